This is an optimization exercise on Yosys and OpenROAD, whose aim is small area, not a production implementation.
RTL that was checked went through simulation tests only; none was proved equivalent to the original.
Order is by start time. A run may have started before the one above it ended, and the first run may already hold edits.
Some runs may be left out. An edit can pass the tests and still lose a function that they never use.
No functional check of the RTL was part of run 1.

===== standard.sh =====
#!/bin/bash
# synth_recipe.tcl (not shown) runs the flow's synth.tcl, then flattens the netlist and writes it again
# the make line also repeats each setting of config.mk as NAME=value (left out here)
make -C /OpenROAD-flow-scripts/flow DESIGN_CONFIG=/design/flow/config.mk WORK_HOME=/design/flow/orfs CLKGATE_MAP_FILE= SYNTH_SCRIPT=/design/flow/synth_recipe.tcl "${@:-finish}"

===== design.v =====
module coef_rom(ix, fsel, k, d, r);
  input [9:0] ix;
  input [1:0] fsel;
  input [2:0] k;
  output reg [33:0] d;
  output [6:0] r;
  reg [6:0] msk;
  reg [2:0] shl;
  reg [5:0] sg0;
  reg [6:0] mk0;
  reg [2:0] sh0;
  always @(*) begin
    casez (ix)
      10'b000???????: begin sg0 = 6'd0; mk0 = 7'd127; sh0 = 3'd0; end
      10'b001???????: begin sg0 = 6'd1; mk0 = 7'd127; sh0 = 3'd0; end
      10'b0100??????: begin sg0 = 6'd2; mk0 = 7'd63; sh0 = 3'd1; end
      10'b0101??????: begin sg0 = 6'd3; mk0 = 7'd63; sh0 = 3'd1; end
      10'b0110??????: begin sg0 = 6'd4; mk0 = 7'd63; sh0 = 3'd1; end
      10'b0111??????: begin sg0 = 6'd5; mk0 = 7'd63; sh0 = 3'd1; end
      10'b1000??????: begin sg0 = 6'd6; mk0 = 7'd63; sh0 = 3'd1; end
      10'b1001??????: begin sg0 = 6'd7; mk0 = 7'd63; sh0 = 3'd1; end
      10'b1010??????: begin sg0 = 6'd8; mk0 = 7'd63; sh0 = 3'd1; end
      10'b1011??????: begin sg0 = 6'd9; mk0 = 7'd63; sh0 = 3'd1; end
      10'b11000?????: begin sg0 = 6'd10; mk0 = 7'd31; sh0 = 3'd2; end
      10'b11001?????: begin sg0 = 6'd11; mk0 = 7'd31; sh0 = 3'd2; end
      10'b11010?????: begin sg0 = 6'd12; mk0 = 7'd31; sh0 = 3'd2; end
      10'b11011?????: begin sg0 = 6'd13; mk0 = 7'd31; sh0 = 3'd2; end
      10'b11100?????: begin sg0 = 6'd14; mk0 = 7'd31; sh0 = 3'd2; end
      10'b111010????: begin sg0 = 6'd15; mk0 = 7'd15; sh0 = 3'd3; end
      10'b111011????: begin sg0 = 6'd16; mk0 = 7'd15; sh0 = 3'd3; end
      10'b111100????: begin sg0 = 6'd17; mk0 = 7'd15; sh0 = 3'd3; end
      10'b111101????: begin sg0 = 6'd18; mk0 = 7'd15; sh0 = 3'd3; end
      10'b1111100???: begin sg0 = 6'd19; mk0 = 7'd7; sh0 = 3'd4; end
      10'b1111101???: begin sg0 = 6'd20; mk0 = 7'd7; sh0 = 3'd4; end
      10'b1111110???: begin sg0 = 6'd21; mk0 = 7'd7; sh0 = 3'd4; end
      10'b11111110??: begin sg0 = 6'd22; mk0 = 7'd3; sh0 = 3'd5; end
      10'b11111111??: begin sg0 = 6'd23; mk0 = 7'd3; sh0 = 3'd5; end
      default: begin sg0 = 6'd0; mk0 = 7'd0; sh0 = 3'd0; end
    endcase
  end
  reg [33:0] c0_0;
  always @(*) begin
    case (sg0)
      6'd0: c0_0 = 34'h108400;
      6'd1: c0_0 = 34'h101b6600;
      6'd2: c0_0 = 34'h2068cb00;
      6'd3: c0_0 = 34'h28bfd800;
      6'd4: c0_0 = 34'h3145cb00;
      6'd5: c0_0 = 34'h3a082b00;
      6'd6: c0_0 = 34'h43182e00;
      6'd7: c0_0 = 34'h4c8bab00;
      6'd8: c0_0 = 34'h567fb000;
      6'd9: c0_0 = 34'h611e0000;
      6'd10: c0_0 = 34'h6ca5ff00;
      6'd11: c0_0 = 34'h72e01d00;
      6'd12: c0_0 = 34'h79821800;
      6'd13: c0_0 = 34'h80a90700;
      6'd14: c0_0 = 34'h88819e00;
      6'd15: c0_0 = 34'h91580900;
      6'd16: c0_0 = 34'h964b3000;
      6'd17: c0_0 = 34'h9bbfeb00;
      6'd18: c0_0 = 34'ha1ec3500;
      6'd19: c0_0 = 34'ha93bb900;
      6'd20: c0_0 = 34'had967d00;
      6'd21: c0_0 = 34'hb2c33c00;
      6'd22: c0_0 = 34'hb98fec00;
      6'd23: c0_0 = 34'hbe7a8000;
      default: c0_0 = 34'h0;
    endcase
  end
  reg [33:0] c0_1;
  always @(*) begin
    case (sg0)
      6'd0: c0_1 = 34'h1fffe100;
      6'd1: c0_1 = 34'h2040e000;
      6'd2: c0_1 = 34'h10875c00;
      6'd3: c0_1 = 34'h10d81800;
      6'd4: c0_1 = 34'h11418000;
      6'd5: c0_1 = 34'h11cc4000;
      6'd6: c0_1 = 34'h127c5f00;
      6'd7: c0_1 = 34'h135bdb00;
      6'd8: c0_1 = 34'h1482ac00;
      6'd9: c0_1 = 34'h160cd600;
      6'd10: c0_1 = 34'hc1aeb00;
      6'd11: c0_1 = 34'hcd44b00;
      6'd12: c0_1 = 34'hdbc4700;
      6'd13: c0_1 = 34'heed8500;
      6'd14: c0_1 = 34'h1091c600;
      6'd15: c0_1 = 34'h97cad00;
      6'd16: c0_1 = 34'ha598200;
      6'd17: c0_1 = 34'hb8b5000;
      6'd18: c0_1 = 34'hd510000;
      6'd19: c0_1 = 34'h820a200;
      6'd20: c0_1 = 34'h9617b00;
      6'd21: c0_1 = 34'hb9c6900;
      6'd22: c0_1 = 34'h850a100;
      6'd23: c0_1 = 34'hd100000;
      default: c0_1 = 34'h0;
    endcase
  end
  reg [33:0] c0_2;
  always @(*) begin
    case (sg0)
      6'd0: c0_2 = 34'hab00;
      6'd1: c0_2 = 34'h83ed00;
      6'd2: c0_2 = 34'h459700;
      6'd3: c0_2 = 34'h5f5900;
      6'd4: c0_2 = 34'h7fa700;
      6'd5: c0_2 = 34'h9b6900;
      6'd6: c0_2 = 34'hc02300;
      6'd7: c0_2 = 34'hff6300;
      6'd8: c0_2 = 34'h14b2700;
      6'd9: c0_2 = 34'h1c3f200;
      6'd10: c0_2 = 34'ha5f600;
      6'd11: c0_2 = 34'hc9f000;
      6'd12: c0_2 = 34'h109c800;
      6'd13: c0_2 = 34'h159ec00;
      6'd14: c0_2 = 34'h1d85c00;
      6'd15: c0_2 = 34'hbc7900;
      6'd16: c0_2 = 34'h1048100;
      6'd17: c0_2 = 34'h15b8700;
      6'd18: c0_2 = 34'h2014f00;
      6'd19: c0_2 = 34'hfc5800;
      6'd20: c0_2 = 34'h19cfd00;
      6'd21: c0_2 = 34'h258ab00;
      6'd22: c0_2 = 34'h1bb0000;
      6'd23: c0_2 = 34'h3fac00000;
      default: c0_2 = 34'h0;
    endcase
  end
  reg [33:0] c0_3;
  always @(*) begin
    case (sg0)
      6'd0: c0_3 = 34'h55cf;
      6'd1: c0_3 = 34'h6009;
      6'd2: c0_3 = 34'hf23;
      6'd3: c0_3 = 34'hfa1;
      6'd4: c0_3 = 34'he22;
      6'd5: c0_3 = 34'h17fa;
      6'd6: c0_3 = 34'h2a1e;
      6'd7: c0_3 = 34'h3203;
      6'd8: c0_3 = 34'h5109;
      6'd9: c0_3 = 34'h8416;
      6'd10: c0_3 = 34'h1863;
      6'd11: c0_3 = 34'h2ac3;
      6'd12: c0_3 = 34'h323b;
      6'd13: c0_3 = 34'h5b69;
      6'd14: c0_3 = 34'hbb1b;
      6'd15: c0_3 = 34'h2e1f;
      6'd16: c0_3 = 34'h36d6;
      6'd17: c0_3 = 34'h80ee;
      6'd18: c0_3 = 34'h12fef;
      6'd19: c0_3 = 34'h5b06;
      6'd20: c0_3 = 34'ha417;
      6'd21: c0_3 = 34'h33333;
      6'd22: c0_3 = 34'h29dab;
      6'd23: c0_3 = 34'h2e0000;
      default: c0_3 = 34'h0;
    endcase
  end
  reg [5:0] sg1;
  reg [6:0] mk1;
  reg [2:0] sh1;
  always @(*) begin
    casez (ix)
      10'b000???????: begin sg1 = 6'd0; mk1 = 7'd127; sh1 = 3'd0; end
      10'b001???????: begin sg1 = 6'd1; mk1 = 7'd127; sh1 = 3'd0; end
      10'b010???????: begin sg1 = 6'd2; mk1 = 7'd127; sh1 = 3'd0; end
      10'b011000????: begin sg1 = 6'd3; mk1 = 7'd15; sh1 = 3'd3; end
      10'b011001????: begin sg1 = 6'd4; mk1 = 7'd15; sh1 = 3'd3; end
      10'b01101?????: begin sg1 = 6'd5; mk1 = 7'd31; sh1 = 3'd2; end
      10'b0111??????: begin sg1 = 6'd6; mk1 = 7'd63; sh1 = 3'd1; end
      10'b1000??????: begin sg1 = 6'd7; mk1 = 7'd63; sh1 = 3'd1; end
      10'b1001??????: begin sg1 = 6'd8; mk1 = 7'd63; sh1 = 3'd1; end
      10'b10100?????: begin sg1 = 6'd9; mk1 = 7'd31; sh1 = 3'd2; end
      10'b10101?????: begin sg1 = 6'd10; mk1 = 7'd31; sh1 = 3'd2; end
      10'b1011??????: begin sg1 = 6'd11; mk1 = 7'd63; sh1 = 3'd1; end
      10'b110???????: begin sg1 = 6'd12; mk1 = 7'd127; sh1 = 3'd0; end
      default: begin sg1 = 6'd0; mk1 = 7'd0; sh1 = 3'd0; end
    endcase
  end
  reg [33:0] c1_0;
  always @(*) begin
    case (sg1)
      6'd0: c1_0 = 34'h10100;
      6'd1: c1_0 = 34'hf65900;
      6'd2: c1_0 = 34'h1af6100;
      6'd3: c1_0 = 34'h1fecb00;
      6'd4: c1_0 = 34'h1fffc00;
      6'd5: c1_0 = 34'h1ff3300;
      6'd6: c1_0 = 34'h1f7a100;
      6'd7: c1_0 = 34'h1d12700;
      6'd8: c1_0 = 34'h18dc100;
      6'd9: c1_0 = 34'h1319f00;
      6'd10: c1_0 = 34'hfc0600;
      6'd11: c1_0 = 34'hc27e00;
      6'd12: c1_0 = 34'h474600;
      default: c1_0 = 34'h0;
    endcase
  end
  reg [33:0] c1_1;
  always @(*) begin
    case (sg1)
      6'd0: c1_1 = 34'h1fff700;
      6'd1: c1_1 = 34'h1c0e700;
      6'd2: c1_1 = 34'h113d900;
      6'd3: c1_1 = 34'h46c00;
      6'd4: c1_1 = 34'h7a00;
      6'd5: c1_1 = 34'h3fff8d800;
      6'd6: c1_1 = 34'h3ffd1e300;
      6'd7: c1_1 = 34'h3ff94ef00;
      6'd8: c1_1 = 34'h3ff5ec700;
      6'd9: c1_1 = 34'h3ff996b00;
      6'd10: c1_1 = 34'h3ff90a100;
      6'd11: c1_1 = 34'h3ff133700;
      6'd12: c1_1 = 34'h3fe044a00;
      default: c1_1 = 34'h0;
    endcase
  end
  reg [33:0] c1_2;
  always @(*) begin
    case (sg1)
      6'd0: c1_2 = 34'h3200;
      6'd1: c1_2 = 34'h3ff849100;
      6'd2: c1_2 = 34'h3ff280200;
      6'd3: c1_2 = 34'h3fffbf700;
      6'd4: c1_2 = 34'h3fffc8f00;
      6'd5: c1_2 = 34'h3ffefe300;
      6'd6: c1_2 = 34'h3ffc0da00;
      6'd7: c1_2 = 34'h3ffc6b300;
      6'd8: c1_2 = 34'h3ffce5000;
      6'd9: c1_2 = 34'h3fff54d00;
      6'd10: c1_2 = 34'h3fff7d500;
      6'd11: c1_2 = 34'h3ffe77f00;
      6'd12: c1_2 = 34'h3ffebc400;
      default: c1_2 = 34'h0;
    endcase
  end
  reg [33:0] c1_3;
  always @(*) begin
    case (sg1)
      6'd0: c1_3 = 34'h3ffa76500;
      6'd1: c1_3 = 34'h3ffb51400;
      6'd2: c1_3 = 34'h3ffd24900;
      6'd4: c1_3 = 34'h3fffc7d00;
      6'd5: c1_3 = 34'h4e00;
      6'd6: c1_3 = 34'h2eb00;
      6'd7: c1_3 = 34'h18300;
      6'd8: c1_3 = 34'h72d00;
      6'd9: c1_3 = 34'h4e700;
      6'd10: c1_3 = 34'h19c00;
      6'd11: c1_3 = 34'ha6600;
      default: c1_3 = 34'h0;
    endcase
  end
  reg [33:0] c1_4;
  always @(*) begin
    case (sg1)
      6'd0: c1_4 = 34'h64e;
      6'd1: c1_4 = 34'hcdd;
      6'd2: c1_4 = 34'h1353;
      6'd4: c1_4 = 34'h4a0;
      6'd7: c1_4 = 34'h479;
      6'd9: c1_4 = 34'h3fffffc0a;
      default: c1_4 = 34'h0;
    endcase
  end
  reg [5:0] sg2;
  reg [6:0] mk2;
  reg [2:0] sh2;
  always @(*) begin
    casez (ix)
      10'b000???????: begin sg2 = 6'd0; mk2 = 7'd127; sh2 = 3'd0; end
      10'b0010??????: begin sg2 = 6'd1; mk2 = 7'd63; sh2 = 3'd1; end
      10'b0011??????: begin sg2 = 6'd2; mk2 = 7'd63; sh2 = 3'd1; end
      10'b01000?????: begin sg2 = 6'd3; mk2 = 7'd31; sh2 = 3'd2; end
      10'b01001?????: begin sg2 = 6'd4; mk2 = 7'd31; sh2 = 3'd2; end
      10'b0101??????: begin sg2 = 6'd5; mk2 = 7'd63; sh2 = 3'd1; end
      10'b011???????: begin sg2 = 6'd6; mk2 = 7'd127; sh2 = 3'd0; end
      10'b1000??????: begin sg2 = 6'd7; mk2 = 7'd63; sh2 = 3'd1; end
      10'b10010?????: begin sg2 = 6'd8; mk2 = 7'd31; sh2 = 3'd2; end
      10'b10011?????: begin sg2 = 6'd9; mk2 = 7'd31; sh2 = 3'd2; end
      10'b1010??????: begin sg2 = 6'd10; mk2 = 7'd63; sh2 = 3'd1; end
      10'b1011??????: begin sg2 = 6'd11; mk2 = 7'd63; sh2 = 3'd1; end
      10'b110???????: begin sg2 = 6'd12; mk2 = 7'd127; sh2 = 3'd0; end
      default: begin sg2 = 6'd0; mk2 = 7'd0; sh2 = 3'd0; end
    endcase
  end
  reg [33:0] c2_0;
  always @(*) begin
    case (sg2)
      6'd0: c2_0 = 34'h2000100;
      6'd1: c2_0 = 34'h1c0d900;
      6'd2: c2_0 = 34'h175f300;
      6'd3: c2_0 = 34'h113cd00;
      6'd4: c2_0 = 34'hdbdd00;
      6'd5: c2_0 = 34'ha08000;
      6'd6: c2_0 = 34'h233a00;
      6'd7: c2_0 = 34'h3ff2a0800;
      6'd8: c2_0 = 34'h3febd9900;
      6'd9: c2_0 = 34'h3fe8e8a00;
      6'd10: c2_0 = 34'h3fe653900;
      6'd11: c2_0 = 34'h3fe266200;
      6'd12: c2_0 = 34'h3fe04fd00;
      default: c2_0 = 34'h0;
    endcase
  end
  reg [33:0] c2_1;
  always @(*) begin
    case (sg2)
      6'd0: c2_1 = 34'h3ffff1100;
      6'd1: c2_1 = 34'h3ff84e500;
      6'd2: c2_1 = 34'h3ff512c00;
      6'd3: c2_1 = 34'h3ff942b00;
      6'd4: c2_1 = 34'h3ff8c7700;
      6'd5: c2_1 = 34'h3ff0cfd00;
      6'd6: c2_1 = 34'h3fe014400;
      6'd7: c2_1 = 34'h3ff176900;
      6'd8: c2_1 = 34'h3ff9ca800;
      6'd9: c2_1 = 34'h3ffa74300;
      6'd10: c2_1 = 34'h3ff673500;
      6'd11: c2_1 = 34'h3ff9ec200;
      6'd12: c2_1 = 34'h3ffb8c700;
      default: c2_1 = 34'h0;
    endcase
  end
  reg [33:0] c2_2;
  always @(*) begin
    case (sg2)
      6'd0: c2_2 = 34'h3feffa800;
      6'd1: c2_2 = 34'h3ffc76f00;
      6'd2: c2_2 = 34'h3ffd0f200;
      6'd3: c2_2 = 34'h3fff74f00;
      6'd4: c2_2 = 34'h3fff8d600;
      6'd5: c2_2 = 34'h3ffeb6100;
      6'd6: c2_2 = 34'h3ffedc700;
      6'd7: c2_2 = 34'h1af700;
      6'd8: c2_2 = 34'h9c300;
      6'd9: c2_2 = 34'hc2f00;
      6'd10: c2_2 = 34'h337000;
      6'd11: c2_2 = 34'h3b6400;
      6'd12: c2_2 = 34'hfe7300;
      default: c2_2 = 34'h0;
    endcase
  end
  reg [33:0] c2_3;
  always @(*) begin
    case (sg2)
      6'd0: c2_3 = 34'he100;
      6'd1: c2_3 = 34'h66300;
      6'd2: c2_3 = 34'h83f00;
      6'd3: c2_3 = 34'h14200;
      6'd4: c2_3 = 34'h19e00;
      6'd5: c2_3 = 34'hb9000;
      6'd6: c2_3 = 34'h580300;
      6'd7: c2_3 = 34'h90a00;
      6'd8: c2_3 = 34'h15c00;
      6'd10: c2_3 = 34'h5a200;
      6'd11: c2_3 = 34'h31c00;
      default: c2_3 = 34'h0;
    endcase
  end
  reg [33:0] c2_4;
  always @(*) begin
    case (sg2)
      6'd0: c2_4 = 34'h14ac;
      6'd5: c2_4 = 34'h3ffffff23;
      6'd6: c2_4 = 34'h3fffffbad;
      default: c2_4 = 34'h0;
    endcase
  end
  always @(*) begin
    case (fsel)
      2'd0: begin msk = mk0; shl = sh0; end
      2'd1: begin msk = mk1; shl = sh1; end
      default: begin msk = mk2; shl = sh2; end
    endcase
  end
  wire [6:0] rm = ix[6:0] & msk;
  assign r = rm << shl;
  always @(*) begin
    case ({fsel, k})
      {2'd0, 3'd0}: d = c0_0;
      {2'd0, 3'd1}: d = c0_1;
      {2'd0, 3'd2}: d = c0_2;
      {2'd0, 3'd3}: d = c0_3;
      {2'd1, 3'd0}: d = c1_0;
      {2'd1, 3'd1}: d = c1_1;
      {2'd1, 3'd2}: d = c1_2;
      {2'd1, 3'd3}: d = c1_3;
      {2'd1, 3'd4}: d = c1_4;
      {2'd2, 3'd0}: d = c2_0;
      {2'd2, 3'd1}: d = c2_1;
      {2'd2, 3'd2}: d = c2_2;
      {2'd2, 3'd3}: d = c2_3;
      {2'd2, 3'd4}: d = c2_4;
      default: d = 34'h0;
    endcase
  end
endmodule
module inv_kin(x, y, theta1, theta2, clock, rst);
  input  [31:0] x, y;
  output [31:0] theta1, theta2;
  input  clock;
  input  rst;
  localparam FA = 8;                        
  localparam [33:0] K265  = 34'd265 << 15;  
  localparam [33:0] K11   = 34'd11 << 15;
  localparam [33:0] MAGIC = 34'd4067204;    
  localparam [33:0] KAC1  = 34'd13177048;   
  localparam [33:0] KAC2  = 34'd13176792;   
  localparam [7:0] T_X2   = 8'd1;     
  localparam [7:0] T_SX   = 8'd17;
  localparam [7:0] T_Y2   = 8'd18;    
  localparam [7:0] T_SUM  = 8'd34;
  localparam [7:0] T_SUBK = 8'd35;
  localparam [7:0] T_ABSM = 8'd36;
  localparam [7:0] T_MG   = 8'd37;    
  localparam [7:0] T_E1   = 8'd48;    
  localparam [7:0] T_AC   = 8'd63;
  localparam [7:0] T_E2   = 8'd64;    
  localparam [7:0] T_S12  = 8'd84;    
  localparam [7:0] T_PX   = 8'd87;    
  localparam [7:0] T_E3   = 8'd103;   
  localparam [7:0] T_P1   = 8'd123;   
  localparam [7:0] T_PY   = 8'd126;   
  localparam [7:0] T_N    = 8'd142;   
  localparam [7:0] T_DIV  = 8'd144;   
  localparam [7:0] T_E4   = 8'd183;   
  localparam [7:0] T_END  = 8'd198;
  reg [31:0] xd, yd;
  reg [7:0]  t;
  reg [33:0] acc;
  reg [31:0] mq;
  reg        bc;
  reg [1:0]  bs;
  reg [30:0] s, py;
  reg [9:0]  ix;
  reg [16:0] th2;
  reg        sgn2, ssg, pxs, pys, nsg;
  wire chg = (x != xd) | (y != yd);
  assign theta2 = {15'd0, th2};
  assign theta1 = {nsg, 15'd0, acc[FA+15:FA]};
  wire [30:0] e16 = {acc[13:0], mq[31:15]};
  localparam A_ACC = 3'd0, A_ZERO = 3'd1, A_ACC31 = 3'd2, A_E16 = 3'd3,
             A_TDIV = 3'd4, A_KAC1 = 3'd5, A_KAC2 = 3'd6, A_K11 = 3'd7;
  localparam X_ZERO = 4'd0, X_X = 4'd1, X_Y = 4'd2, X_MAGIC = 4'd3, X_ROM = 4'd4,
             X_MQ = 4'd5, X_MQM = 4'd6, X_PY = 4'd7, X_S = 4'd8, X_ACC = 4'd9,
             X_ACCM = 4'd10, X_K265 = 4'd11;
  localparam C_HOLD = 3'd0, C_SUM = 3'd1, C_BOOTH = 3'd2, C_DIV = 3'd3, C_CLR = 3'd4;
  localparam M_HOLD = 3'd0, M_BOOTH = 3'd1, M_SUM = 3'd2, M_SUM10 = 3'd3, M_ACC = 3'd4, M_SHL = 3'd5;
  reg [2:0] a_sel;
  reg [3:0] x_sel;
  reg       two_c, inv_c;      
  reg       booth;             
  reg       use_r;             
  reg [2:0] acc_op, mq_op;
  reg [1:0] fsel;
  reg [2:0] kc;
  reg       ld_s_e16, ld_s_acc, ld_py, ld_ix_mg, ld_ix_ac, div_step, ld_th2;
  reg       bc_clr;
  function [4:0] evs;
    input [7:0] tt, t0;
    reg [7:0] d;
    begin
      d = tt - t0;
      evs = d[4:0];
    end
  endfunction
  wire in_e1 = (t >= T_E1) && (t < T_E1 + 8'd15);
  wire in_e2 = (t >= T_E2) && (t < T_E2 + 8'd20);
  wire in_e3 = (t >= T_E3) && (t < T_E3 + 8'd20);
  wire in_e4 = (t >= T_E4) && (t < T_E4 + 8'd15);
  wire [7:0] ev0 = in_e1 ? T_E1 : in_e2 ? T_E2 : in_e3 ? T_E3 : T_E4;
  wire [4:0] ev = evs(t, ev0);
  wire in_ev = in_e1 | in_e2 | in_e3 | in_e4;
  wire quart = in_e2 | in_e3;
  wire [1:0] est = (ev < 5'd5) ? 2'd0 : (ev < 5'd10) ? 2'd1 : (ev < 5'd15) ? 2'd2 : 2'd3;
  wire [4:0] est5 = {est, 2'b00} + {3'd0, est};
  wire [2:0] epos = ev - est5;
  wire sa = ~pxs;
  wire sb = pys;
  wire same = (sa == sb);
  always @(*) begin
    a_sel = A_ACC; x_sel = X_ZERO; two_c = 1'b0; inv_c = 1'b0;
    booth = 1'b0; use_r = 1'b0; acc_op = C_HOLD; mq_op = M_HOLD;
    fsel = in_e1 | in_e4 ? 2'd0 : in_e2 ? 2'd1 : 2'd2;
    kc = 2'd3;
    ld_s_e16 = 1'b0; ld_s_acc = 1'b0; ld_py = 1'b0; ld_ix_mg = 1'b0; ld_ix_ac = 1'b0;
    div_step = 1'b0; ld_th2 = 1'b0; bc_clr = 1'b0;
    if (t == 8'd0) begin
      a_sel = A_ZERO; x_sel = X_X; mq_op = M_SUM; acc_op = C_CLR; bc_clr = 1'b1;
    end else if (t >= T_X2 && t < T_X2 + 8'd16) begin
      booth = 1'b1; x_sel = X_X; acc_op = C_BOOTH; mq_op = M_BOOTH;
    end else if (t == T_SX) begin
      ld_s_e16 = 1'b1; a_sel = A_ZERO; x_sel = X_Y; mq_op = M_SUM; acc_op = C_CLR; bc_clr = 1'b1;
    end else if (t >= T_Y2 && t < T_Y2 + 8'd16) begin
      booth = 1'b1; x_sel = X_Y; acc_op = C_BOOTH; mq_op = M_BOOTH;
    end else if (t == T_SUM) begin
      a_sel = A_E16; x_sel = X_S; acc_op = C_SUM;
    end else if (t == T_SUBK) begin
      ld_s_acc = 1'b1; a_sel = A_ACC31; x_sel = X_K265; inv_c = 1'b1; acc_op = C_SUM;
    end else if (t == T_ABSM) begin
      if (acc[33]) begin a_sel = A_ZERO; x_sel = X_ACC; inv_c = 1'b1; end
      else begin a_sel = A_ACC; x_sel = X_ZERO; end
      mq_op = M_SUM10; acc_op = C_CLR; bc_clr = 1'b1;
    end else if (t >= T_MG && t < T_MG + 8'd11) begin
      booth = 1'b1; x_sel = X_MAGIC; acc_op = C_BOOTH; mq_op = M_BOOTH;
      if (t == T_MG + 8'd10) ld_ix_mg = 1'b1;
    end else if (in_ev) begin
      kc = (quart ? 3'd4 : 3'd3) - {1'b0, est} - ((epos == 3'd0) ? 3'd1 : 3'd0);
      if (epos == 3'd0) begin
        a_sel = A_ZERO; x_sel = X_ROM; acc_op = C_SUM;
        if (est != 2'd0) mq_op = M_ACC;
        if (in_e3 && est == 2'd0) ld_py = 1'b1;
      end else begin
        booth = 1'b1; use_r = 1'b1; acc_op = C_BOOTH;
        x_sel = (est == 2'd0) ? X_ROM : X_MQ;
      end
    end else if (t == T_AC) begin
      ld_th2 = 1'b1; ld_ix_ac = 1'b1;
      if (sgn2) begin a_sel = A_KAC2; x_sel = X_ACC; end
      else begin a_sel = A_KAC1; x_sel = X_ACC; inv_c = 1'b1; end
    end else if (t == T_S12) begin
      mq_op = M_ACC; a_sel = A_ZERO; x_sel = X_ACCM; inv_c = acc[33]; acc_op = C_SUM;
    end else if (t == T_S12 + 8'd1) begin
      a_sel = A_ACC; x_sel = X_MQM; two_c = 1'b1; inv_c = ssg; acc_op = C_SUM;
    end else if (t == T_S12 + 8'd2) begin
      a_sel = A_ACC; x_sel = X_ZERO; mq_op = M_SUM; acc_op = C_CLR; bc_clr = 1'b1;
    end else if (t >= T_PX && t < T_PX + 8'd16) begin
      booth = 1'b1; x_sel = X_X; acc_op = C_BOOTH; mq_op = M_BOOTH;
    end else if (t == T_P1) begin
      mq_op = M_ACC; a_sel = A_K11; x_sel = X_ACCM; acc_op = C_SUM;
    end else if (t == T_P1 + 8'd1) begin
      a_sel = A_ACC; x_sel = X_MQM; two_c = 1'b1; acc_op = C_SUM;
    end else if (t == T_P1 + 8'd2) begin
      if (acc[33]) begin a_sel = A_ZERO; x_sel = X_ACC; inv_c = 1'b1; end
      else begin a_sel = A_ACC; x_sel = X_ZERO; end
      mq_op = M_SUM; acc_op = C_CLR; bc_clr = 1'b1;
    end else if (t >= T_PY && t < T_PY + 8'd16) begin
      booth = 1'b1; x_sel = X_Y; acc_op = C_BOOTH; mq_op = M_BOOTH;
    end else if (t == T_N) begin
      a_sel = A_E16; x_sel = X_PY; inv_c = ~same; acc_op = C_SUM;
    end else if (t == T_N + 8'd1) begin
      if (same) begin a_sel = A_ACC31; x_sel = X_ZERO; end
      else if (acc[33]) begin a_sel = A_ZERO; x_sel = X_ACC; inv_c = 1'b1; end
      else begin a_sel = A_ACC; x_sel = X_ZERO; end
      mq_op = M_SUM; acc_op = C_CLR;
    end else if (t >= T_DIV && t < T_DIV + 8'd39) begin
      a_sel = A_TDIV; x_sel = X_S; inv_c = 1'b1; acc_op = C_DIV; mq_op = M_SHL; div_step = 1'b1;
    end
  end
  wire [33:0] rom_d;
  wire [6:0]  rom_r;
  coef_rom u_rom(.ix(ix), .fsel(fsel), .k(kc), .d(rom_d), .r(rom_r));
  wire [7:0] rr = {1'b0, rom_r};
  reg  [2:0] rw;
  always @(*) begin
    case (bs)
      2'd0: rw = {rr[1:0], 1'b0};
      2'd1: rw = rr[3:1];
      2'd2: rw = rr[5:3];
      default: rw = rr[7:5];
    endcase
  end
  wire [2:0] bw = use_r ? rw : {mq[1], mq[0], bc};
  wire b_zero = (bw == 3'b000) | (bw == 3'b111);
  wire b_two  = (bw == 3'b011) | (bw == 3'b100);
  wire b_neg  = bw[2];
  reg [33:0] xv;
  always @(*) begin
    case (x_sel)
      X_X:     xv = {3'd0, xd[30:0]};
      X_Y:     xv = {3'd0, yd[30:0]};
      X_MAGIC: xv = MAGIC;
      X_ROM:   xv = rom_d;
      X_MQ:    xv = {{2{mq[31]}}, mq};
      X_MQM:   xv = {{2{mq[31]}}, mq[31:2], 2'b00};
      X_PY:    xv = {3'd0, py};
      X_S:     xv = {3'd0, s};
      X_ACC:   xv = acc;
      X_ACCM:  xv = {acc[33:2], 2'b00};
      X_K265:  xv = K265;
      default: xv = 34'd0;
    endcase
  end
  reg [33:0] av;
  always @(*) begin
    case (a_sel)
      A_ACC:   av = acc;
      A_ZERO:  av = 34'd0;
      A_ACC31: av = {3'd0, acc[30:0]};
      A_E16:   av = {3'd0, e16};
      A_TDIV:  av = {acc[32:0], mq[30]};
      A_KAC1:  av = KAC1;
      A_KAC2:  av = KAC2;
      default: av = K11;
    endcase
  end
  wire zero = booth ? b_zero : 1'b0;
  wire two  = booth ? b_two  : two_c;
  wire inv  = booth ? (b_neg & ~b_zero) : inv_c;
  wire [33:0] bv0 = zero ? 34'd0 : (two ? {xv[32:0], 1'b0} : xv);
  wire [33:0] sum = av + (bv0 ^ {34{inv}}) + {33'd0, inv};
  always @(posedge clock) begin
    xd <= x;
    yd <= y;
    if (rst | chg) t <= 8'd0;
    else if (t != T_END) t <= t + 8'd1;
    case (acc_op)
      C_SUM:   acc <= sum;
      C_BOOTH: acc <= {{2{sum[33]}}, sum[33:2]};
      C_DIV:   acc <= sum[33] ? av : sum;
      C_CLR:   acc <= 34'd0;
      default: ;
    endcase
    case (mq_op)
      M_BOOTH: mq <= {sum[1:0], mq[31:2]};
      M_SUM:   mq <= sum[31:0];
      M_SUM10: mq <= {11'd0, sum[30:10]};
      M_ACC:   mq <= acc[31:0];
      M_SHL:   mq <= {mq[30:0], 1'b0};
      default: ;
    endcase
    if (booth & ~use_r) bc <= mq[1];
    else if (bc_clr) bc <= 1'b0;
    if (booth & use_r) bs <= bs + 2'd1;
    else bs <= 2'd0;
    if (ld_s_e16) s <= e16;
    else if (ld_s_acc) s <= acc[30:0];
    if (ld_py) py <= e16;
    if (t == T_ABSM) sgn2 <= acc[33];
    if (t == T_S12) ssg <= acc[33];
    if (t == T_S12 + 8'd2) pxs <= ssg ^ xd[31];
    if (t == T_P1 + 8'd2) pys <= acc[33] ^ yd[31];
    if (t == T_N + 8'd1) begin
      if (same) nsg <= sa;
      else if (acc[33]) nsg <= sa;
      else nsg <= sb & (acc[30:0] != 31'd0);
    end
    if (ld_ix_mg) ix <= sum[16:7];
    else if (ld_ix_ac) ix <= sum[FA+16:FA+7];
    else if (div_step) ix <= {ix[8:0], ~sum[33]};
    if (ld_th2) th2 <= sum[FA+16:FA];
  end
endmodule

===== constraint.sdc =====
create_clock -name core_clock -period 20.0 [get_ports {clock}]
set_input_delay 4.0000 -clock core_clock [delete_from_list [all_inputs] [get_ports {clock}]]
set_output_delay 4.0000 -clock core_clock [all_outputs]
set_load 0.01 [all_outputs]

===== config.mk =====
export PLATFORM = sky130hd
export DESIGN_NAME = inv_kin
export DESIGN_NICKNAME = inv_kin
export VERILOG_FILES = /design/flow/design.v
export SDC_FILE = /design/flow/constraint.sdc
export NUM_CORES = 8
export LEC_CHECK = 0
export ABC_AREA = 1
export CAP_MARGIN = 20
export CORE_MARGIN = 2
export CORE_UTILIZATION = 22
export SLEW_MARGIN = 20
export SYNTH_MEMORY_MAX_BITS = 131072

===== flow/abc_area.script =====
strash
dch
map -a
strash
dch
map -a
topo

===== flow/run.sh =====
#!/bin/bash
# Own layout flow: the standard flow, except that synthesis maps the logic with an
# area-only ABC script (flow/abc_area.script) and the port buffers are buf_1 cells.
set -euo pipefail
here=$(pwd)
rm -rf scripts_own
cp -r "$FLOW_HOME/scripts" scripts_own
cp flow/abc_area.script scripts_own/abc_area.script
bash standard.sh SCRIPTS_DIR="$here/scripts_own" synth > synth.log 2>&1
bash standard.sh "BUFFER_PORTS_ARGS=-buffer_cell sky130_fd_sc_hd__buf_1" finish > layout.log 2>&1

==> flow_metrics.tcl, run 1 <==
set metrics [dict create \
    relSlewSlack_pct 19.0 \
    hold_path_depth 0 \
    cp-end-kind "flip-flop" \
    avgSynthCellArea_sq_um 7.23 \
    drc 0 \
    post-route-min-period_ns 14.60 \
    ys_types 49 \
    cts.sinks 235 \
    pin_count 130 \
    async_flop_share_pct 0 \
    port_buffers 99 \
    r2r-end "mq[20]$_DFFE_PP_" \
    vias 24100 \
    grt.total_usage_pct 22.7 \
    antenna_left 0 \
    fill_cells 10200 \
    start_kind "flip-flop" \
    tightest_slew_ns 1.20 \
    ys_seq_area_share_pct 31.1 \
    clkTransAtPathRegs_ns 0.07 \
    cap_violations 0 \
    status "finished clean" \
    die-height_microns 308 \
    skew_ns 0.0224 \
    synth_edf_count 161 \
    drive_gt1_share_pct 4.77 \
    synthCells 2807 \
    fin_nets 3131 \
    postCtsHoldBufs 0 \
    synthFlopType "edfxtp_1" \
    syn_area_sq_um 20300 \
    dp_hpwl_microns 88000 \
    yosys_warnings 2 \
    vias_per_cell 5.75 \
    core_sq_um 91500 \
    synth_top_area_share_pct 23.8 \
    setup_viol 0 \
    cp_max_fo 13 \
    min_path_type "reg2reg" \
    yosys.area.top_type "edfxtp_1" \
    antenna_found_initial 6 \
    overflow 0 \
    hold_path.startpoint "mq[19]$_DFFE_PP_" \
    globalplace.congestion 1.05 \
    cts_tree "built" \
    slowest_delay_ns 0.59 \
    largest_reg_flops 34 \
    synthToLayoutAreaGrowth_pct 15.1 \
    dr.first_iter.drc_count 3908 \
    grt_pass1_vias 22100 \
    root_buffer "clkbuf_16" \
    firstDrtPassIters 6 \
    slew_violations 0 \
    postCtsSetupRepairBufs 0 \
    arrival_ns 14.95 \
    r2r_start "t[3]$_SDFFE_PP0N_" \
    routed_wl_microns 112000 \
    cts_buffers 29 \
    top_register "acc" \
    synth_common_cells "nor2_1 (452), clkinv_1 (448), nand2_1 (313)" \
    required_ns 20.34 \
    cts_buffer_depth 3 \
    fmax_ghz 0.0685 \
    critPathKind "reg2reg" \
    synthMostInstantiatedCell "nor2_1" \
    grt_pass1_wl_microns 159000 \
    die_w_microns 308 \
    grt_setup_unrepaired "false" \
    htreeDepth 1 \
    initial_core_util_pct 22.2 \
    num_rows 111 \
    die_area_sq_um 94700 \
    clk_latency_ns 0.61 \
    setup_tns_ns 0 \
    cts_resized 0 \
    rr_worst_depth 79 \
    hold_ws_ns 0.460 \
    synth.area.top_cells "edfxtp_1 (24%), nor2_1 (8.4%), clkinv_1 (8.3%)" \
    synth_seq_cells 235 \
    period_share_pct 73.0 \
    path_common_cell "clkinv_1" \
    cp_slowest_cell "o311ai_0" \
    holdPathEnd "py[4]$_DFFE_PP_" \
    finish.utilization_pct 25.5 \
    grt_max_degree 63 \
    hold_violations 0 \
    rrSetupSlack_ns 5.40 \
    wl_per_cell_microns 26.8 \
]
-- cell usage in the layout, fill, tap and decap left out, types with 32 or more instances in the layout --
cell type	count
nor3_1	90
nand4_1	41
xor2_1	64
edfxtp_1	161
clkinv_1	449
o22ai_1	44
xnor2_1	40
a31oi_1	32
o21ai_0	216
ha_1	85
a21oi_1	202
nor2_1	444
buf_4	57
a221oi_1	51
a22oi_1	117
dfxtp_1	74
o221ai_1	39
buf_1	99
nand2_1	312
nand3_1	69
-- per-layer routing --
metal / vias up / track usage [%] / wire (microns)
li1: 10400 / - / -
met1: 11400 / 30.3 / 44000
met2: 1842 / 34.0 / 47100
met3: 385 / 5.15 / 13500
met4: 6 / 12.1 / 7490
met5: - / 0 / 41
-- worst max-delay path by stage --
stage,startpoint,cells past startpoint,to
finish,t[3]$_SDFFE_PP0N_,79,mq[20]$_DFFE_PP_
detailed placement,t[3]$_SDFFE_PP0N_,79,mq[30]$_DFFE_PP_
CTS,t[3]$_SDFFE_PP0N_,79,mq[20]$_DFFE_PP_
global route,t[3]$_SDFFE_PP0N_,81,mq[20]$_DFFE_PP_
global placement,t[3]$_SDFFE_PP0N_,81,mq[30]$_DFFE_PP_
floorplan,t[3]$_SDFFE_PP0N_,65,mq[30]$_DFFE_PP_
-- critical path: cells and delay by family, from the launching register on --
kind            cells  cell delay [ns]
buf+inv            18             2.70
fa+ha+maj           7             2.53
xor+xnor            4             0.61
flops               1             0.54
compound gates     23             4.39
simple gates       27             3.57
-- logic make-up after synthesis --
| logic type | share of synthesized area (%) |
|---|---|
| simple gates | 20.7 |
| compound gates | 27.8 |
| other cells | 0.0185 |
| xor+xnor | 4.53 |
| buf+inv | 10.0 |
| fa+ha+maj | 5.73 |
| flops | 31.1 |
| mux | 0.0493 |
-- final cells by class --
cell class	count	area (sq um)	share of cell area (%)
clock buffer	36	792	3.39
timing repair buffer	156	800	3.42
tap	1186	1480	6.36
multi-input combinational	2105	12100	51.9
antenna	1	2.50	0.0107
clock inverter	18	150	0.643
sequential	235	6320	27.1
inverter	448	1680	7.20
-- per-stage QoR --
step | std cells | setup slack, ns | area (sq um)
after floorplan | 2836 | 7.26 | 20400
after global placement | 4130 | 5.90 | 22400
after detailed placement | 4130 | 5.68 | 22400
after CTS | 4184 | 5.62 | 23300
after global routing | 4185 | 4.12 | 23300
final | 4185 | 5.40 | 23300
Power of run 1 is not shown: the default activity estimate is doubtful for this run.
==> inputs of run 2 (changes only) <==
==> design.v (replaced) <==
module coef_rom(ix, fsel, k, d, r);
  input [9:0] ix;
  input [1:0] fsel;
  input [2:0] k;
  output reg [33:0] d;
  output [6:0] r;
  reg [5:0] seg;
  reg [6:0] msk;
  reg [2:0] shl;
  wire [6:0] rm = ix[6:0] & msk;
  assign r = rm << shl;
  always @(*) begin
    seg = 6'd0; msk = 7'd0; shl = 3'd0;
    case (fsel)
      2'd0: begin
        casez (ix)
          10'b000???????: begin seg = 6'd0; msk = 7'd127; shl = 3'd0; end
          10'b001???????: begin seg = 6'd1; msk = 7'd127; shl = 3'd0; end
          10'b0100??????: begin seg = 6'd2; msk = 7'd63; shl = 3'd1; end
          10'b0101??????: begin seg = 6'd3; msk = 7'd63; shl = 3'd1; end
          10'b0110??????: begin seg = 6'd4; msk = 7'd63; shl = 3'd1; end
          10'b0111??????: begin seg = 6'd5; msk = 7'd63; shl = 3'd1; end
          10'b1000??????: begin seg = 6'd6; msk = 7'd63; shl = 3'd1; end
          10'b1001??????: begin seg = 6'd7; msk = 7'd63; shl = 3'd1; end
          10'b1010??????: begin seg = 6'd8; msk = 7'd63; shl = 3'd1; end
          10'b1011??????: begin seg = 6'd9; msk = 7'd63; shl = 3'd1; end
          10'b11000?????: begin seg = 6'd10; msk = 7'd31; shl = 3'd2; end
          10'b11001?????: begin seg = 6'd11; msk = 7'd31; shl = 3'd2; end
          10'b11010?????: begin seg = 6'd12; msk = 7'd31; shl = 3'd2; end
          10'b11011?????: begin seg = 6'd13; msk = 7'd31; shl = 3'd2; end
          10'b11100?????: begin seg = 6'd14; msk = 7'd31; shl = 3'd2; end
          10'b111010????: begin seg = 6'd15; msk = 7'd15; shl = 3'd3; end
          10'b111011????: begin seg = 6'd16; msk = 7'd15; shl = 3'd3; end
          10'b111100????: begin seg = 6'd17; msk = 7'd15; shl = 3'd3; end
          10'b111101????: begin seg = 6'd18; msk = 7'd15; shl = 3'd3; end
          10'b1111100???: begin seg = 6'd19; msk = 7'd7; shl = 3'd4; end
          10'b1111101???: begin seg = 6'd20; msk = 7'd7; shl = 3'd4; end
          10'b1111110???: begin seg = 6'd21; msk = 7'd7; shl = 3'd4; end
          10'b11111110??: begin seg = 6'd22; msk = 7'd3; shl = 3'd5; end
          10'b11111111??: begin seg = 6'd23; msk = 7'd3; shl = 3'd5; end
          default: begin seg = 6'd0; msk = 7'd0; end
        endcase
      end
      2'd1: begin
        casez (ix)
          10'b000???????: begin seg = 6'd0; msk = 7'd127; shl = 3'd0; end
          10'b001???????: begin seg = 6'd1; msk = 7'd127; shl = 3'd0; end
          10'b010???????: begin seg = 6'd2; msk = 7'd127; shl = 3'd0; end
          10'b011000????: begin seg = 6'd3; msk = 7'd15; shl = 3'd3; end
          10'b011001????: begin seg = 6'd4; msk = 7'd15; shl = 3'd3; end
          10'b01101?????: begin seg = 6'd5; msk = 7'd31; shl = 3'd2; end
          10'b0111??????: begin seg = 6'd6; msk = 7'd63; shl = 3'd1; end
          10'b1000??????: begin seg = 6'd7; msk = 7'd63; shl = 3'd1; end
          10'b1001??????: begin seg = 6'd8; msk = 7'd63; shl = 3'd1; end
          10'b10100?????: begin seg = 6'd9; msk = 7'd31; shl = 3'd2; end
          10'b10101?????: begin seg = 6'd10; msk = 7'd31; shl = 3'd2; end
          10'b1011??????: begin seg = 6'd11; msk = 7'd63; shl = 3'd1; end
          10'b110???????: begin seg = 6'd12; msk = 7'd127; shl = 3'd0; end
          default: begin seg = 6'd0; msk = 7'd0; end
        endcase
      end
      2'd2: begin
        casez (ix)
          10'b000???????: begin seg = 6'd0; msk = 7'd127; shl = 3'd0; end
          10'b0010??????: begin seg = 6'd1; msk = 7'd63; shl = 3'd1; end
          10'b0011??????: begin seg = 6'd2; msk = 7'd63; shl = 3'd1; end
          10'b01000?????: begin seg = 6'd3; msk = 7'd31; shl = 3'd2; end
          10'b01001?????: begin seg = 6'd4; msk = 7'd31; shl = 3'd2; end
          10'b0101??????: begin seg = 6'd5; msk = 7'd63; shl = 3'd1; end
          10'b011???????: begin seg = 6'd6; msk = 7'd127; shl = 3'd0; end
          10'b1000??????: begin seg = 6'd7; msk = 7'd63; shl = 3'd1; end
          10'b10010?????: begin seg = 6'd8; msk = 7'd31; shl = 3'd2; end
          10'b10011?????: begin seg = 6'd9; msk = 7'd31; shl = 3'd2; end
          10'b1010??????: begin seg = 6'd10; msk = 7'd63; shl = 3'd1; end
          10'b1011??????: begin seg = 6'd11; msk = 7'd63; shl = 3'd1; end
          10'b110???????: begin seg = 6'd12; msk = 7'd127; shl = 3'd0; end
          default: begin seg = 6'd0; msk = 7'd0; end
        endcase
      end
      default: ;
    endcase
  end
  reg [33:0] ck0;
  always @(*) begin
    case ({fsel, seg})
      {2'd0, 6'd0}: ck0 = 34'h108300;
      {2'd0, 6'd1}: ck0 = 34'h101b6600;
      {2'd0, 6'd2}: ck0 = 34'h2068ca00;
      {2'd0, 6'd3}: ck0 = 34'h28bfd600;
      {2'd0, 6'd4}: ck0 = 34'h3145c700;
      {2'd0, 6'd5}: ck0 = 34'h3a082c00;
      {2'd0, 6'd6}: ck0 = 34'h43185300;
      {2'd0, 6'd7}: ck0 = 34'h4c8bb000;
      {2'd0, 6'd8}: ck0 = 34'h567fb000;
      {2'd0, 6'd9}: ck0 = 34'h611e0000;
      {2'd0, 6'd10}: ck0 = 34'h6ca5ff00;
      {2'd0, 6'd11}: ck0 = 34'h72e00000;
      {2'd0, 6'd12}: ck0 = 34'h79820400;
      {2'd0, 6'd13}: ck0 = 34'h80a90000;
      {2'd0, 6'd14}: ck0 = 34'h8881a000;
      {2'd0, 6'd15}: ck0 = 34'h91580000;
      {2'd0, 6'd16}: ck0 = 34'h964b2800;
      {2'd0, 6'd17}: ck0 = 34'h9bbfee00;
      {2'd0, 6'd18}: ck0 = 34'ha1ecd800;
      {2'd0, 6'd19}: ck0 = 34'ha93b5000;
      {2'd0, 6'd20}: ck0 = 34'had963000;
      {2'd0, 6'd21}: ck0 = 34'hb2c3d000;
      {2'd0, 6'd22}: ck0 = 34'hb98fe000;
      {2'd0, 6'd23}: ck0 = 34'hbe7a8000;
      {2'd1, 6'd0}: ck0 = 34'h10100;
      {2'd1, 6'd1}: ck0 = 34'hf65900;
      {2'd1, 6'd2}: ck0 = 34'h1af6100;
      {2'd1, 6'd3}: ck0 = 34'h1fecb00;
      {2'd1, 6'd4}: ck0 = 34'h1fffc00;
      {2'd1, 6'd5}: ck0 = 34'h1ff3300;
      {2'd1, 6'd6}: ck0 = 34'h1f7a100;
      {2'd1, 6'd7}: ck0 = 34'h1d12700;
      {2'd1, 6'd8}: ck0 = 34'h18dc100;
      {2'd1, 6'd9}: ck0 = 34'h1319f00;
      {2'd1, 6'd10}: ck0 = 34'hfc0600;
      {2'd1, 6'd11}: ck0 = 34'hc27e00;
      {2'd1, 6'd12}: ck0 = 34'h474800;
      {2'd2, 6'd0}: ck0 = 34'h2000100;
      {2'd2, 6'd1}: ck0 = 34'h1c0d900;
      {2'd2, 6'd2}: ck0 = 34'h175f300;
      {2'd2, 6'd3}: ck0 = 34'h113cd00;
      {2'd2, 6'd4}: ck0 = 34'hdbdc00;
      {2'd2, 6'd5}: ck0 = 34'ha08000;
      {2'd2, 6'd6}: ck0 = 34'h233a00;
      {2'd2, 6'd7}: ck0 = 34'h3ff2a0800;
      {2'd2, 6'd8}: ck0 = 34'h3febd9a00;
      {2'd2, 6'd9}: ck0 = 34'h3fe8e8a00;
      {2'd2, 6'd10}: ck0 = 34'h3fe653900;
      {2'd2, 6'd11}: ck0 = 34'h3fe266200;
      {2'd2, 6'd12}: ck0 = 34'h3fe04fe00;
      default: ck0 = 34'h0;
    endcase
  end
  reg [33:0] ck1;
  always @(*) begin
    case ({fsel, seg})
      {2'd0, 6'd0}: ck1 = 34'h1fffed00;
      {2'd0, 6'd1}: ck1 = 34'h2040da00;
      {2'd0, 6'd2}: ck1 = 34'h10877800;
      {2'd0, 6'd3}: ck1 = 34'h10d83000;
      {2'd0, 6'd4}: ck1 = 34'h1141e000;
      {2'd0, 6'd5}: ck1 = 34'h11ccc000;
      {2'd0, 6'd6}: ck1 = 34'h127a4f00;
      {2'd0, 6'd7}: ck1 = 34'h135b8000;
      {2'd0, 6'd8}: ck1 = 34'h14828000;
      {2'd0, 6'd9}: ck1 = 34'h160cd500;
      {2'd0, 6'd10}: ck1 = 34'hc1ae800;
      {2'd0, 6'd11}: ck1 = 34'hcd62000;
      {2'd0, 6'd12}: ck1 = 34'hdbe2000;
      {2'd0, 6'd13}: ck1 = 34'heee6000;
      {2'd0, 6'd14}: ck1 = 34'h10920000;
      {2'd0, 6'd15}: ck1 = 34'h97ee000;
      {2'd0, 6'd16}: ck1 = 34'ha5ac000;
      {2'd0, 6'd17}: ck1 = 34'hb8b4000;
      {2'd0, 6'd18}: ck1 = 34'hd46e000;
      {2'd0, 6'd19}: ck1 = 34'h8270000;
      {2'd0, 6'd20}: ck1 = 34'h96e0000;
      {2'd0, 6'd21}: ck1 = 34'hb938000;
      {2'd0, 6'd22}: ck1 = 34'h84b8000;
      {2'd0, 6'd23}: ck1 = 34'hd100000;
      {2'd1, 6'd0}: ck1 = 34'h1fffc00;
      {2'd1, 6'd1}: ck1 = 34'h1c0e700;
      {2'd1, 6'd2}: ck1 = 34'h113e000;
      {2'd1, 6'd3}: ck1 = 34'h46c00;
      {2'd1, 6'd4}: ck1 = 34'h7900;
      {2'd1, 6'd5}: ck1 = 34'h3fff8da00;
      {2'd1, 6'd6}: ck1 = 34'h3ffd1e300;
      {2'd1, 6'd7}: ck1 = 34'h3ff94f100;
      {2'd1, 6'd8}: ck1 = 34'h3ff5ec800;
      {2'd1, 6'd9}: ck1 = 34'h3ff996b00;
      {2'd1, 6'd10}: ck1 = 34'h3ff90a100;
      {2'd1, 6'd11}: ck1 = 34'h3ff133700;
      {2'd1, 6'd12}: ck1 = 34'h3fe03e000;
      {2'd2, 6'd0}: ck1 = 34'h3ffff0f00;
      {2'd2, 6'd1}: ck1 = 34'h3ff84e500;
      {2'd2, 6'd2}: ck1 = 34'h3ff512b00;
      {2'd2, 6'd3}: ck1 = 34'h3ff942f00;
      {2'd2, 6'd4}: ck1 = 34'h3ff8c8600;
      {2'd2, 6'd5}: ck1 = 34'h3ff0cfb00;
      {2'd2, 6'd6}: ck1 = 34'h3fe014100;
      {2'd2, 6'd7}: ck1 = 34'h3ff176900;
      {2'd2, 6'd8}: ck1 = 34'h3ff9ca400;
      {2'd2, 6'd9}: ck1 = 34'h3ffa74300;
      {2'd2, 6'd10}: ck1 = 34'h3ff673300;
      {2'd2, 6'd11}: ck1 = 34'h3ff9ec000;
      {2'd2, 6'd12}: ck1 = 34'h3ffb8a000;
      default: ck1 = 34'h0;
    endcase
  end
  reg [33:0] ck2;
  always @(*) begin
    case ({fsel, seg})
      {2'd0, 6'd0}: ck2 = 34'h8000;
      {2'd0, 6'd1}: ck2 = 34'h840000;
      {2'd0, 6'd2}: ck2 = 34'h450000;
      {2'd0, 6'd3}: ck2 = 34'h5f0000;
      {2'd0, 6'd4}: ck2 = 34'h7e0000;
      {2'd0, 6'd5}: ck2 = 34'h970000;
      {2'd0, 6'd6}: ck2 = 34'hc87800;
      {2'd0, 6'd7}: ck2 = 34'h1010000;
      {2'd0, 6'd8}: ck2 = 34'h14c0000;
      {2'd0, 6'd9}: ck2 = 34'h1c3fc00;
      {2'd0, 6'd10}: ck2 = 34'ha64000;
      {2'd0, 6'd11}: ck2 = 34'hc40000;
      {2'd0, 6'd12}: ck2 = 34'h1000000;
      {2'd0, 6'd13}: ck2 = 34'h1560000;
      {2'd0, 6'd14}: ck2 = 34'h1d60000;
      {2'd0, 6'd15}: ck2 = 34'hb00000;
      {2'd0, 6'd16}: ck2 = 34'hfe0000;
      {2'd0, 6'd17}: ck2 = 34'h15c0000;
      {2'd0, 6'd18}: ck2 = 34'h22a0000;
      {2'd0, 6'd19}: ck2 = 34'he00000;
      {2'd0, 6'd20}: ck2 = 34'h15a0000;
      {2'd0, 6'd21}: ck2 = 34'h2800000;
      {2'd0, 6'd22}: ck2 = 34'h2000000;
      {2'd0, 6'd23}: ck2 = 34'h3fac00000;
      {2'd1, 6'd0}: ck2 = 34'hc00;
      {2'd1, 6'd1}: ck2 = 34'h3ff849600;
      {2'd1, 6'd2}: ck2 = 34'h3ff27ac00;
      {2'd1, 6'd3}: ck2 = 34'h3fffbf800;
      {2'd1, 6'd4}: ck2 = 34'h3fffc9600;
      {2'd1, 6'd5}: ck2 = 34'h3ffefd000;
      {2'd1, 6'd6}: ck2 = 34'h3ffc0da00;
      {2'd1, 6'd7}: ck2 = 34'h3ffc69f00;
      {2'd1, 6'd8}: ck2 = 34'h3ffce4600;
      {2'd1, 6'd9}: ck2 = 34'h3fff55c00;
      {2'd1, 6'd10}: ck2 = 34'h3fff7d500;
      {2'd1, 6'd11}: ck2 = 34'h3ffe77c00;
      {2'd1, 6'd12}: ck2 = 34'h3fff00000;
      {2'd2, 6'd0}: ck2 = 34'h3feffb200;
      {2'd2, 6'd1}: ck2 = 34'h3ffc77000;
      {2'd2, 6'd2}: ck2 = 34'h3ffd10200;
      {2'd2, 6'd3}: ck2 = 34'h3fff72d00;
      {2'd2, 6'd4}: ck2 = 34'h3fff89000;
      {2'd2, 6'd5}: ck2 = 34'h3ffeb6b00;
      {2'd2, 6'd6}: ck2 = 34'h3ffede500;
      {2'd2, 6'd7}: ck2 = 34'h1af700;
      {2'd2, 6'd8}: ck2 = 34'h9c600;
      {2'd2, 6'd9}: ck2 = 34'hc3000;
      {2'd2, 6'd10}: ck2 = 34'h338200;
      {2'd2, 6'd11}: ck2 = 34'h3b7200;
      {2'd2, 6'd12}: ck2 = 34'h1000000;
      default: ck2 = 34'h0;
    endcase
  end
  reg [33:0] ck3;
  always @(*) begin
    case ({fsel, seg})
      {2'd0, 6'd0}: ck3 = 34'h5600;
      {2'd0, 6'd1}: ck3 = 34'h6000;
      {2'd0, 6'd2}: ck3 = 34'h1000;
      {2'd0, 6'd3}: ck3 = 34'h1000;
      {2'd0, 6'd4}: ck3 = 34'h1000;
      {2'd0, 6'd5}: ck3 = 34'h2000;
      {2'd0, 6'd6}: ck3 = 34'h2000;
      {2'd0, 6'd7}: ck3 = 34'h3000;
      {2'd0, 6'd8}: ck3 = 34'h5000;
      {2'd0, 6'd9}: ck3 = 34'h8400;
      {2'd0, 6'd10}: ck3 = 34'h1800;
      {2'd0, 6'd11}: ck3 = 34'h3000;
      {2'd0, 6'd12}: ck3 = 34'h4000;
      {2'd0, 6'd13}: ck3 = 34'h6000;
      {2'd0, 6'd14}: ck3 = 34'hc000;
      {2'd0, 6'd15}: ck3 = 34'h4000;
      {2'd0, 6'd16}: ck3 = 34'h4000;
      {2'd0, 6'd17}: ck3 = 34'h8000;
      {2'd0, 6'd18}: ck3 = 34'h10000;
      {2'd0, 6'd19}: ck3 = 34'h8000;
      {2'd0, 6'd20}: ck3 = 34'h10000;
      {2'd0, 6'd21}: ck3 = 34'h30000;
      {2'd0, 6'd22}: ck3 = 34'h20000;
      {2'd0, 6'd23}: ck3 = 34'h2e0000;
      {2'd1, 6'd0}: ck3 = 34'h3ffa7c400;
      {2'd1, 6'd1}: ck3 = 34'h3ffb4f900;
      {2'd1, 6'd2}: ck3 = 34'h3ffd37e00;
      {2'd1, 6'd4}: ck3 = 34'h3fffc8000;
      {2'd1, 6'd5}: ck3 = 34'h8000;
      {2'd1, 6'd6}: ck3 = 34'h2eb00;
      {2'd1, 6'd7}: ck3 = 34'h1c000;
      {2'd1, 6'd8}: ck3 = 34'h74000;
      {2'd1, 6'd9}: ck3 = 34'h4c000;
      {2'd1, 6'd10}: ck3 = 34'h19c00;
      {2'd1, 6'd11}: ck3 = 34'ha7000;
      {2'd2, 6'd0}: ck3 = 34'he700;
      {2'd2, 6'd1}: ck3 = 34'h66000;
      {2'd2, 6'd2}: ck3 = 34'h82000;
      {2'd2, 6'd3}: ck3 = 34'h18000;
      {2'd2, 6'd4}: ck3 = 34'h20000;
      {2'd2, 6'd5}: ck3 = 34'hb9000;
      {2'd2, 6'd6}: ck3 = 34'h57a900;
      {2'd2, 6'd7}: ck3 = 34'h90a00;
      {2'd2, 6'd8}: ck3 = 34'h15c00;
      {2'd2, 6'd10}: ck3 = 34'h58000;
      {2'd2, 6'd11}: ck3 = 34'h30000;
      default: ck3 = 34'h0;
    endcase
  end
  reg [33:0] ck4;
  always @(*) begin
    case ({fsel, seg})
      {2'd1, 6'd0}: ck4 = 34'h600;
      {2'd1, 6'd1}: ck4 = 34'hd00;
      {2'd1, 6'd2}: ck4 = 34'h1200;
      {2'd1, 6'd4}: ck4 = 34'h480;
      {2'd1, 6'd7}: ck4 = 34'h440;
      {2'd1, 6'd9}: ck4 = 34'h3fffffc00;
      {2'd2, 6'd0}: ck4 = 34'h1480;
      {2'd2, 6'd5}: ck4 = 34'h3ffffff00;
      {2'd2, 6'd6}: ck4 = 34'h3fffffc00;
      default: ck4 = 34'h0;
    endcase
  end
  always @(*) begin
    case (k)
      3'd0: d = ck0;
      3'd1: d = ck1;
      3'd2: d = ck2;
      3'd3: d = ck3;
      3'd4: d = ck4;
      default: d = 34'h0;
    endcase
  end
endmodule
module inv_kin(x, y, theta1, theta2, clock, rst);
  input  [31:0] x, y;
  output [31:0] theta1, theta2;
  input  clock;
  input  rst;
  localparam FA = 8;                        
  localparam [33:0] K265  = 34'd265 << 15;  
  localparam [33:0] K11   = 34'd11 << 15;
  localparam [33:0] MAGIC = 34'd4067204;    
  localparam [33:0] KAC1  = 34'd13177048;   
  localparam [33:0] KAC2  = 34'd13176792;   
  localparam [7:0] T_X2   = 8'd1;     
  localparam [7:0] T_SX   = 8'd17;
  localparam [7:0] T_Y2   = 8'd18;    
  localparam [7:0] T_SUM  = 8'd34;
  localparam [7:0] T_SUBK = 8'd35;
  localparam [7:0] T_ABSM = 8'd36;
  localparam [7:0] T_MG   = 8'd37;    
  localparam [7:0] T_E1   = 8'd48;    
  localparam [7:0] T_AC   = 8'd63;
  localparam [7:0] T_E2   = 8'd64;    
  localparam [7:0] T_S12  = 8'd84;    
  localparam [7:0] T_PX   = 8'd87;    
  localparam [7:0] T_E3   = 8'd103;   
  localparam [7:0] T_P1   = 8'd123;   
  localparam [7:0] T_PY   = 8'd126;   
  localparam [7:0] T_N    = 8'd142;   
  localparam [7:0] T_DIV  = 8'd144;   
  localparam [7:0] T_E4   = 8'd183;   
  localparam [7:0] T_END  = 8'd198;
  reg [31:0] xd, yd;
  reg [7:0]  t;
  reg [33:0] acc;
  reg [31:0] mq;
  reg        bc;
  reg [30:0] s, py;
  reg [9:0]  ix;
  reg [16:0] th2;
  reg        sgn2, ssg, pxs, pys, nsg;
  wire chg = (x != xd) | (y != yd);
  assign theta2 = {15'd0, th2};
  assign theta1 = {nsg, 15'd0, acc[FA+15:FA]};
  wire [30:0] e16 = {acc[13:0], mq[31:15]};
  localparam A_ACC = 3'd0, A_ZERO = 3'd1, A_ACC31 = 3'd2, A_E16 = 3'd3,
             A_TDIV = 3'd4, A_KAC1 = 3'd5, A_KAC2 = 3'd6, A_K11 = 3'd7;
  localparam X_ZERO = 4'd0, X_X = 4'd1, X_Y = 4'd2, X_MAGIC = 4'd3, X_ROM = 4'd4,
             X_MQ = 4'd5, X_MQM = 4'd6, X_PY = 4'd7, X_S = 4'd8, X_ACC = 4'd9,
             X_ACCM = 4'd10, X_K265 = 4'd11;
  localparam C_HOLD = 3'd0, C_SUM = 3'd1, C_BOOTH = 3'd2, C_DIV = 3'd3, C_CLR = 3'd4;
  localparam M_HOLD = 3'd0, M_BOOTH = 3'd1, M_SUM = 3'd2, M_SUM10 = 3'd3, M_ACC = 3'd4, M_SHL = 3'd5;
  reg [2:0] a_sel;
  reg [3:0] x_sel;
  reg       two_c, inv_c;      
  reg       booth;             
  reg       use_r;             
  reg [2:0] acc_op, mq_op;
  reg [1:0] fsel;
  reg [2:0] kc;
  reg       ld_s_acc, ld_py, ld_ix_mg, ld_ix_ac, div_step, ld_th2;
  reg       bc_clr;
  wire in_e1 = (t >= T_E1) && (t < T_E1 + 8'd15);
  wire in_e2 = (t >= T_E2) && (t < T_E2 + 8'd20);
  wire in_e3 = (t >= T_E3) && (t < T_E3 + 8'd20);
  wire in_e4 = (t >= T_E4) && (t < T_E4 + 8'd15);
  wire in_ev = in_e1 | in_e2 | in_e3 | in_e4;
  wire quart = in_e2 | in_e3;
  reg [1:0] est;
  reg [2:0] epos;
  wire sa = ~pxs;
  wire sb = pys;
  wire same = (sa == sb);
  always @(*) begin
    a_sel = A_ACC; x_sel = X_ZERO; two_c = 1'b0; inv_c = 1'b0;
    booth = 1'b0; use_r = 1'b0; acc_op = C_SUM; mq_op = M_HOLD;
    fsel = in_e1 | in_e4 ? 2'd0 : in_e2 ? 2'd1 : 2'd2;
    kc = 2'd3;
    ld_s_acc = 1'b0; ld_py = 1'b0; ld_ix_mg = 1'b0; ld_ix_ac = 1'b0;
    div_step = 1'b0; ld_th2 = 1'b0; bc_clr = 1'b0;
    if (t == 8'd0) begin
      a_sel = A_ZERO; x_sel = X_X; mq_op = M_SUM; acc_op = C_CLR; bc_clr = 1'b1;
    end else if (t >= T_X2 && t < T_X2 + 8'd16) begin
      booth = 1'b1; x_sel = X_X; acc_op = C_BOOTH; mq_op = M_BOOTH;
    end else if (t == T_SX) begin
      ld_py = 1'b1; a_sel = A_ZERO; x_sel = X_Y; mq_op = M_SUM; acc_op = C_CLR; bc_clr = 1'b1;
    end else if (t >= T_Y2 && t < T_Y2 + 8'd16) begin
      booth = 1'b1; x_sel = X_Y; acc_op = C_BOOTH; mq_op = M_BOOTH;
    end else if (t == T_SUM) begin
      a_sel = A_E16; x_sel = X_PY; acc_op = C_SUM;
    end else if (t == T_SUBK) begin
      ld_s_acc = 1'b1; a_sel = A_ACC31; x_sel = X_K265; inv_c = 1'b1; acc_op = C_SUM;
    end else if (t == T_ABSM) begin
      if (acc[33]) begin a_sel = A_ZERO; x_sel = X_ACC; inv_c = 1'b1; end
      else begin a_sel = A_ACC; x_sel = X_ZERO; end
      mq_op = M_SUM10; acc_op = C_CLR; bc_clr = 1'b1;
    end else if (t >= T_MG && t < T_MG + 8'd11) begin
      booth = 1'b1; x_sel = X_MAGIC; acc_op = C_BOOTH; mq_op = M_BOOTH;
      if (t == T_MG + 8'd10) ld_ix_mg = 1'b1;
    end else if (in_ev) begin
      kc = (quart ? 3'd4 : 3'd3) - {1'b0, est} - ((epos == 3'd0) ? 3'd1 : 3'd0);
      if (epos == 3'd0) begin
        a_sel = A_ZERO; x_sel = X_ROM; acc_op = C_SUM;
        if (est != 2'd0) mq_op = M_ACC;
        if (in_e3 && est == 2'd0) ld_py = 1'b1;
      end else begin
        booth = 1'b1; use_r = 1'b1; acc_op = C_BOOTH;
        x_sel = (est == 2'd0) ? X_ROM : X_MQ;
      end
    end else if (t == T_AC) begin
      ld_th2 = 1'b1; ld_ix_ac = 1'b1;
      if (sgn2) begin a_sel = A_KAC2; x_sel = X_ACC; end
      else begin a_sel = A_KAC1; x_sel = X_ACC; inv_c = 1'b1; end
    end else if (t == T_S12) begin
      mq_op = M_ACC; a_sel = A_ZERO; x_sel = X_ACCM; inv_c = acc[33]; acc_op = C_SUM;
    end else if (t == T_S12 + 8'd1) begin
      a_sel = A_ACC; x_sel = X_MQM; two_c = 1'b1; inv_c = ssg; acc_op = C_SUM;
    end else if (t == T_S12 + 8'd2) begin
      a_sel = A_ACC; x_sel = X_ZERO; mq_op = M_SUM; acc_op = C_CLR; bc_clr = 1'b1;
    end else if (t >= T_PX && t < T_PX + 8'd16) begin
      booth = 1'b1; x_sel = X_X; acc_op = C_BOOTH; mq_op = M_BOOTH;
    end else if (t == T_P1) begin
      mq_op = M_ACC; a_sel = A_K11; x_sel = X_ACCM; acc_op = C_SUM;
    end else if (t == T_P1 + 8'd1) begin
      a_sel = A_ACC; x_sel = X_MQM; two_c = 1'b1; acc_op = C_SUM;
    end else if (t == T_P1 + 8'd2) begin
      if (acc[33]) begin a_sel = A_ZERO; x_sel = X_ACC; inv_c = 1'b1; end
      else begin a_sel = A_ACC; x_sel = X_ZERO; end
      mq_op = M_SUM; acc_op = C_CLR; bc_clr = 1'b1;
    end else if (t >= T_PY && t < T_PY + 8'd16) begin
      booth = 1'b1; x_sel = X_Y; acc_op = C_BOOTH; mq_op = M_BOOTH;
    end else if (t == T_N) begin
      a_sel = A_E16; x_sel = X_PY; inv_c = ~same; acc_op = C_SUM;
    end else if (t == T_N + 8'd1) begin
      if (same) begin a_sel = A_ACC31; x_sel = X_ZERO; end
      else if (acc[33]) begin a_sel = A_ZERO; x_sel = X_ACC; inv_c = 1'b1; end
      else begin a_sel = A_ACC; x_sel = X_ZERO; end
      mq_op = M_SUM; acc_op = C_CLR;
    end else if (t >= T_DIV && t < T_DIV + 8'd39) begin
      a_sel = A_TDIV; x_sel = X_S; inv_c = 1'b1; acc_op = C_DIV; mq_op = M_SHL; div_step = 1'b1;
    end
  end
  wire [33:0] rom_d;
  wire [6:0]  rom_r;
  coef_rom u_rom(.ix(ix), .fsel(fsel), .k(kc), .d(rom_d), .r(rom_r));
  wire [7:0] rr = {1'b0, rom_r};
  reg  [2:0] rw;
  always @(*) begin
    case (epos)
      3'd1: rw = {rr[1:0], 1'b0};
      3'd2: rw = rr[3:1];
      3'd3: rw = rr[5:3];
      default: rw = rr[7:5];
    endcase
  end
  wire [2:0] bw = use_r ? rw : {mq[1], mq[0], bc};
  wire b_zero = (bw == 3'b000) | (bw == 3'b111);
  wire b_two  = (bw == 3'b011) | (bw == 3'b100);
  wire b_neg  = bw[2];
  reg [33:0] xv;
  always @(*) begin
    case (x_sel)
      X_X:     xv = {3'd0, xd[30:0]};
      X_Y:     xv = {3'd0, yd[30:0]};
      X_MAGIC: xv = MAGIC;
      X_ROM:   xv = rom_d;
      X_MQ:    xv = {{2{mq[31]}}, mq};
      X_MQM:   xv = {{2{mq[31]}}, mq[31:2], 2'b00};
      X_PY:    xv = {3'd0, py};
      X_S:     xv = {3'd0, s};
      X_ACC:   xv = acc;
      X_ACCM:  xv = {acc[33:2], 2'b00};
      X_K265:  xv = K265;
      default: xv = 34'd0;
    endcase
  end
  reg [33:0] av;
  always @(*) begin
    case (a_sel)
      A_ACC:   av = acc;
      A_ZERO:  av = 34'd0;
      A_ACC31: av = {3'd0, acc[30:0]};
      A_E16:   av = {3'd0, e16};
      A_TDIV:  av = {acc[32:0], mq[30]};
      A_KAC1:  av = KAC1;
      A_KAC2:  av = KAC2;
      default: av = K11;
    endcase
  end
  wire zero = booth ? b_zero : 1'b0;
  wire two  = booth ? b_two  : two_c;
  wire inv  = booth ? (b_neg & ~b_zero) : inv_c;
  wire [33:0] bv0 = zero ? 34'd0 : (two ? {xv[32:0], 1'b0} : xv);
  wire [33:0] bvx = bv0 ^ {34{inv}};
  wire [34:0] cy;
  wire [33:0] sum;
  assign cy[0] = inv;
  genvar gi;
  generate
    for (gi = 0; gi < 34; gi = gi + 1) begin : rca
      assign sum[gi] = av[gi] ^ bvx[gi] ^ cy[gi];
      assign cy[gi+1] = (av[gi] & bvx[gi]) | (cy[gi] & (av[gi] ^ bvx[gi]));
    end
  endgenerate
  wire qbit = ~sum[33] | (s == 31'd0);
  always @(posedge clock) begin
    xd <= x;
    yd <= y;
    if (rst | chg) t <= 8'd0;
    else if (t != T_END) t <= t + 8'd1;
    case (acc_op)
      C_BOOTH: acc <= {{2{sum[33]}}, sum[33:2]};
      C_DIV:   acc <= qbit ? sum : av;
      C_CLR:   acc <= 34'd0;
      default: acc <= sum;
    endcase
    case (mq_op)
      M_BOOTH: mq <= {sum[1:0], mq[31:2]};
      M_SUM:   mq <= sum[31:0];
      M_SUM10: mq <= {11'd0, sum[30:10]};
      M_ACC:   mq <= acc[31:0];
      M_SHL:   mq <= {mq[30:0], 1'b0};
      default: ;
    endcase
    if (booth & ~use_r) bc <= mq[1];
    else if (bc_clr) bc <= 1'b0;
    if (in_ev) begin
      epos <= (epos == 3'd4) ? 3'd0 : epos + 3'd1;
      if (epos == 3'd4) est <= est + 2'd1;
    end else begin
      epos <= 3'd0;
      est <= 2'd0;
    end
    if (ld_s_acc) s <= acc[30:0];
    if (ld_py) py <= e16;
    if (t == T_ABSM) sgn2 <= acc[33];
    if (t == T_S12) ssg <= acc[33];
    if (t == T_S12 + 8'd2) pxs <= ssg ^ xd[31];
    if (t == T_P1 + 8'd2) pys <= acc[33] ^ yd[31];
    if (t == T_N + 8'd1) begin
      if (same) nsg <= sa;
      else if (acc[33]) nsg <= sa;
      else nsg <= sb & (acc[30:0] != 31'd0);
    end
    if (ld_ix_mg) ix <= sum[16:7];
    else if (ld_ix_ac) ix <= sum[FA+16:FA+7];
    else if (div_step) ix <= {ix[8:0], qbit};
    if (ld_th2) th2 <= sum[FA+16:FA];
  end
endmodule
==> flow/abc_area.script (replaced) <==
strash
dch
map -a
strash
dch
map -a
strash
dch
map -a
topo
--- a/config.mk
+++ b/config.mk
@@ -9,5 +9,8 @@
 export CAP_MARGIN = 20
 export CORE_MARGIN = 2
 export CORE_UTILIZATION = 22
+export CTS_BUF_LIST = sky130_fd_sc_hd__clkbuf_16
+export CTS_CLUSTER_DIAMETER = 100
+export CTS_CLUSTER_SIZE = 16
 export SLEW_MARGIN = 20
 export SYNTH_MEMORY_MAX_BITS = 131072
==> flow_metrics.tcl, run 2 <==
set metrics [dict create \
    num_rows 102 \
    critPathKind "reg2reg" \
    dr.first_iter.drc_count 2969 \
    cts_tree "built" \
    clk_latency_ns 0.53 \
    yosys_warnings 2 \
    final_common_cell "nor2_1" \
    drc 0 \
    place_ws_ns 0.222 \
    die-height_microns 285 \
    synth_common_cells "nor2_1 (385), clkinv_1 (336), nand2_1 (293)" \
    cp_max_fo 22 \
    vias_per_cell 5.68 \
    grt_pass1_wl_microns 146000 \
    slowest_delay_ns 0.47 \
    die_w_microns 285 \
    antenna_found_initial 4 \
    wl_per_cell_microns 29.4 \
    antenna_left 0 \
    routed-wl-met3_microns 10500 \
    synthFlopType "edfxtp_1" \
    postCtsHoldBufs 0 \
    cap_violations 0 \
    drive_gt1_share_pct 7.97 \
    wl_met2_microns 46100 \
    cp_slowest_cell "edfxtp_1" \
    vias 20400 \
    core_sq_um 77700 \
    yosys.area.top_type "edfxtp_1" \
    top_register "acc" \
    ys_seq_area_share_pct 34.8 \
    met1Wirelength_microns 40800 \
    grt.total_usage_pct 24.9 \
    start_kind "flip-flop" \
    status "finished clean" \
    synthMostInstantiatedCell "nor2_1" \
    relSlewSlack_pct 25.7 \
    overflow 0 \
    grt_max_degree 54 \
    setup_viol 0 \
    skew_ns 0.0148 \
    hold_ws_ns 0.478 \
    syn_area_sq_um 17300 \
    grt_pass1_vias 19000 \
    required_ns 20.38 \
    mostFrequentLayoutCells "nor2_1 (374), clkinv_1 (327), nand2_1 (291), a21oi_1 (127), edfxtp_1 (127)" \
    ys_types 46 \
    setup_ws_ns 0.952 \
    avgSynthCellArea_sq_um 7.50 \
    post-route-min-period_ns 19.05 \
    synth_top_area_share_pct 22.0 \
    globalplace.congestion 1.06 \
    largest_reg_flops 34 \
    cp-end-kind "flip-flop" \
    fmax_ghz 0.0525 \
    cts_buffers 18 \
    synthCells 2311 \
    slew_violations 0 \
    synth_edf_count 127 \
    htreeDepth 1 \
    clkTransAtPathRegs_ns 0.08 \
    period_share_pct 95.2 \
    tightest_slew_ns 1.11 \
    root_buffer "clkbuf_16" \
    min_path_type "reg2reg" \
    fin_nets 2646 \
    synth_seq_cells 238 \
    initial_core_util_pct 22.3 \
    die_area_sq_um 81000 \
    cts_buffer_depth 3 \
    synth.area.top_cells "edfxtp_1 (22%), dfxtp_1 (13%), nor2_1 (8.3%)" \
    hold_violations 0 \
    pin_count 130 \
    highest_layer "met5" \
    async_flop_share_pct 0 \
    synthToLayoutAreaGrowth_pct 17.4 \
    arrival_ns 19.43 \
    path_common_cell "fa_1" \
    cts.sinks 238 \
    port_buffers 99 \
    routed_wl_microns 105000 \
    firstDrtPassIters 7 \
    dp_hpwl_microns 81600 \
]
## run 2: final cells by class
cell class                      instances  area [sq um]
Antenna cell                            1          2.50
Clock buffer                           18           450
Clock inverter                         13          61.3
Fill cell                            8676         57400
Inverter                              336          1270
Multi-Input combinational cell       1720          9930
Sequential cell                       238          6040
Tap cell                             1040          1300
Timing Repair Buffer                  221          1290
Timing Repair inverter                  1          5.00
## run 2: routing by layer
| metal | track usage (%) | vias up |
|---|---|---|
| li1 | - | 8740 |
| met1 | 31.8 | 9780 |
| met2 | 38.8 | 1478 |
| met3 | 4.60 | 388 |
| met4 | 15.1 | 6 |
| met5 | 0 | - |
## run 2: worst max-delay path, delay by kind of cell (launching register included)
kind / cells / cell delay, ns
buf+inv: 19 / 2.46
xor+xnor: 4 / 0.83
fa+ha+maj: 32 / 11.41
flops: 1 / 0.47
compound gates: 12 / 1.49
simple gates: 14 / 2.17
## run 2: per-stage QoR
step	cell area, sq um	setup TNS [ns]	std cells	util (%)
after global routing	20300	-0.0285	3587	26.2
after global placement	19600	0	3539	25.2
after floorplan	17500	0	2340	-
after detailed placement	19600	0	3540	25.2
final	20400	0	3588	26.2
after CTS	20100	0	3571	25.9
## run 2: path summary, 6_finish.rpt
kind | start | end | slack, ns | cells past startpoint
max | ix[8]$_DFFE_PP_ | acc[18]$_DFF_P_ | 0.95 | 81
min | mq[22]$_DFFE_PP_ | py[7]$_DFFE_PP_ | 0.48 | 0
max reg2reg | ix[8]$_DFFE_PP_ | acc[18]$_DFF_P_ | 0.95 | 81
min reg2reg | mq[22]$_DFFE_PP_ | py[7]$_DFFE_PP_ | 0.48 | 0
## run 2: cells by family after synthesis
kind of cell	Yosys count	synth area share (%)
buf+inv	383	9.31
compound gates	576	22.2
fa+ha+maj	44	4.65
other cells	1	0.0216
simple gates	983	24.6
xor+xnor	86	4.35
flops	238	34.8
## run 2: timing repair
item                       in CTS  in global routing
gates resized for setup         0                 34
setup endpoints to repair       0                 35
setup buffers                   0                 14
Power of run 2 is not shown: the default activity estimate is doubtful for this run.
==> inputs of run 3 (changes only) <==
==> flow/abc_area.script (replaced) <==
strash
dch -f
amap -F 4 -A 4
strash
dch -f
amap -F 4 -A 4
strash
dch -f
amap -F 4 -A 4
topo
==> flow_metrics.tcl, run 3 <==
set metrics [dict create \
    pin_count 130 \
    routed_wl_microns 101000 \
    met1Wirelength_microns 37100 \
    ys_types 52 \
    highest_layer "met5" \
    core_sq_um 75600 \
    num_rows 101 \
    synth_seq_cells 238 \
    ys_seq_area_share_pct 36.2 \
    status "finished clean" \
    layout.area.seq_sq_um 6040 \
    setup_ws_ns 0.951 \
    cts_buffer_depth 3 \
    die-height_microns 279 \
    mostFrequentLayoutCells "nor2_1 (261), clkinv_1 (224), o21ai_0 (151), o22ai_1 (145), edfxtp_1 (127)" \
    vias_per_cell 6.20 \
    min_path_type "reg2reg" \
    cts_tree "built" \
    htreeDepth 1 \
    grt_pass1_vias 18800 \
    firstDrtPassIters 11 \
    cp-end-kind "flip-flop" \
    dp_hpwl_microns 76500 \
    hold_violations 0 \
    fin_nets 2343 \
    cts_buffers 18 \
    placed_cell_area_sq_um 19100 \
    root_buffer "clkbuf_16" \
    cts.sinks 238 \
    overflow 0 \
    required_ns 20.42 \
    synthFlopType "edfxtp_1" \
    hold_path_depth 1 \
    place_ws_ns 0.590 \
    top_register "acc" \
    start_kind "flip-flop" \
    final_common_cell "nor2_1" \
    synth_edf_count 127 \
    critPathKind "reg2reg" \
    relSlewSlack_pct 21.7 \
    cp_max_fo 59 \
    clk_latency_ns 0.54 \
    postCtsHoldBufs 0 \
    antenna_found_initial 3 \
    hold_ws_ns 0.484 \
    path_common_cell "fa_2" \
    fill_cells 8326 \
    fmax_ghz 0.0525 \
    synthMostInstantiatedCell "nor2_1" \
    drive_gt1_share_pct 8.64 \
    routed-wl-met3_microns 11200 \
    grt_pass1_wl_microns 142000 \
    skew_ns 0.0195 \
    clkTransAtPathRegs_ns 0.09 \
    globalplace.congestion 1.04 \
    wl_per_cell_microns 31.5 \
    avgSynthCellArea_sq_um 8.26 \
    grt.total_usage_pct 25.0 \
    dr.first_iter.drc_count 3938 \
    yosys.area.top_type "edfxtp_1" \
    period_share_pct 95.2 \
    port_buffers 99 \
    largest_reg_flops 34 \
    vias 20000 \
    grt_setup_unrepaired "false" \
    die_area_sq_um 78100 \
    tightest_slew_ns 1.16 \
    arrival_ns 19.47 \
    synthCells 2021 \
    cap_violations 0 \
    antenna_left 0 \
    rr_worst_depth 73 \
    post-route-min-period_ns 19.05 \
    synth.area.top_cells "edfxtp_1 (23%), dfxtp_1 (13%), nor2_1 (6.0%)" \
    drc 0 \
    synth_common_cells "nor2_1 (269), clkinv_1 (228), o21ai_0 (157)" \
    slew_violations 0 \
    initial_core_util_pct 22.1 \
    setup_tns_ns 0 \
    wl_met2_microns 44300 \
    yosys_warnings 2 \
    syn_area_sq_um 16700 \
    synthToLayoutAreaGrowth_pct 18.1 \
    async_flop_share_pct 0 \
    die_w_microns 279 \
    synth_top_area_share_pct 22.8 \
    cp_slowest_cell "o221ai_2" \
    setup_viol 0 \
    grt_max_degree 60 \
    multi_input_area_sq_um 9840 \
    slowest_delay_ns 0.53 \
    stdcell_area_sq_um 19700 \
]
## run 3: timing repair
| action | in CTS | in global routing |
|---|---|---|
| hold endpoints to repair | 0 | 0 |
| resized for setup | 0 | 5 |
| setup buffers | 0 | 1 |
| endpoints found under the setup margin | 0 | 35 |
## run 3: stage by stage
| step | cells | util [%] |
|---|---|---|
| after floorplan | 2050 | - |
| after global placement | 3188 | 25.3 |
| after detailed placement | 3188 | 25.3 |
| after CTS | 3220 | 26.0 |
| after global routing | 3223 | 26.1 |
| final | 3226 | 26.1 |
## run 3: final timing paths
| check | startpoint | endpoint | slack (ns) |
|---|---|---|---|
| max | t[0]$_SDFFE_PP0N_ | acc[0]$_DFF_P_ | 0.95 |
| min | epos[0]$_SDFF_PP0_ | epos[0]$_SDFF_PP0_ | 0.48 |
| max reg2reg | t[0]$_SDFFE_PP0N_ | acc[0]$_DFF_P_ | 0.95 |
| min reg2reg | epos[0]$_SDFF_PP0_ | epos[0]$_SDFF_PP0_ | 0.48 |
## run 3: logic make-up after synthesis
| family | Yosys count | synth area share (%) |
|---|---|---|
| AOI/OAI and AO/OA | 732 | 30.7 |
| and+or+nand+nor | 728 | 20.9 |
| buffers and inverters | 275 | 7.24 |
| DFF | 238 | 36.2 |
| adders and majority gates | 44 | 4.83 |
| xor gates and xnor gates | 3 | 0.157 |
| other | 1 | 0.0225 |
## run 3: metal layers
layer,global-route usage (%),vias up
met4,17.4,6
met1,30.8,9559
met2,39.0,1559
met3,5.31,431
met5,0.563,-
li1,-,8445
## run 3: final cells by class
| class | instances | share of cell area (%) |
|---|---|---|
| inverter | 228 | 4.46 |
| sequential | 238 | 30.7 |
| multi-input combinational | 1537 | 49.9 |
| antenna | 3 | 0.0381 |
| clock buffer | 18 | 2.29 |
| timing repair buffer | 210 | 6.12 |
| tap | 978 | 6.21 |
| clock inverter | 14 | 0.330 |
## run 3: worst max-delay path, delay by kind of cell, from the launching register on
kind / cells / cell delay [ns]
AOI/OAI and AO/OA: 19 / 3.90
adders and majority gates: 33 / 10.87
buffers and inverters: 13 / 1.91
DFF: 1 / 0.45
and+or+nand+nor: 8 / 1.73
Power of run 3 is not shown: the default activity estimate is doubtful for this run.
==> inputs of run 4 (changes only) <==
--- a/design.v
+++ b/design.v
@@ -334,7 +334,7 @@
   localparam FA = 8;                        
   localparam [33:0] K265  = 34'd265 << 15;  
   localparam [33:0] K11   = 34'd11 << 15;
-  localparam [33:0] MAGIC = 34'd4067204;    
+  localparam [33:0] MAGIC = 34'd4067204 << 8;    
   localparam [33:0] KAC1  = 34'd13177048;   
   localparam [33:0] KAC2  = 34'd13176792;   
   localparam [7:0] T_X2   = 8'd1;     
@@ -364,7 +364,7 @@
   reg [30:0] s, py;
   reg [9:0]  ix;
   reg [16:0] th2;
-  reg        sgn2, ssg, pxs, pys, nsg;
+  reg        sgn2, pxs, pys, nsg;
   wire chg = (x != xd) | (y != yd);
   assign theta2 = {15'd0, th2};
   assign theta1 = {nsg, 15'd0, acc[FA+15:FA]};
@@ -397,74 +397,118 @@
   wire sa = ~pxs;
   wire sb = pys;
   wire same = (sa == sb);
+  localparam [4:0] P_INIT = 5'd0, P_X2 = 5'd1, P_SX = 5'd2, P_Y2 = 5'd3, P_SUM = 5'd4, P_SUBK = 5'd5,
+                   P_ABSM = 5'd6, P_MG = 5'd7, P_EV = 5'd8, P_AC = 5'd9, P_S12A = 5'd10, P_S12B = 5'd11,
+                   P_S12C = 5'd12, P_PX = 5'd13, P_P1A = 5'd14, P_P1B = 5'd15, P_P1C = 5'd16, P_PY = 5'd17,
+                   P_N = 5'd18, P_N1 = 5'd19, P_DIV = 5'd20, P_IDLE = 5'd21;
+  reg [4:0] ph;
+  always @(*) begin
+    if (t == 8'd0) ph = P_INIT;
+    else if (t < T_SX) ph = P_X2;
+    else if (t == T_SX) ph = P_SX;
+    else if (t < T_SUM) ph = P_Y2;
+    else if (t == T_SUM) ph = P_SUM;
+    else if (t == T_SUBK) ph = P_SUBK;
+    else if (t == T_ABSM) ph = P_ABSM;
+    else if (t < T_E1) ph = P_MG;
+    else if (t < T_AC) ph = P_EV;
+    else if (t == T_AC) ph = P_AC;
+    else if (t < T_S12) ph = P_EV;
+    else if (t == T_S12) ph = P_S12A;
+    else if (t == T_S12 + 8'd1) ph = P_S12B;
+    else if (t == T_S12 + 8'd2) ph = P_S12C;
+    else if (t < T_E3) ph = P_PX;
+    else if (t < T_P1) ph = P_EV;
+    else if (t == T_P1) ph = P_P1A;
+    else if (t == T_P1 + 8'd1) ph = P_P1B;
+    else if (t == T_P1 + 8'd2) ph = P_P1C;
+    else if (t < T_N) ph = P_PY;
+    else if (t == T_N) ph = P_N;
+    else if (t == T_N + 8'd1) ph = P_N1;
+    else if (t < T_E4) ph = P_DIV;
+    else if (t < T_END) ph = P_EV;
+    else ph = P_IDLE;
+  end
   always @(*) begin
     a_sel = A_ACC; x_sel = X_ZERO; two_c = 1'b0; inv_c = 1'b0;
     booth = 1'b0; use_r = 1'b0; acc_op = C_SUM; mq_op = M_HOLD;
     fsel = in_e1 | in_e4 ? 2'd0 : in_e2 ? 2'd1 : 2'd2;
-    kc = 2'd3;
+    kc = 3'd3;
     ld_s_acc = 1'b0; ld_py = 1'b0; ld_ix_mg = 1'b0; ld_ix_ac = 1'b0;
     div_step = 1'b0; ld_th2 = 1'b0; bc_clr = 1'b0;
-    if (t == 8'd0) begin
-      a_sel = A_ZERO; x_sel = X_X; mq_op = M_SUM; acc_op = C_CLR; bc_clr = 1'b1;
-    end else if (t >= T_X2 && t < T_X2 + 8'd16) begin
-      booth = 1'b1; x_sel = X_X; acc_op = C_BOOTH; mq_op = M_BOOTH;
-    end else if (t == T_SX) begin
-      ld_py = 1'b1; a_sel = A_ZERO; x_sel = X_Y; mq_op = M_SUM; acc_op = C_CLR; bc_clr = 1'b1;
-    end else if (t >= T_Y2 && t < T_Y2 + 8'd16) begin
-      booth = 1'b1; x_sel = X_Y; acc_op = C_BOOTH; mq_op = M_BOOTH;
-    end else if (t == T_SUM) begin
-      a_sel = A_E16; x_sel = X_PY; acc_op = C_SUM;
-    end else if (t == T_SUBK) begin
-      ld_s_acc = 1'b1; a_sel = A_ACC31; x_sel = X_K265; inv_c = 1'b1; acc_op = C_SUM;
-    end else if (t == T_ABSM) begin
-      if (acc[33]) begin a_sel = A_ZERO; x_sel = X_ACC; inv_c = 1'b1; end
-      else begin a_sel = A_ACC; x_sel = X_ZERO; end
-      mq_op = M_SUM10; acc_op = C_CLR; bc_clr = 1'b1;
-    end else if (t >= T_MG && t < T_MG + 8'd11) begin
-      booth = 1'b1; x_sel = X_MAGIC; acc_op = C_BOOTH; mq_op = M_BOOTH;
-      if (t == T_MG + 8'd10) ld_ix_mg = 1'b1;
-    end else if (in_ev) begin
-      kc = (quart ? 3'd4 : 3'd3) - {1'b0, est} - ((epos == 3'd0) ? 3'd1 : 3'd0);
-      if (epos == 3'd0) begin
-        a_sel = A_ZERO; x_sel = X_ROM; acc_op = C_SUM;
-        if (est != 2'd0) mq_op = M_ACC;
-        if (in_e3 && est == 2'd0) ld_py = 1'b1;
-      end else begin
-        booth = 1'b1; use_r = 1'b1; acc_op = C_BOOTH;
-        x_sel = (est == 2'd0) ? X_ROM : X_MQ;
-      end
-    end else if (t == T_AC) begin
-      ld_th2 = 1'b1; ld_ix_ac = 1'b1;
-      if (sgn2) begin a_sel = A_KAC2; x_sel = X_ACC; end
-      else begin a_sel = A_KAC1; x_sel = X_ACC; inv_c = 1'b1; end
-    end else if (t == T_S12) begin
-      mq_op = M_ACC; a_sel = A_ZERO; x_sel = X_ACCM; inv_c = acc[33]; acc_op = C_SUM;
-    end else if (t == T_S12 + 8'd1) begin
-      a_sel = A_ACC; x_sel = X_MQM; two_c = 1'b1; inv_c = ssg; acc_op = C_SUM;
-    end else if (t == T_S12 + 8'd2) begin
-      a_sel = A_ACC; x_sel = X_ZERO; mq_op = M_SUM; acc_op = C_CLR; bc_clr = 1'b1;
-    end else if (t >= T_PX && t < T_PX + 8'd16) begin
-      booth = 1'b1; x_sel = X_X; acc_op = C_BOOTH; mq_op = M_BOOTH;
-    end else if (t == T_P1) begin
-      mq_op = M_ACC; a_sel = A_K11; x_sel = X_ACCM; acc_op = C_SUM;
-    end else if (t == T_P1 + 8'd1) begin
-      a_sel = A_ACC; x_sel = X_MQM; two_c = 1'b1; acc_op = C_SUM;
-    end else if (t == T_P1 + 8'd2) begin
-      if (acc[33]) begin a_sel = A_ZERO; x_sel = X_ACC; inv_c = 1'b1; end
-      else begin a_sel = A_ACC; x_sel = X_ZERO; end
-      mq_op = M_SUM; acc_op = C_CLR; bc_clr = 1'b1;
-    end else if (t >= T_PY && t < T_PY + 8'd16) begin
-      booth = 1'b1; x_sel = X_Y; acc_op = C_BOOTH; mq_op = M_BOOTH;
-    end else if (t == T_N) begin
-      a_sel = A_E16; x_sel = X_PY; inv_c = ~same; acc_op = C_SUM;
-    end else if (t == T_N + 8'd1) begin
-      if (same) begin a_sel = A_ACC31; x_sel = X_ZERO; end
-      else if (acc[33]) begin a_sel = A_ZERO; x_sel = X_ACC; inv_c = 1'b1; end
-      else begin a_sel = A_ACC; x_sel = X_ZERO; end
-      mq_op = M_SUM; acc_op = C_CLR;
-    end else if (t >= T_DIV && t < T_DIV + 8'd39) begin
-      a_sel = A_TDIV; x_sel = X_S; inv_c = 1'b1; acc_op = C_DIV; mq_op = M_SHL; div_step = 1'b1;
-    end
+    case (ph)
+      P_INIT: begin
+        a_sel = A_ZERO; x_sel = X_X; mq_op = M_SUM; acc_op = C_CLR; bc_clr = 1'b1;
+      end
+      P_X2, P_PX: begin
+        booth = 1'b1; x_sel = X_X; acc_op = C_BOOTH; mq_op = M_BOOTH;
+      end
+      P_SX: begin
+        ld_py = 1'b1; a_sel = A_ZERO; x_sel = X_Y; mq_op = M_SUM; acc_op = C_CLR; bc_clr = 1'b1;
+      end
+      P_Y2, P_PY: begin
+        booth = 1'b1; x_sel = X_Y; acc_op = C_BOOTH; mq_op = M_BOOTH;
+      end
+      P_SUM: begin
+        a_sel = A_E16; x_sel = X_PY;
+      end
+      P_SUBK: begin
+        ld_s_acc = 1'b1; a_sel = A_ACC31; x_sel = X_K265; inv_c = 1'b1;
+      end
+      P_ABSM, P_P1C: begin
+        if (acc[33]) begin a_sel = A_ZERO; x_sel = X_ACC; inv_c = 1'b1; end
+        else begin a_sel = A_ACC; x_sel = X_ZERO; end
+        mq_op = (ph == P_ABSM) ? M_SUM10 : M_SUM; acc_op = C_CLR; bc_clr = 1'b1;
+      end
+      P_MG: begin
+        booth = 1'b1; x_sel = X_MAGIC; acc_op = C_BOOTH; mq_op = M_BOOTH;
+        if (t == T_MG + 8'd10) ld_ix_mg = 1'b1;
+      end
+      P_EV: begin
+        kc = (quart ? 3'd4 : 3'd3) - {1'b0, est} - ((epos == 3'd0) ? 3'd1 : 3'd0);
+        if (epos == 3'd0) begin
+          a_sel = A_ZERO; x_sel = X_ROM;
+          if (est != 2'd0) mq_op = M_ACC;
+          if (in_e3 && est == 2'd0) ld_py = 1'b1;
+        end else begin
+          booth = 1'b1; use_r = 1'b1; acc_op = C_BOOTH;
+          x_sel = (est == 2'd0) ? X_ROM : X_MQ;
+        end
+      end
+      P_AC: begin
+        ld_th2 = 1'b1; ld_ix_ac = 1'b1;
+        if (sgn2) begin a_sel = A_KAC2; x_sel = X_ACC; end
+        else begin a_sel = A_KAC1; x_sel = X_ACC; inv_c = 1'b1; end
+      end
+      P_S12A: begin
+        mq_op = M_ACC; a_sel = A_ZERO; x_sel = X_ACCM; inv_c = acc[33];
+      end
+      P_S12B: begin
+        a_sel = A_ACC; x_sel = X_MQM; two_c = 1'b1; inv_c = mq[31];
+      end
+      P_S12C: begin
+        a_sel = A_ACC; x_sel = X_ZERO; mq_op = M_SUM; acc_op = C_CLR; bc_clr = 1'b1;
+      end
+      P_P1A: begin
+        mq_op = M_ACC; a_sel = A_K11; x_sel = X_ACCM;
+      end
+      P_P1B: begin
+        a_sel = A_ACC; x_sel = X_MQM; two_c = 1'b1;
+      end
+      P_N: begin
+        a_sel = A_E16; x_sel = X_PY; inv_c = ~same;
+      end
+      P_N1: begin
+        if (same) begin a_sel = A_ACC31; x_sel = X_ZERO; end
+        else if (acc[33]) begin a_sel = A_ZERO; x_sel = X_ACC; inv_c = 1'b1; end
+        else begin a_sel = A_ACC; x_sel = X_ZERO; end
+        mq_op = M_SUM; acc_op = C_CLR;
+      end
+      P_DIV: begin
+        a_sel = A_TDIV; x_sel = X_S; inv_c = 1'b1; acc_op = C_DIV; mq_op = M_SHL; div_step = 1'b1;
+      end
+      default: ;
+    endcase
   end
   wire [33:0] rom_d;
   wire [6:0]  rom_r;
@@ -560,16 +604,14 @@
     if (ld_s_acc) s <= acc[30:0];
     if (ld_py) py <= e16;
     if (t == T_ABSM) sgn2 <= acc[33];
-    if (t == T_S12) ssg <= acc[33];
-    if (t == T_S12 + 8'd2) pxs <= ssg ^ xd[31];
+    if (t == T_S12 + 8'd2) pxs <= mq[31] ^ xd[31];
     if (t == T_P1 + 8'd2) pys <= acc[33] ^ yd[31];
     if (t == T_N + 8'd1) begin
       if (same) nsg <= sa;
       else if (acc[33]) nsg <= sa;
       else nsg <= sb & (acc[30:0] != 31'd0);
     end
-    if (ld_ix_mg) ix <= sum[16:7];
-    else if (ld_ix_ac) ix <= sum[FA+16:FA+7];
+    if (ld_ix_mg | ld_ix_ac) ix <= sum[FA+16:FA+7];
     else if (div_step) ix <= {ix[8:0], qbit};
     if (ld_th2) th2 <= sum[FA+16:FA];
   end
==> flow/abc_area.script (replaced) <==
strash
dch -f
amap -F 4 -A 4
strash
dc2
dch -f
amap -F 4 -A 4
strash
dc2
dch -f
amap -F 4 -A 4
strash
dch -f
amap -F 4 -A 4
topo
==> flow_metrics.tcl, run 4 <==
set metrics [dict create \
    status "finished clean" \
    cts_tree "built" \
    setup_viol 0 \
    final_common_cell "nor2_1" \
    grt_max_degree 51 \
    top_register "acc" \
    clkTransAtPathRegs_ns 0.08 \
    relSlewSlack_pct 18.5 \
    cp_max_fo 11 \
    antenna_left 0 \
    grt_pass1_wl_microns 136000 \
    hold_ws_ns 0.481 \
    synth_top_area_share_pct 23.2 \
    yosys.area.top_type "edfxtp_1" \
    arrival_ns 19.78 \
    post-route-min-period_ns 19.37 \
    period_share_pct 96.8 \
    avgSynthCellArea_sq_um 8.23 \
    overflow 0 \
    cts.sinks 237 \
    globalplace.congestion 1.08 \
    slew_violations 0 \
    synthToLayoutAreaGrowth_pct 19.9 \
    synth.area.top_cells "edfxtp_1 (23%), dfxtp_1 (14%), nor2_1 (6.4%)" \
    ys_types 52 \
    initial_core_util_pct 22.3 \
    setup_tns_ns 0 \
    vias 19600 \
    routed_wl_microns 95600 \
    synth_seq_cells 237 \
    async_flop_share_pct 0 \
    dr.first_iter.drc_count 3816 \
    slowest_delay_ns 0.45 \
    drive_gt1_share_pct 10.2 \
    core_sq_um 73200 \
    required_ns 20.42 \
    min_path_type "reg2reg" \
    num_rows 99 \
    grt.total_usage_pct 23.9 \
    dp_hpwl_microns 72400 \
    antenna_cells 0 \
    synth_common_cells "nor2_1 (278), clkinv_1 (267), o21ai_0 (136)" \
    htreeDepth 1 \
    cp-end-kind "flip-flop" \
    die_w_microns 276 \
    path_common_cell "fa_1" \
    critPathKind "reg2reg" \
    ys_seq_area_share_pct 36.8 \
    yosys_warnings 2 \
    drc 0 \
    synthFlopType "edfxtp_1" \
    skew_ns 0.0260 \
    hold_violations 0 \
    antenna_found_initial 6 \
    cap_violations 0 \
    cts_buffer_depth 3 \
    finish.utilization_pct 26.7 \
    vias_per_cell 6.18 \
    port_buffers 99 \
    fmax_ghz 0.0516 \
    root_buffer "clkbuf_16" \
    cp_slowest_cell "fa_1" \
    synth_edf_count 126 \
    mostFrequentLayoutCells "nor2_1 (261), clkinv_1 (251), o21ai_0 (130), edfxtp_1 (126), buf_4 (121)" \
    fin_nets 2317 \
    synthCells 1982 \
    wl_per_cell_microns 30.1 \
    die-height_microns 276 \
    synthMostInstantiatedCell "nor2_1" \
    die_area_sq_um 76400 \
    firstDrtPassIters 12 \
    cts_buffers 18 \
    grt_pass1_vias 18200 \
    clk_latency_ns 0.53 \
    dpl.cell_count 3125 \
    tightest_slew_ns 1.21 \
    instances_no_fill 3177 \
    syn_area_sq_um 16300 \
    largest_reg_flops 34 \
    pin_count 130 \
    start_kind "flip-flop" \
]
## run 4: changes by cell type after synthesis, moves of 7 or more
cell       before  now
a31oi_1        23   30
a21oi_1        88  103
nand4_1        29   12
nor2_1        269  278
a22oi_1        31   14
o22ai_1       149  112
a2111oi_0      17    9
nor3_1         93   79
clkinv_1      228  267
or3_1          50   62
a222oi_1       83  100
o221ai_1       63   48
o21ai_0       157  136
a211oi_1        7   14
## run 4: per-stage QoR
| stage | setup slack, ns | area (sq um) |
|---|---|---|
| after detailed placement | -0.180 | 18700 |
| after floorplan | 0.00532 | 16600 |
| after global placement | 0.166 | 18700 |
| final | 0.635 | 19600 |
| after CTS | 0.00390 | 19200 |
| after global routing | -0.0282 | 19600 |
## run 4: final cells by class
cell class,count,area [sq um]
well taps,959,1200
multi-input cells,1462,9500
repair buffers,221,1290
clock inverters,13,62.6
fillers,7968,53600
clock buffers,18,450
flip-flops and latches,237,6010
inverters,267,1040
## run 4: kinds of logic after synthesis
group | share of synthesized area (%)
AOI/OAI and AO/OA | 29.3
xor gates and xnor gates | 0.107
adders and majority gates | 4.94
buffers and inverters | 8.30
DFF | 36.8
other | 0.0230
and+or+nand+nor | 20.5
## run 4: final timing paths
path / from / to / slack (ns) / depth (start not counted)
setup / recovery: t[1]$_SDFFE_PP0N_ / acc[6]$_DFF_P_ / 0.63 / 79
hold / removal: epos[0]$_SDFF_PP0_ / epos[0]$_SDFF_PP0_ / 0.48 / 1
setup reg to reg: t[1]$_SDFFE_PP0N_ / acc[6]$_DFF_P_ / 0.63 / 79
hold reg to reg: epos[0]$_SDFF_PP0_ / epos[0]$_SDFF_PP0_ / 0.48 / 1
## run 4: layer usage
metal  part of all wire, %  wire (microns)  global-route usage, %
met1                    37           35200                   30.4
met2                    42           40200                   36.2
met3                    14           13100                   7.08
met4                   7.3            7020                   12.8
met5                 0.048              46                      0
## run 4: what timing repair did
item	in CTS	in global routing
hold buffers	0	0
gates resized for setup	4	49
endpoints found under the setup margin	33	35
pin swaps	3	10
buffers inserted	3	16
cloned	1	1
## run 4: critical path: cells and delay by family (launching register included)
kind / cells / cell delay, ns
compound gates: 14 / 2.44
simple gates: 12 / 2.07
fa+ha+maj: 33 / 11.99
flops: 1 / 0.39
xor+xnor: 1 / 0.26
buf+inv: 19 / 2.11
Power of run 4 is not shown: the default activity estimate is doubtful for this run.
==> inputs of run 5 (changes only) <==
--- a/design.v
+++ b/design.v
@@ -374,7 +374,7 @@
   localparam X_ZERO = 4'd0, X_X = 4'd1, X_Y = 4'd2, X_MAGIC = 4'd3, X_ROM = 4'd4,
              X_MQ = 4'd5, X_MQM = 4'd6, X_PY = 4'd7, X_S = 4'd8, X_ACC = 4'd9,
              X_ACCM = 4'd10, X_K265 = 4'd11;
-  localparam C_HOLD = 3'd0, C_SUM = 3'd1, C_BOOTH = 3'd2, C_DIV = 3'd3, C_CLR = 3'd4;
+  localparam C_HOLD = 3'd0, C_SUM = 3'd1, C_BOOTH = 3'd2, C_CLR = 3'd4;
   localparam M_HOLD = 3'd0, M_BOOTH = 3'd1, M_SUM = 3'd2, M_SUM10 = 3'd3, M_ACC = 3'd4, M_SHL = 3'd5;
   reg [2:0] a_sel;
   reg [3:0] x_sel;
@@ -505,7 +505,7 @@
         mq_op = M_SUM; acc_op = C_CLR;
       end
       P_DIV: begin
-        a_sel = A_TDIV; x_sel = X_S; inv_c = 1'b1; acc_op = C_DIV; mq_op = M_SHL; div_step = 1'b1;
+        a_sel = A_TDIV; x_sel = X_S; inv_c = ~acc[33]; mq_op = M_SHL; div_step = 1'b1;
       end
       default: ;
     endcase
@@ -580,7 +580,6 @@
     else if (t != T_END) t <= t + 8'd1;
     case (acc_op)
       C_BOOTH: acc <= {{2{sum[33]}}, sum[33:2]};
-      C_DIV:   acc <= qbit ? sum : av;
       C_CLR:   acc <= 34'd0;
       default: acc <= sum;
     endcase
==> flow_metrics.tcl, run 5 <==
set metrics [dict create \
    status "finished clean" \
    fill_cells 7983 \
    root_buffer "clkbuf_16" \
    cp_top_family "adder cells" \
    muxShareOfSynthArea_pct 0 \
    cts_buffer_depth 3 \
    grt_pass1_wl_microns 134000 \
    synth_top_area_share_pct 23.5 \
    ys_seq_area_share_pct 37.3 \
    ys_types 56 \
    antenna_found_initial 10 \
    die-height_microns 275 \
    die_w_microns 275 \
    post-route-min-period_ns 18.83 \
    port_buffers 99 \
    cts.sinks 237 \
    wl_per_cell_microns 30.6 \
    vias_per_cell 6.03 \
    synth_compound_area_share_pct 27.9 \
    vias 18800 \
    antenna_cells 0 \
    largest_reg_flops 34 \
    cp_max_fo 32 \
    yosys.area.top_type "edfxtp_1" \
    clk_latency_ns 0.53 \
    async_flop_share_pct 0 \
    num_rows 99 \
    initial_core_util_pct 22.2 \
    r2r-end "ix[0]$_DFFE_PP_" \
    overflow 0 \
    relSlewSlack_pct 22.6 \
    core_sq_um 72700 \
    synth_common_cells "nor2_1 (284), clkinv_1 (230), o21ai_0 (147)" \
    drc 0 \
    grt_pass1_vias 17800 \
    hold_path_depth 1 \
    tightest_slew_ns 1.15 \
    cap_violations 0 \
    grt_setup_unrepaired "false" \
    fin_nets 2261 \
    cp-end-kind "flip-flop" \
    top_register "acc" \
    synthToLayoutAreaGrowth_pct 17.2 \
    avgSynthCellArea_sq_um 8.25 \
    syn_area_sq_um 16100 \
    start_kind "flip-flop" \
    routed_wl_microns 95400 \
    path_common_cell "fa_1" \
    rrSetupSlack_ns 1.17 \
    synth.area.top_cells "edfxtp_1 (23%), dfxtp_1 (14%), nor2_1 (6.6%)" \
    setup_tns_ns 0 \
    hold_path.startpoint "epos[0]$_SDFF_PP0_" \
    clkTransAtPathRegs_ns 0.08 \
    globalplace.congestion 1.06 \
    postCtsSetupRepairBufs 0 \
    cts_buffers 18 \
    slew_violations 0 \
    htreeDepth 1 \
    dp_hpwl_microns 73600 \
    skew_ns 0.0129 \
    die_area_sq_um 75400 \
    setup_viol 0 \
    path_buf_inv 15 \
    drive_gt1_share_pct 7.27 \
    multi_input_area_sq_um 9210 \
    synthFlopType "edfxtp_1" \
    pin_count 130 \
    postCtsHoldBufs 0 \
    period_share_pct 94.1 \
    cts_tree "built" \
    final_common_cell "nor2_1" \
    dr.first_iter.drc_count 3005 \
    synth_seq_cells 237 \
    arrival_ns 19.09 \
    hold_violations 0 \
    yosys_warnings 2 \
    synth_top_family_by_area "compound AO/OA/AOI/OAI gates" \
    grt_max_degree 61 \
    cp_slowest_cell "or3_1" \
    holdPathEnd "epos[0]$_SDFF_PP0_" \
    synthMostInstantiatedCell "nor2_1" \
    grt.total_usage_pct 24.4 \
    synthCells 1953 \
    rr_worst_depth 78 \
    required_ns 20.27 \
    layout.area.seq_sq_um 6010 \
    r2r_start "ix[9]$_DFFE_PP_" \
    synth_edf_count 126 \
    firstDrtPassIters 9 \
    synthSimpleGateAreaFrac_pct 22.0 \
    synth_xor_xnor_area_share_pct 0.163 \
    fmax_ghz 0.0531 \
    slowest_delay_ns 0.53 \
    mostFrequentLayoutCells "nor2_1 (271), clkinv_1 (225), o21ai_0 (143), o22ai_1 (143), edfxtp_1 (126)" \
    min_path_type "reg2reg" \
    synthAdderAreaFrac_pct 5.08 \
    critPathKind "reg2reg" \
    antenna_left 0 \
]
[run 5: layer usage]
layer  GRT usage (%)  vias up  part of all wire (%)
li1                -     8001                     -
met1            31.5     9022                    39
met2            37.7     1448                    43
met3            5.73      333                    11
met4            13.1       20                   6.5
met5               0        -                  0.15
[run 5: through the flow]
stage / hold WS [ns] / setup slack (ns) / cell area, sq um / std cells / utilization [%]
floorplan: 0.437 / 0.0343 / 16300 / 1982 / -
global placement: 0.462 / 1.09 / 18300 / 3089 / 25.2
finish: 0.490 / 1.17 / 18900 / 3120 / 26.0
global route: 0.515 / 0.0162 / 18900 / 3120 / 26.0
CTS: 0.489 / 0.883 / 18800 / 3120 / 25.9
detailed placement: 0.472 / 0.873 / 18300 / 3089 / 25.2
[run 5: how the worst max path moves through the flow]
| stage | from | endpoint | slack (ns) | cells past startpoint |
|---|---|---|---|---|
| detailed placement | t[4]$_SDFFE_PP0N_ | ix[0]$_DFFE_PP_ | 0.87 | 80 |
| CTS | t[4]$_SDFFE_PP0N_ | ix[0]$_DFFE_PP_ | 0.88 | 80 |
| global route | ix[9]$_DFFE_PP_ | ix[0]$_DFFE_PP_ | 0.02 | 78 |
| floorplan | t[4]$_SDFFE_PP0N_ | ix[0]$_DFFE_PP_ | 0.03 | 78 |
| finish | ix[9]$_DFFE_PP_ | ix[0]$_DFFE_PP_ | 1.17 | 78 |
| global placement | t[4]$_SDFFE_PP0N_ | ix[0]$_DFFE_PP_ | 1.09 | 80 |
[run 5: layout make-up]
| type | instances | area share, % |
|---|---|---|
| clock buffer | 18 | 2.38 |
| clock inverter | 13 | 0.325 |
| timing repair buffer | 195 | 5.78 |
| tap | 959 | 6.35 |
| sequential | 237 | 31.8 |
| multi-input combinational | 1468 | 48.7 |
| inverter | 230 | 4.62 |
[run 5: kinds of logic (layout without fill, tap and decap cells)]
| group | count (synthesis) | after routing |
|---|---|---|
| flops | 237 | 237 |
| other cells | 1 | 30 |
| xor+xnor | 3 | 3 |
| buf+inv | 277 | 456 |
| compound gates | 649 | 649 |
| simple gates | 741 | 741 |
| fa+ha+maj | 45 | 45 |
[run 5: timing repair]
item,CTS,global route
hold endpoints to repair,0,0
setup endpoints to repair,0,6
resized for setup,0,17
Power of run 5 is not shown: the default activity estimate is doubtful for this run.
==> inputs of run 6 (changes only) <==
==> flow/run.sh (replaced) <==
#!/bin/bash
# Own layout flow: the standard flow, except that
#  - synthesis maps the logic with an area-only ABC script (flow/abc_area.script),
#  - the port buffers are buf_1 cells,
#  - clock tree synthesis adds no dummy loads,
#  - timing-driven global placement does not reweight nets.
set -euo pipefail
here=$(pwd)
rm -rf scripts_own
cp -r "$FLOW_HOME/scripts" scripts_own
cp flow/abc_area.script scripts_own/abc_area.script
bash standard.sh SCRIPTS_DIR="$here/scripts_own" synth > synth.log 2>&1
bash standard.sh "BUFFER_PORTS_ARGS=-buffer_cell sky130_fd_sc_hd__buf_1" \
  "CTS_ARGS=-sink_clustering_enable -repair_clock_nets -sink_clustering_size 16 -sink_clustering_max_diameter 100 -buf_list sky130_fd_sc_hd__clkbuf_16 -dont_use_dummy_load" \
  "GLOBAL_PLACEMENT_ARGS=-timing_driven_nets_percentage 0" \
  finish > layout.log 2>&1
==> flow_metrics.tcl, run 6 <==
set metrics [dict create \
    cap_violations 0 \
    wl_per_cell_microns 29.4 \
    yosys.area.top_type "edfxtp_1" \
    mostFrequentLayoutCells "nor2_1 (264), clkinv_1 (224), o21ai_0 (141), o22ai_1 (141), edfxtp_1 (126)" \
    vias 18600 \
    critPathKind "reg2reg" \
    vias_per_cell 6.06 \
    hold_path.startpoint "epos[0]$_SDFF_PP0_" \
    skew_ns 0.0530 \
    cp-end-kind "flip-flop" \
    cts_buffers 18 \
    dr.first_iter.drc_count 3476 \
    r2r_start "ix[5]$_DFFE_PP_" \
    grt_pass1_wl_microns 129000 \
    avgSynthCellArea_sq_um 8.25 \
    synthMostInstantiatedCell "nor2_1" \
    cts_tree "built" \
    holdPathEnd "epos[0]$_SDFF_PP0_" \
    grt_max_degree 59 \
    synth_common_cells "nor2_1 (284), clkinv_1 (230), o21ai_0 (147)" \
    r2r-end "acc[31]$_DFF_P_" \
    firstDrtPassIters 12 \
    path_common_cell "fa_1" \
    synth_top_area_share_pct 23.5 \
    globalplace.congestion 1.03 \
    clkTransAtPathRegs_ns 0.08 \
    synthFlopType "edfxtp_1" \
    fmax_ghz 0.0525 \
    die_w_microns 275 \
    tightest_slew_ns 1.27 \
    async_flop_share_pct 0 \
    root_buffer "clkbuf_16" \
    hold_ws_ns 0.483 \
    top_register "acc" \
    pin_count 130 \
    grt.total_usage_pct 23.1 \
    yosys_warnings 2 \
    largest_reg_flops 34 \
    clk_latency_ns 0.53 \
    rr_worst_depth 72 \
    cp_slowest_cell "or2_2" \
    relSlewSlack_pct 14.9 \
    port_buffers 99 \
    period_share_pct 95.2 \
    synth_edf_count 126 \
    initial_core_util_pct 22.2 \
    min_path_type "reg2reg" \
    cts_buffer_depth 3 \
    die-height_microns 275 \
    cts.sinks 237 \
    setup_viol 0 \
    rrSetupSlack_ns 0.96 \
    synth_seq_cells 237 \
    slew_violations 0 \
    core_sq_um 72700 \
    grt_pass1_vias 17500 \
    fin_nets 2228 \
    start_kind "flip-flop" \
    htreeDepth 1 \
    synthCells 1953 \
    arrival_ns 19.38 \
    synthToLayoutAreaGrowth_pct 16.1 \
    cp_top_family "adder cells" \
    hold_violations 0 \
    final_common_cell "nor2_1" \
    post-route-min-period_ns 19.04 \
    ys_types 56 \
    overflow 0 \
    die_area_sq_um 75400 \
    postCtsHoldBufs 0 \
    slowest_delay_ns 0.70 \
    status "finished clean" \
    path_buf_inv 12 \
    antenna_found_initial 5 \
    antenna_left 0 \
    routed_wl_microns 90400 \
    hold_path_depth 1 \
    drc 0 \
    required_ns 20.34 \
    drive_gt1_share_pct 6.71 \
    synth.area.top_cells "edfxtp_1 (23%), dfxtp_1 (14%), nor2_1 (6.6%)" \
    syn_area_sq_um 16100 \
    ys_seq_area_share_pct 37.3 \
    dp_hpwl_microns 67900 \
    cp_max_fo 27 \
    num_rows 99 \
    fill_cells 8006 \
]
==> run 6: cell counts after synthesis <==
No cell type changed its count.
==> run 6: metal layers <==
layer,track usage (%),part of all wire [%],up-vias
met2,35.1,42,1522
met3,5.46,13,356
li1,-,-,7902
met1,30.9,39,8838
met5,0,0.053,-
met4,10.9,6.3,8
==> run 6: cell type report <==
class / instances / area, sq um / area share, %
multi-input combinational: 1469 / 9320 / 49.8
sequential: 237 / 6010 / 32.1
tap: 959 / 1200 / 6.41
inverter: 230 / 880 / 4.70
timing repair buffer: 161 / 845 / 4.51
clock buffer: 18 / 450 / 2.41
antenna: 2 / 5.00 / 0.0267
==> run 6: cell families (layout without fill, tap and decap cells) <==
family | after synthesis | after routing | synth area share, %
flip-flops | 237 | 237 | 37.3
AND/OR/NAND/NOR | 741 | 741 | 22.0
AO/OA/AOI/OAI | 649 | 650 | 27.9
buffers and inverters | 277 | 409 | 7.55
adder cells (fa/ha/maj) | 45 | 45 | 5.08
other | 1 | 32 | 0.0233
XOR/XNOR | 3 | 3 | 0.163
==> run 6: worst max-delay path by stage <==
stage	slack [ns]	from	cells after the start	endpoint
global placement	-0.88	t[4]$_SDFFE_PP0N_	78	acc[31]$_DFF_P_
global route	-0.04	t[1]$_SDFFE_PP0N_	82	acc[31]$_DFF_P_
floorplan	0.03	t[4]$_SDFFE_PP0N_	78	ix[0]$_DFFE_PP_
CTS	0.05	t[4]$_SDFFE_PP0N_	83	acc[31]$_DFF_P_
finish	0.96	ix[5]$_DFFE_PP_	72	acc[31]$_DFF_P_
detailed placement	-0.40	t[4]$_SDFFE_PP0N_	81	acc[31]$_DFF_P_
==> run 6: what timing repair did <==
action / in CTS / in global routing
buffers inserted: 0 / 13
gates cloned: 1 / 0
gates resized for setup: 5 / 31
endpoints found under the setup margin: 4 / 9
pin swaps: 0 / 4
==> run 6: per-stage QoR <==
step / cell area (sq um) / setup WS (ns) / std cells / setup TNS (ns) / utilization (%)
finish: 18700 / 0.959 / 3076 / 0 / 25.7
global route: 18700 / -0.0391 / 3074 / -0.0449 / 25.7
CTS: 18500 / 0.0521 / 3061 / 0 / 25.4
detailed placement: 18000 / -0.397 / 3042 / -1.41 / 24.8
global placement: 17900 / -0.882 / 3040 / -3.54 / 24.6
floorplan: 16300 / 0.0343 / 1982 / 0 / -
Power of run 6 is not shown: the default activity estimate is doubtful for this run.

## port drivers added, routing unchanged
Ports are ideal in the flow. The routed layouts listed here were re-timed in OpenROAD. Step 1 sets driving cells, clkbuf_16 on the clock port and buf_2 on the other inputs (assumed; they add their load-dependent delay and slew). Step 2 adds t to the input delays and takes it off the output delays; t is the mean of the earliest and latest rising clock arrival at the registers after step 1. Input paths then give back, and output paths get back, about the clock's delay inside the block. a / b / c = ideal ports / drivers / drivers and shift; a / b = the first two.
run	t (ns)	setup slack, ns	worst slew at a driven data input, ns
run 1	0.661	5.398 / 5.398 / 5.398	0.08
run 2	0.577	0.952 / 0.952 / 0.952	0.05
run 3	0.581	0.951 / 0.951 / 0.951	0.04
run 4	0.572	0.635 / 0.635 / 0.635	0.15
run 5	0.575	1.174 / 1.174 / 1.174	0.07
run 6	0.556	0.959 / 0.959 / 0.959	0.18
After both steps every run listed still meets setup and hold.
